What follows belongs to an exercise in optimizing a design on an open flow for small area and a short achievable clock period; a production flow would make more cautious choices. Only simulation tests tie the RTL to the original design; equivalence was not proved. The runs stand in the order in which they began. Some may have run side by side, so a run need not build on the results above it, and the first need not be the original design. Not every run is shown, and edits may drop behaviour that the tests do not exercise. No activity file was given, so power comes from the tool's default toggle rates.

==> design/flow/design.v <==
module mux_2x1 #(parameter W=4) (in0,in1,sel,out);
	input [(W-1):0] in0,in1;
	input sel;
	output [(W-1):0] out;
	assign out = sel ? in1 : in0;
endmodule
module mux_4x1 #(parameter W=32) (in0,in1,in2,in3,sel,out);
	input [(W-1):0] in0,in1,in2,in3;
	input [1:0] sel;
	output reg [(W-1):0] out;
	always @(in0,in1,in2,in3,sel)
		case(sel)
			2'b00: out = in0;
			2'b01: out = in1;
			2'b10: out = in2;
			2'b11: out = in3;
		endcase
endmodule
module register_r #(parameter W=32)(clk, reset, in, out);
	input clk;
	input wire [(W-1):0] in;
	input wire reset;
	output reg [(W-1):0] out;
	always @(posedge clk)
		out <= (reset==1) ? 0 : in;
endmodule
module register_we #(parameter W=8) (clk, reset, en, in, out);
	input clk, reset, en;
	input [(W-1):0] in;
	output reg [(W-1):0] out;
	always @(posedge clk)
		begin
			if (reset) begin
				out <= 0;
			end
			else if (en) begin
				out <= in;
			end
		end
endmodule
  module add_four (in,out);
	input [31:0] in;
	output [31:0] out;
	assign out = in + 2'b01;
endmodule 
module ALU #(parameter W=32)(A,B,control,C,V,N,Z,out);
	input [(W-1):0] A,B;
	input [2:0] control;
	output reg C,V,N,Z;
	output reg [(W-1):0] out;
	wire [(W-1):0] A_comp,B_comp;
	assign A_comp = ~A + 1;
	assign B_comp = ~B + 1;
	always @(*)
		begin
		case(control)
			3'b000: begin
				{C,out} = A + B;
				V = (A[W-1] ~^ B[W-1]) & (A[W-1] ^ out[W-1]);
				end
			3'b001: begin
				{C,out} = A + B_comp;
				V = (A[W-1] ~^ B_comp[W-1]) & (A[W-1] ^ out[W-1]);
				end
			3'b010: begin 
				{C,out} = B + A_comp;
				V = (A_comp[W-1] ~^ B[W-1]) & (A_comp[W-1] ^ out[W-1]);
				end
			3'b011: begin
				out = A & ~B;
				C = 0;
				V = 0;
				end
			3'b100: begin 
				out = A & B;
				C = 0;
				V = 0;
				end
			3'b101: begin 
				out = A | B;
				C = 0;
				V = 0;
				end
			3'b110: begin 
				out = A ^ B;
				C = 0;
				V = 0;
				end
			3'b111: begin 
				out = ~(A ^ B);
				C = 0;
				V = 0;
				end
		endcase
		Z = (out==0);
		N = out[W-1];
		end
endmodule
module shifter(A,B,dir_sel,out);
	input [31:0] A,B;
	input dir_sel;
	output reg [31:0] out;
	always @(*)begin
			if(dir_sel==0)begin
				out=A<<B;
			end else begin
				out=A>>B;
			end
	end
endmodule
module extend(in,len_sel,out);
	input [11:0] in;
	input len_sel;
	output reg [31:0] out;
	always @ (*)
	begin
		if(len_sel==0)begin
			if(in[11]==0)begin
			out={24'b0, in[7:0]};			
			end
			else begin
			out={24'b1, in[7:0]};
			end
		end
		else begin
			if(in[11]==0)begin
			out={20'b0, in};			
			end
			else begin
			out={20'b1, in};
			end
		end
	end
endmodule
module register_file(CLK,reset,A1,A2,A3,WE3,WD3,R15,RD1,RD2);
input CLK, reset, WE3;
input [3:0] A1, A2, A3;
input [31:0]  WD3, R15;
output [31:0] RD1, RD2;
wire [31:0] r0,r1,r2,r3,r4,r5,r6,r7,r8,r9,r10,r11,r12,r13,r14,r15, o10,o11,o12,o13,o20,o21,o22,o23; 
wire [15:0] we;
assign we[0] = ~A3[3] & ~A3[2] & ~A3[1] & ~A3[0] & WE3; 
assign we[1] = ~A3[3] & ~A3[2] & ~A3[1] &  A3[0] & WE3; 
assign we[2] = ~A3[3] & ~A3[2] &  A3[1] & ~A3[0] & WE3; 
assign we[3] = ~A3[3] & ~A3[2] &  A3[1] &  A3[0] & WE3; 
assign we[4] = ~A3[3] &  A3[2] & ~A3[1] & ~A3[0] & WE3; 
assign we[5] = ~A3[3] &  A3[2] & ~A3[1] &  A3[0] & WE3; 
assign we[6] = ~A3[3] &  A3[2] &  A3[1] & ~A3[0] & WE3; 
assign we[7] = ~A3[3] &  A3[2] &  A3[1] &  A3[0] & WE3; 
assign we[8] =  A3[3] & ~A3[2] & ~A3[1] & ~A3[0] & WE3; 
assign we[9] =  A3[3] & ~A3[2] & ~A3[1] &  A3[0] & WE3; 
assign we[10] = A3[3] & ~A3[2] &  A3[1] & ~A3[0] & WE3; 
assign we[11] = A3[3] & ~A3[2] &  A3[1] &  A3[0] & WE3; 
assign we[12] = A3[3] &  A3[2] & ~A3[1] & ~A3[0] & WE3; 
assign we[13] = A3[3] &  A3[2] & ~A3[1] &  A3[0] & WE3; 
assign we[14] = A3[3] &  A3[2] &  A3[1] & ~A3[0] & WE3; 
assign we[15] = A3[3] &  A3[2] &  A3[1] &  A3[0] & WE3;
register_we #(32) R0(.clk(CLK), .reset(reset), .en(we[0]), .in(WD3), .out(r0));
register_we #(32) R1(.clk(CLK), .reset(reset), .en(we[1]), .in(WD3), .out(r1));
register_we #(32) R2(.clk(CLK), .reset(reset), .en(we[2]), .in(WD3), .out(r2));
register_we #(32) R3(.clk(CLK), .reset(reset), .en(we[3]), .in(WD3), .out(r3));
register_we #(32) R4(.clk(CLK), .reset(reset), .en(we[4]), .in(WD3), .out(r4));
register_we #(32) R5(.clk(CLK), .reset(reset), .en(we[5]), .in(WD3), .out(r5));
register_we #(32) R6(.clk(CLK), .reset(reset), .en(we[6]), .in(WD3), .out(r6));
register_we #(32) R7(.clk(CLK), .reset(reset), .en(we[7]), .in(WD3), .out(r7));
register_we #(32) R8(.clk(CLK), .reset(reset), .en(we[8]), .in(WD3), .out(r8));
register_we #(32) R9(.clk(CLK), .reset(reset), .en(we[9]), .in(WD3), .out(r9));
register_we #(32) R10(.clk(CLK), .reset(reset), .en(we[10]), .in(WD3), .out(r10));
register_we #(32) R11(.clk(CLK), .reset(reset), .en(we[11]), .in(WD3), .out(r11));
register_we #(32) R12(.clk(CLK), .reset(reset), .en(we[12]), .in(WD3), .out(r12));
register_we #(32) R13(.clk(CLK), .reset(reset), .en(we[13]), .in(WD3), .out(r13));
register_we #(32) R14(.clk(CLK), .reset(reset), .en(we[14]), .in(WD3), .out(r14));
register_we #(32) R15_reg(.clk(CLK), .reset(reset), .en(1'b1), .in(R15), .out(r15));
mux_4x1 #(32) m10(.in0(r0),.in1(r1),.in2(r2),.in3(r3),.sel(A1[1:0]),.out(o10));
mux_4x1 #(32) m11(.in0(r4),.in1(r5),.in2(r6),.in3(r7),.sel(A1[1:0]),.out(o11));
mux_4x1 #(32) m12(.in0(r8),.in1(r9),.in2(r10),.in3(r11),.sel(A1[1:0]),.out(o12));
mux_4x1 #(32) m13(.in0(r12),.in1(r13),.in2(r14),.in3(r15),.sel(A1[1:0]),.out(o13));
mux_4x1 #(32) m14(.in0(o10),.in1(o11),.in2(o12),.in3(o13),.sel(A1[3:2]),.out(RD1));
mux_4x1 #(32) m20(.in0(r0),.in1(r1),.in2(r2),.in3(r3),.sel(A2[1:0]),.out(o20));
mux_4x1 #(32) m21(.in0(r4),.in1(r5),.in2(r6),.in3(r7),.sel(A2[1:0]),.out(o21));
mux_4x1 #(32) m22(.in0(r8),.in1(r9),.in2(r10),.in3(r11),.sel(A2[1:0]),.out(o22));
mux_4x1 #(32) m23(.in0(r12),.in1(r13),.in2(r14),.in3(r15),.sel(A2[1:0]),.out(o23));
mux_4x1 #(32) m24(.in0(o20),.in1(o21),.in2(o22),.in3(o23),.sel(A2[3:2]),.out(RD2));
endmodule
module datapath(
	reg_Write,
	alu_srcB,
	shift_dir,
	alu_or_shift,
	mem_to_reg,
	clk,
	A2src,
	pcsrc,
	extend_length,
	pc_reset,
	alu_op,
	aluflags,
	cond,
	funct,
	op,
	imem_addr,
	imem_data,
	dmem_addr,
	dmem_wdata,
	dmem_rdata
);
input wire	reg_Write;
input wire	alu_srcB;
input wire	shift_dir;
input wire	alu_or_shift;
input wire	mem_to_reg;
input wire	clk;
input wire	A2src;
input wire	pcsrc;
input wire	extend_length;
input wire	pc_reset;
input wire	[2:0] alu_op;
output wire	[3:0] aluflags;
output wire	[3:0] cond;
output wire	[5:0] funct;
output wire	[1:0] op;
output wire	[31:0] imem_addr;
input wire	[31:0] imem_data;
output wire	[31:0] dmem_addr;
output wire	[31:0] dmem_wdata;
input wire	[31:0] dmem_rdata;
wire	[3:0] aluflags_ALTERA_SYNTHESIZED;
wire	[31:0] instr;
wire	[31:0] SYNTHESIZED_WIRE_21;
wire	[31:0] SYNTHESIZED_WIRE_22;
wire	[31:0] SYNTHESIZED_WIRE_23;
wire	[31:0] SYNTHESIZED_WIRE_3;
wire	[31:0] SYNTHESIZED_WIRE_24;
wire	[31:0] SYNTHESIZED_WIRE_5;
wire	[31:0] SYNTHESIZED_WIRE_25;
wire	[31:0] SYNTHESIZED_WIRE_9;
wire	[31:0] SYNTHESIZED_WIRE_10;
wire	[31:0] SYNTHESIZED_WIRE_11;
wire	[31:0] SYNTHESIZED_WIRE_26;
wire	[3:0] SYNTHESIZED_WIRE_14;
wire	[31:0] SYNTHESIZED_WIRE_15;
wire	[31:0] SYNTHESIZED_WIRE_27;
add_four	b2v_adder4_1(
	.in(SYNTHESIZED_WIRE_21),
	.out(SYNTHESIZED_WIRE_22));
add_four	b2v_adder4_2(
	.in(SYNTHESIZED_WIRE_22),
	.out(SYNTHESIZED_WIRE_15));
ALU	b2v_alu(
	.A(SYNTHESIZED_WIRE_23),
	.B(SYNTHESIZED_WIRE_3),
	.control(alu_op),
	.C(aluflags_ALTERA_SYNTHESIZED[1]),
	.V(aluflags_ALTERA_SYNTHESIZED[0]),
	.N(aluflags_ALTERA_SYNTHESIZED[3]),
	.Z(aluflags_ALTERA_SYNTHESIZED[2]),
	.out(SYNTHESIZED_WIRE_24));
	defparam	b2v_alu.W = 32;
mux_2x1	b2v_aluorshft(
	.sel(alu_or_shift),
	.in0(SYNTHESIZED_WIRE_24),
	.in1(SYNTHESIZED_WIRE_5),
	.out(SYNTHESIZED_WIRE_10));
	defparam	b2v_aluorshft.W = 32;
assign	dmem_addr = SYNTHESIZED_WIRE_24;
assign	dmem_wdata = SYNTHESIZED_WIRE_25;
assign	SYNTHESIZED_WIRE_9 = dmem_rdata;
extend	b2v_inst1(
	.len_sel(extend_length),
	.in(instr[11:0]),
	.out(SYNTHESIZED_WIRE_27));
assign	imem_addr = SYNTHESIZED_WIRE_21;
assign	instr = imem_data;
mux_2x1	b2v_memtoreg(
	.sel(mem_to_reg),
	.in0(SYNTHESIZED_WIRE_9),
	.in1(SYNTHESIZED_WIRE_10),
	.out(SYNTHESIZED_WIRE_26));
	defparam	b2v_memtoreg.W = 32;
register_r	b2v_PC(
	.clk(clk),
	.reset(pc_reset),
	.in(SYNTHESIZED_WIRE_11),
	.out(SYNTHESIZED_WIRE_21));
	defparam	b2v_PC.W = 32;
mux_2x1	b2v_PC_src(
	.sel(pcsrc),
	.in0(SYNTHESIZED_WIRE_26),
	.in1(SYNTHESIZED_WIRE_22),
	.out(SYNTHESIZED_WIRE_11));
	defparam	b2v_PC_src.W = 32;
mux_2x1	b2v_reg_A2src(
	.sel(A2src),
	.in0(instr[3:0]),
	.in1(instr[15:12]),
	.out(SYNTHESIZED_WIRE_14));
	defparam	b2v_reg_A2src.W = 4;
register_file	b2v_regfile(
	.CLK(clk),
	.reset(pc_reset),
	.WE3(reg_Write),
	.A1(instr[19:16]),
	.A2(SYNTHESIZED_WIRE_14),
	.A3(instr[15:12]),
	.R15(SYNTHESIZED_WIRE_15),
	.WD3(SYNTHESIZED_WIRE_26),
	.RD1(SYNTHESIZED_WIRE_23),
	.RD2(SYNTHESIZED_WIRE_25));
shifter	b2v_shifter(
	.dir_sel(shift_dir),
	.A(SYNTHESIZED_WIRE_23),
	.B(SYNTHESIZED_WIRE_27),
	.out(SYNTHESIZED_WIRE_5));
mux_2x1	b2v_srcB(
	.sel(alu_srcB),
	.in0(SYNTHESIZED_WIRE_25),
	.in1(SYNTHESIZED_WIRE_27),
	.out(SYNTHESIZED_WIRE_3));
	defparam	b2v_srcB.W = 32;
assign	aluflags = aluflags_ALTERA_SYNTHESIZED;
assign	cond[3:0] = instr[31:28];
assign	funct[5:0] = instr[25:20];
assign	op[1:0] = instr[27:26];
endmodule
module controller_decoder(op,funct,flagW,pcs,reg_A2src,regW,immsrc,alu_srcB,alu_op,shift_dir,memW,aluorshft,memtoreg);
	input [1:0] op;
	input [5:0] funct;
	output reg pcs,reg_A2src,regW,immsrc,alu_srcB,shift_dir,flagW,memW,aluorshft,memtoreg;
	output reg [2:0] alu_op;
	parameter add=6'b001000,sub=6'b000100,and_op=6'b000000,orr=6'b011000,lsr=6'b111110,lsl=6'b111100,cmp=6'b010101;
	parameter str=6'b011000,ldr=6'b011001;
	always @(*)begin
		pcs=1;
		reg_A2src=0;
		regW=0;
		immsrc=0;
		alu_srcB=0;
		shift_dir=0;
		flagW=0;
		memW=0;
		aluorshft=0;
		memtoreg=1;
		alu_op=3'b000;
		case(op)
			2'b00:begin
						reg_A2src=0;
						immsrc=0;
						alu_srcB=0;
						memW=0;
						memtoreg=1;
						if(funct==cmp)begin
							regW=0;
							flagW=1;
						end else begin
							regW=1;
							flagW=0;
						end
						if(funct==lsr)begin
							shift_dir=1;
							aluorshft=1;
						end else if(funct==lsl)begin
							shift_dir=0;
							aluorshft=1;
						end else begin
							shift_dir=0;
							aluorshft=0;
						end
						case(funct)
							add: alu_op=3'b000;
							sub: alu_op=3'b001;
							and_op: alu_op=3'b100;
							orr: alu_op=3'b101;
							lsr: alu_op=3'b000;
							lsl: alu_op=3'b000;
							cmp: alu_op=3'b001;
						endcase
					end
			2'b01:begin
						reg_A2src=1;
						immsrc=1;
						alu_srcB=1;
						alu_op=3'b000;
						shift_dir=0;
						aluorshft=0;
						memtoreg=0;
						flagW=0;
						if(funct==str)begin
							regW=0;
							memW=1;
						end else if(funct==ldr)begin
							regW=1;
							memW=0;
						end
					end				
		endcase
	end
endmodule
module controller_conditional_logic(clk,ALU_flags,cond,flagW,pcs,regW,memW,pc_src,regWrite,memWrite);
	input clk;
	input [3:0] ALU_flags;
	input [3:0] cond;
	input flagW,pcs,regW,memW;
	output wire pc_src,regWrite,memWrite;
	assign pc_src = pcs & (cond==4'b0000);
	assign regWrite = regW & (cond==4'b0000);
	assign memWrite = memW & (cond==4'b0000);
endmodule
module controller(clk,cond,op,funct,ALU_flags,pc_src,reg_A2src,regWrite,immsrc,alu_srcB,alu_op,shift_dir,memWrite,aluorshft,memtoreg);
	input clk;
	input [3:0] cond;
	input [1:0] op;
	input [5:0] funct;
	input [3:0] ALU_flags;
	output wire [2:0] alu_op;
	output wire pc_src,reg_A2src,regWrite,immsrc,alu_srcB,shift_dir,memWrite,aluorshft,memtoreg;
	wire flag_en,pcs_pcsrc,regw_regWrite,memW_memWrite;
	controller_decoder cd(.op(op),
								 .funct(funct),
								 .flagW(flag_en),
								 .pcs(pcs_pcsrc),
								 .reg_A2src(reg_A2src),
								 .regW(regw_regWrite),
								 .immsrc(immsrc),
								 .alu_srcB(alu_srcB),
								 .alu_op(alu_op),
								 .shift_dir(shift_dir),
								 .memW(memW_memWrite),
								 .aluorshft(aluorshft),
								 .memtoreg(memtoreg)
								 );
	controller_conditional_logic ccl(.clk(clk),
											  .ALU_flags(ALU_flags),
											  .cond(cond),
											  .flagW(flag_en),
											  .pcs(pcs_pcsrc),
											  .regW(regw_regWrite),
											  .memW(memW_memWrite),
											  .pc_src(pc_src),
											  .regWrite(regWrite),
											  .memWrite(memWrite)
											  );
endmodule
module single_cycle_processor(clk,reset,imem_addr,imem_data,dmem_addr,dmem_wdata,dmem_we,dmem_rdata);
	input clk;
	input reset;
	output [31:0] imem_addr;
	input [31:0] imem_data;
	output [31:0] dmem_addr;
	output [31:0] dmem_wdata;
	output dmem_we;
	input [31:0] dmem_rdata;
	wire [3:0] condwire;
	wire [1:0] opwire;
	wire [5:0] functwire;
	wire [3:0] alu_flags_wire;
	wire [2:0] alu_op_wire;
	wire PCSwire,reg_A2src_wire,regWrite_wire,immsrc_wire,alu_srcB_wire,shftdir_wire,memWrite_wire,aluorshft_wire,memtoreg_wire;
	assign dmem_we = memWrite_wire;
	controller CU(.clk(clk),
					  .cond(condwire),
					  .op(opwire),
					  .funct(functwire),
					  .ALU_flags(alu_flags_wire),
					  .pc_src(PCSwire),
					  .reg_A2src(reg_A2src_wire),
					  .regWrite(regWrite_wire),
					  .immsrc(immsrc_wire),
					  .alu_srcB(alu_srcB_wire),
					  .alu_op(alu_op_wire),
					  .shift_dir(shftdir_wire),
					  .memWrite(memWrite_wire),
					  .aluorshft(aluorshft_wire),
					  .memtoreg(memtoreg_wire)
						);
	datapath DP(.reg_Write(regWrite_wire),
					.alu_srcB(alu_srcB_wire),
					.shift_dir(shftdir_wire),
					.alu_or_shift(aluorshft_wire),
					.mem_to_reg(memtoreg_wire),
					.clk(clk),
					.A2src(reg_A2src_wire),
					.pcsrc(PCSwire),
					.extend_length(immsrc_wire),
					.pc_reset(reset),
					.alu_op(alu_op_wire),
					.aluflags(alu_flags_wire),
					.cond(condwire),
					.funct(functwire),
					.op(opwire),
					.imem_addr(imem_addr),
					.imem_data(imem_data),
					.dmem_addr(dmem_addr),
					.dmem_wdata(dmem_wdata),
					.dmem_rdata(dmem_rdata)
					);
endmodule
==> design/flow/run.sh <==
#!/bin/bash
# synth_recipe.tcl (not shown) runs the flow's synth.tcl, then flattens the netlist and writes it again
# the make line also repeats each setting of config.mk as NAME=value (left out here)
make -C /OpenROAD-flow-scripts/flow DESIGN_CONFIG=/design/flow/config.mk WORK_HOME=/design/flow/orfs CLKGATE_MAP_FILE= SYNTH_SCRIPT=/design/flow/synth_recipe.tcl finish
==> design/flow/config.mk <==
export PLATFORM = sky130hd
export DESIGN_NAME = single_cycle_processor
export DESIGN_NICKNAME = single_cycle_processor
export VERILOG_FILES = /design/flow/design.v
export SDC_FILE = /design/flow/constraint.sdc
export NUM_CORES = 4
export LEC_CHECK = 0
export CAP_MARGIN = 20
export CORE_MARGIN = 2
export CORE_UTILIZATION = 40
export SLEW_MARGIN = 20
==> design/flow/constraint.sdc <==
create_clock -name core_clock -period 12.0 [get_ports {clk}]
set_input_delay 2.4000 -clock core_clock [delete_from_list [all_inputs] [get_ports {clk}]]
set_output_delay 2.4000 -clock core_clock [all_outputs]
set_load 0.01 [all_outputs]
==> results.cfg, run 1 <==
[cells_and_area]
final_common_cell = nor2_1
synthToLayoutAreaGrowth_pct = 13.4
fillers = 10000
nets = 5298
final_area_mm2 = 0.0457
drive_above_1_share = 0.132
mostFrequentLayoutCells = nor2_1 (611), dfxtp_1 (544), nand2_1 (377)

[critical_path]
slowest_delay_ns = 0.79
worst-path-stages = 19
rr_startpoint = DP.b2v_regfile.R4.out[0]
worstPathCellList = clkdlybuf4s50_1, and3b_1, a21o_4, buf_4, mux2i_1, o22ai_1, or4_1, nand2_1, ha_1, or4_1, nor4_1, a31oi_1, a31oi_1, buf_4, a21boi_0, o22ai_1, nor2_1, o2bb2ai_1, clkdlybuf4s50_1
worstSetupStartpointType = input pin
ff2ff_path_depth = 20
end_kind = output port
path_class = input pin to output port
path_delay_family = simple AND/OR/NAND/NOR gates
required_ns = 9.60
cp_slowest_cell = or4_1
worstReg2RegEnd = DP.b2v_regfile.R6.out[12]
reg2reg_slack_ns = 5.53
crit_buf_inv = 4
crit_fanout = 39
cp.arrival_ns = 9.18

[detailed_routing]
dr.first_iter.drc_count = 6554
drc = 0
dr_wl_met3_um = 23000
first_pass_iters = 6
vias = 43900
wire_per_inst_um = 32.3
ant_nets = 0
viasPerCell = 6.77
drt-total-wl_um = 209000
wirelength_met1_um = 84100
top_layer = met5
wl_met2_um = 89500

[clocking]
insertion_delay_ns = 0.65
cts_buffers = 57
cts-root-buf = clkbuf_16
cts_sinks = 544
ctsHoldBuffers = 0
htreeDepth = 2
cts_buffer_depth = 3
cts_tree = done
cts_resized = 0
clkSlewWorstSetupHoldPaths_ns = 0.06
post-cts-setup-buffers = 0

[logic_synthesis]
synth_ff_type = dfxtp_1
synth_edf_count = 0
synth_area_leader_cell = dfxtp_1
synth_area_leaders = dfxtp_1 (27%), a211oi_1 (7.0%), nor2_1 (5.8%), mux2_2 (4.7%), nand2_1 (3.5%)
ys_seq_elements = 544
synth_nets = 5321
synth_cell_type_count = 102
seq_area_frac_synth = 0.270
syn_inst = 5156
yosysWarnings = 7
syn-cell-area_mm2 = 0.0403
async_reset_ff_frac = 0
yosys.area.top_type_share = 0.270
syn_area_per_cell_um2 = 7.81

[timing]
rsz0062_at_grt = no
final.setup.tns_ns = 0
hold_viol = 0
setup_slack_ns = 0.418
period_share = 0.965
tightestPinTransition_ns = 1.31
drv_slew = 0
max_freq_mhz = 86.3
min_period_ns = 11.58
relSlewSlack = 0.128
setup_viol = 0
fin_skew_ns = 0.0456

[placement]
postPlaceCellArea_mm2 = 0.0436
dp_hpwl_um = 152000
dp_slack_ns = 0.480
routabilityCongestion = 1.07
io_buffers = 162

[global_routing]
grt_pass1_vias = 40200
grt_pass1_wl_um = 296000
antenna_found_initial = 3
grt_max_degree = 229
overflow = 0
track_usage = 0.389

[hold_path]
holdPathEnd = DP.b2v_regfile.R14.out[17]
min_delay_path_depth = 2
hold_start = DP.b2v_regfile.R14.out[17]
hp-class = flop to flop

[floorplan]
die_w_um = 321
die_h_um = 321
die-area_mm2 = 0.103
coreArea_mm2 = 0.100
rows = 116
ios = 163
initial_core_util = 0.403

[power_and_ir_drop]
switching_share = 0.352
clock_power_share = 0.368
leakage_nw = 15.9
internal-power_w = 0.00349
p_seq_frac = 0.347
ir_drop_mv = 0.114
total_power_w = 0.00539
p_comb_frac = 0.285
p_sw_w = 0.00189
power_density_mw_per_mm2 = 118

[run_status]
status = no timing/DRC/antenna violations

[job]
maxCapViolations = 0
[Yosys cell counts, types with 28 or more instances]
master,instances
buf_2,77
a41oi_1,71
o22ai_1,54
xnor2_1,43
o21ai_1,75
and2_1,46
mux2i_1,93
mux2_2,168
nand3_1,82
o211ai_1,163
nand2_1,377
o21ai_0,266
a21o_1,34
inv_1,122
a21oi_1,257
a311oi_1,32
a221oi_1,34
nor2b_1,28
nor4_1,33
nor2_1,624
o31ai_1,57
dfxtp_1,544
a31oi_1,40
nand3b_1,65
buf_6,29
ha_1,97
or3_1,42
mux2_1,104
o221ai_1,102
a211oi_1,375
nor3_1,92
nand4_1,57
clkbuf_1,359
a22oi_1,49
[per-layer routing]
metal  vias to the layer above  GRT usage
li1                      19500          -
met1                     21200      0.516
met2                      2723      0.590
met3                       565     0.0834
met4                         2      0.204
met5                         -          0
[power groups by stage]
stage                     combinational [W]  sequential (W)  clock (W)
after floorplan                    0.000801         0.00189          0
after global placement              0.00148         0.00191          0
after detailed placement            0.00147         0.00191          0
after CTS                           0.00147         0.00187    0.00199
after global routing                0.00158         0.00187    0.00207
final                               0.00153         0.00187    0.00198
[worst register-to-register path, cell delays in order (launching register included)]
cell	delay (ns)
dfxtp_1	0.35
mux2_2	0.28
o211ai_1	0.18
nand4_1	0.35
or2_2	0.51
inv_1	0.40
ha_1	0.26
inv_1	0.06
fa_1	0.45
a21oi_1	0.19
o22ai_1	0.20
o31ai_1	0.23
buf_4	0.18
o21ai_0	0.14
xnor2_1	0.24
a21oi_1	0.09
a311oi_1	0.43
a211oi_1	0.13
a21oi_1	0.38
o31a_1	1.06
a211oi_1	0.19
[per-stage QoR]
step	cells	utilization	hold slack [ns]
2_1_floorplan	5156	-	0.441
3_3_place_gp	6372	0.436	0.457
3_5_place_dp	6372	0.436	0.461
4_1_cts	6480	0.456	0.470
5_1_grt	6480	0.456	0.486
6_report	6481	0.456	0.472
[area by class of cell]
class,count,area (µm²),share of cell area
antenna,1,2.50,0.0000548
clock buffer,77,1680,0.0369
clock inverter,31,397,0.00869
inverter,129,484,0.0106
multi-input combinational,3977,26900,0.588
sequential,544,10900,0.239
tap,1298,1620,0.0356
timing repair buffer,424,3720,0.0814
[worst max path at each step]
stage | start | to | slack (ns)
floorplan | imem_data[13] | dmem_addr[31] | 2.41
global placement | imem_data[13] | dmem_addr[23] | 0.55
detailed placement | imem_data[27] | dmem_addr[25] | 0.48
CTS | imem_data[27] | dmem_addr[25] | 0.47
global route | imem_data[26] | dmem_addr[31] | 0.16
finish | imem_data[13] | dmem_addr[23] | 0.42
[cells by family (layout without fill, tap and decap cells)]
logic type / count (synthesis) / count (layout) / synth area share
buffers and inverters: 635 / 661 / 0.0689
and+or+nand+nor: 1555 / 1555 / 0.178
adders and majority gates: 99 / 99 / 0.0311
other: 0 / 1 / 0
AOI/OAI and AO/OA: 1879 / 1879 / 0.333
xor gates and xnor gates: 69 / 69 / 0.0150
muxes: 375 / 375 / 0.104
DFF: 544 / 544 / 0.270
==> inputs of run 2 (changes only) <==
==> design/flow/design.v (replaced) <==
module single_cycle_processor(clk,reset,imem_addr,imem_data,dmem_addr,dmem_wdata,dmem_we,dmem_rdata);
	input clk;
	input reset;
	output [31:0] imem_addr;
	input [31:0] imem_data;
	output [31:0] dmem_addr;
	output [31:0] dmem_wdata;
	output dmem_we;
	input [31:0] dmem_rdata;
	wire [31:0] ins = imem_data;
	wire [3:0] cond = ins[31:28];
	wire [1:0] op = ins[27:26];
	wire [5:0] funct = ins[25:20];
	wire [3:0] rn = ins[19:16];
	wire [3:0] rd = ins[15:12];
	wire [3:0] rm = ins[3:0];
	reg [31:0] pc;
	reg [31:0] r15;
	wire [511:0] rq;    
	wire cond0 = (cond == 4'b0000);
	wire is_dp = (op == 2'b00);
	wire is_mem = (op == 2'b01);
	wire f_sub = (funct == 6'b000100) | (funct == 6'b010101);
	wire f_and = (funct == 6'b000000);
	wire f_orr = (funct == 6'b011000);
	wire f_lsr = (funct == 6'b111110);
	wire f_lsl = (funct == 6'b111100);
	wire f_cmp = (funct == 6'b010101);
	wire big = ins[11] | ins[7] | ins[6] | ins[5];    
	wire s_mem = is_mem;
	wire s_and = is_dp & f_and;
	wire s_orr = is_dp & f_orr;
	wire s_lsr = is_dp & f_lsr & ~big;
	wire s_lsl = is_dp & f_lsl & ~big;
	wire s_sum = ~is_mem & ~(is_dp & (f_and | f_orr | f_lsr | f_lsl));
	wire sub = is_dp & f_sub;
	wire reg_we = cond0 & ((is_dp & ~f_cmp) | (is_mem & (funct == 6'b011001)));
	assign dmem_we = cond0 & is_mem & (funct == 6'b011000);
	wire [3:0] a2 = is_mem ? rd : rm;
	wire [31:0] ra, rb;
	rf_read u_rda(.sel(rn), .rq(rq), .out(ra));
	rf_read u_rdb(.sel(a2), .rq(rq), .out(rb));
	wire [31:0] imm12 = {19'b0, ins[11], ins[11:0]};
	addr_add u_aadd(.a(ra), .b(imm12), .s(dmem_addr));
	assign dmem_wdata = rb;
	assign imem_addr = pc;
	wire [31:0] sum;
	alu_add u_alu(.a(ra), .b(rb ^ {32{sub}}), .cin(sub), .s(sum));
	wire [31:0] sr, sl;
	shifter u_sh(.a(ra), .left(~funct[1]), .amt(ins[4:0]), .sr(sr), .sl(sl));
	wire [31:0] result = ({32{s_mem}} & dmem_rdata)
	                   | ({32{s_and}} & (ra & rb))
	                   | ({32{s_orr}} & (ra | rb))
	                   | ({32{s_lsr}} & sr)
	                   | ({32{s_lsl}} & sl)
	                   | ({32{s_sum}} & sum);
	wire [31:0] pc1, pc2;
	pc_inc u_inc(.pc(pc), .pc1(pc1), .pc2(pc2));
	always @(posedge clk) begin
		pc <= reset ? 32'd0 : (cond0 ? pc1 : result);
		r15 <= reset ? 32'd0 : pc2;
	end
	assign rq[511:480] = r15;
	wire [31:0] wd = result & {32{~reset}};
	genvar i;
	generate for (i = 0; i < 15; i = i + 1) begin : g_rf
		reg [31:0] q;
		wire en = reset | (reg_we & (rd == i));
		always @(posedge clk)
			if (en) q <= wd;
		assign rq[32*i+31:32*i] = q;
	end endgenerate
endmodule
module rf_read(sel, rq, out);
	input [3:0] sel;
	input [511:0] rq;
	output reg [31:0] out;
	wire [15:0] oh = 16'd1 << sel;
	integer k;
	always @(*) begin
		out = 32'd0;
		for (k = 0; k < 16; k = k + 1)
			out = out | ({32{oh[k]}} & rq[32*k +: 32]);
	end
endmodule
module pc_inc(pc, pc1, pc2);
	input [31:0] pc;
	output [31:0] pc1, pc2;
	wire [31:0] t;
	assign t[0] = 1'b0;
	assign t[1] = 1'b1;
	genvar i;
	generate for (i = 2; i < 32; i = i + 1) begin : g_inc
		assign t[i] = t[i-1] & pc[i-1];
	end endgenerate
	assign pc2 = {pc[31:1] ^ t[31:1], pc[0]};
	assign pc1 = pc[0] ? {pc2[31:1], 1'b0} : {pc[31:1], 1'b1};
endmodule
module shifter(a, left, amt, sr, sl);
	input [31:0] a;
	input left;
	input [4:0] amt;
	output [31:0] sr, sl;
	wire [31:0] a_rev;
	genvar i;
	generate for (i = 0; i < 32; i = i + 1) begin : g_rev
		assign a_rev[i] = a[31 - i];
		assign sl[i] = sr[31 - i];
	end endgenerate
	wire [31:0] sh0 = left ? a_rev : a;
	wire [31:0] sh1 = amt[0] ? {1'b0, sh0[31:1]} : sh0;
	wire [31:0] sh2 = amt[1] ? {2'b0, sh1[31:2]} : sh1;
	wire [31:0] sh3 = amt[2] ? {4'b0, sh2[31:4]} : sh2;
	wire [31:0] sh4 = amt[3] ? {8'b0, sh3[31:8]} : sh3;
	assign sr = amt[4] ? {16'b0, sh4[31:16]} : sh4;
endmodule
module addr_add(a, b, s);
	input [31:0] a, b;
	output [31:0] s;
	prefix_add #(.N(32), .BK(0)) u(.a(a), .b(b), .cin(1'b0), .s(s));
endmodule
module alu_add(a, b, cin, s);
	input [31:0] a, b;
	input cin;
	output [31:0] s;
	prefix_add #(.N(32), .BK(1)) u(.a(a), .b(b), .cin(cin), .s(s));
endmodule
module prefix_add #(parameter N = 32, parameter BK = 0) (a, b, cin, s);
	input [N-1:0] a, b;
	input cin;
	output [N-1:0] s;
	reg [N-1:0] g, p, gg, pp;
	reg [N:0] c;
	integer i, j, d;
	always @(*) begin
		g = a & b;
		p = a ^ b;
		g[0] = g[0] | (p[0] & cin);
		gg = g;
		pp = p;
		if (BK == 0) begin
			for (d = 1; d < N; d = d * 2)
				for (i = 0; i < N; i = i + 1)
					if ((i / d) % 2 == 1) begin
						j = (i / d) * d - 1;
						gg[i] = gg[i] | (pp[i] & gg[j]);
						pp[i] = pp[i] & pp[j];
					end
		end else begin
			for (d = 1; d < N; d = d * 2)
				for (i = 2 * d - 1; i < N; i = i + 2 * d) begin
					gg[i] = gg[i] | (pp[i] & gg[i - d]);
					pp[i] = pp[i] & pp[i - d];
				end
			for (d = N / 2; d >= 1; d = d / 2)
				for (i = 3 * d - 1; i < N; i = i + 2 * d) begin
					gg[i] = gg[i] | (pp[i] & gg[i - d]);
					pp[i] = pp[i] & pp[i - d];
				end
		end
		c[0] = cin;
		for (i = 0; i < N; i = i + 1)
			c[i + 1] = gg[i];
	end
	assign s = p ^ c[N-1:0];
endmodule
==> results.cfg, run 2 <==
[run_status]
status = no timing/DRC/antenna violations

[hold_path]
hold_start = pc[1]
hp-class = flop to flop

[critical_path]
cp_slowest_cell = a2111oi_1
worst-path-stages = 18
crit_buf_inv = 3
ff2ff_path_depth = 27
slowest_delay_ns = 0.87
worstReg2RegEnd = g_rf[8].q[31]
end_kind = output port
worstSetupStartpointType = input pin
cp.arrival_ns = 8.65
required_ns = 9.60
worstPathCellList = buf_4, buf_4, or3b_2, a21oi_1, a2111oi_1, nand3_1, ha_1, nor3_1, nor2_1, nand2_1, o21ai_0, nor2_1, a221o_1, or4_1, nor3_2, nand4_1, xnor2_1, clkdlybuf4s50_1
cp-startpoint = imem_data[18]
reg2reg_slack_ns = 4.66
endpoint = dmem_addr[31]
path_class = input pin to output port
rr_startpoint = g_rf[7].q[0]
path_delay_family = simple AND/OR/NAND/NOR gates
crit_fanout = 50

[floorplan]
rows = 105
coreArea_mm2 = 0.0820
die_h_um = 291
die-area_mm2 = 0.0849
initial_core_util = 0.403
ios = 163
die_w_um = 291

[timing]
min_period_ns = 11.05
fin_skew_ns = 0.0330
hold_viol = 0
tightestPinTransition_ns = 1.28
final.setup.tns_ns = 0
relSlewSlack = 0.137
max_freq_mhz = 90.5
drv_slew = 0
period_share = 0.921
rsz0062_at_grt = no
setup_viol = 0

[logic_synthesis]
yosys.area.top_type_share = 0.436
syn-cell-area_mm2 = 0.0331
synth_edf_count = 480
synth_cell_type_count = 110
syn_area_per_cell_um2 = 10.8
synth_nets = 3212
yosysWarnings = 4
synth_area_leader_cell = edfxtp_1
async_reset_ff_frac = 0
synth_most_common_cell = edfxtp_1
seq_area_frac_synth = 0.475
syn_inst = 3054
ys_top_cells_by_count = edfxtp_1 (480), a22oi_1 (189), nand3_1 (188)
synth_ff_type = edfxtp_1
synth_area_leaders = edfxtp_1 (44%), a22oi_1 (4.3%), dfxtp_1 (3.9%), mux2i_1 (3.2%), nand3_1 (2.8%)
ys_seq_elements = 544

[clocking]
cts_sinks = 544
cts-root-buf = clkbuf_16
insertion_delay_ns = 0.65
clkSlewWorstSetupHoldPaths_ns = 0.06
cts_buffers = 55
post-cts-setup-buffers = 0
htreeDepth = 2
ctsHoldBuffers = 0
cts_buffer_depth = 3
cts_resized = 0
cts_tree = done

[cells_and_area]
mostFrequentLayoutCells = edfxtp_1 (480), buf_4 (257), a22oi_1 (189)
synthToLayoutAreaGrowth_pct = 18.7
final_cells = 4427
largest_reg_flops = 480
reg_top3 = g_rf.q (480), pc (32), r15 (32)
nets = 3461
top_register = g_rf.q
drive_above_1_share = 0.166
fillers = 7550
seq_area_mm2 = 0.0157
final_common_cell = edfxtp_1
multiInputGateArea_mm2 = 0.0162
post-route-util = 0.478

[detailed_routing]
first_pass_iters = 9
dr.first_iter.drc_count = 5966
viasPerCell = 7.41
vias = 32800
wire_per_inst_um = 46.1
ant_nets = 0
drc = 0
drt-total-wl_um = 204000

[global_routing]
overflow = 0
track_usage = 0.468
grt_pass1_wl_um = 271000
grt_max_degree = 73
antenna_found_initial = 14
grt_pass1_vias = 30900

[job]
maxCapViolations = 0

[power_and_ir_drop]
ir_drop_mv = 0.153
power_density_mw_per_mm2 = 202
leakage_nw = 14.2

[placement]
placed_cells = 4314
routabilityCongestion = 1.09
dp_hpwl_um = 150000
io_buffers = 162
==> run 2: worst register-to-register path, delay by kind of cell, from the launching register on <==
kind                     cells  cell delay [ns]
XOR/XNOR                     3             0.51
adder cells (fa/ha/maj)      2             0.90
AO/OA/AOI/OAI               13             2.68
flip-flops                   1             0.56
AND/OR/NAND/NOR              5             1.67
buffers and inverters        4             0.67
==> run 2: per-layer routing <==
metal | routed length [µm] | vias up | track usage
met3 | 27100 | 864 | 0.141
met2 | 84400 | 3131 | 0.689
li1 | - | 12700 | -
met4 | 21400 | 8 | 0.377
met1 | 71100 | 16100 | 0.567
met5 | 57 | - | 0
==> run 2: layout make-up <==
type                       count  area share
multi-input combinational   2186       0.413
tap                         1070      0.0341
antenna                        9    0.000574
clock buffer                  58      0.0354
clock inverter                44      0.0140
sequential                   544       0.400
timing repair buffer         426      0.0943
inverter                      90     0.00861
==> run 2: cell families (layout without fill, tap and decap cells) <==
family | after synthesis | after routing | synth area share
AO/OA/AOI/OAI | 918 | 918 | 0.210
XOR/XNOR | 71 | 71 | 0.0188
adder cells (fa/ha/maj) | 92 | 92 | 0.0394
buffers and inverters | 324 | 618 | 0.0434
flip-flops | 544 | 544 | 0.475
multiplexers | 163 | 163 | 0.0582
other | 0 | 9 | 0
AND/OR/NAND/NOR | 942 | 942 | 0.156
==> run 2: through the flow <==
step / instance area (µm²) / total power [W] / worst slack, ns / hold WS [ns]
after floorplan: 33100 / 0.00407 / 2.97 / 0.479
final: 39200 / 0.00791 / 0.950 / 0.523
after detailed placement: 37200 / 0.00588 / 1.11 / 0.505
after global placement: 37200 / 0.00588 / 1.18 / 0.494
after CTS: 39100 / 0.00771 / 1.21 / 0.522
after global routing: 39200 / 0.00802 / 0.756 / 0.573
==> run 2: how the worst min path moves through the flow <==
| stage | to | slack (ns) | depth (start not counted) |
|---|---|---|---|
| 2_1_floorplan | r15[1] | 0.48 | 1 |
| 3_3_place_gp | r15[1] | 0.49 | 1 |
| 3_5_place_dp | r15[1] | 0.51 | 1 |
| 4_1_cts | r15[1] | 0.52 | 1 |
| 5_1_grt | r15[1] | 0.57 | 1 |
| 6_report | r15[1] | 0.52 | 1 |
==> run 2: power breakdown <==
group,total (W),switching (W),leakage (nW),internal [W]
registers,0.00296,0.000347,5.43,0.00262
logic,0.00308,0.00205,7.87,0.00103
clock network,0.00186,0.000795,0.920,0.00106
==> inputs of run 3 (changes only) <==
--- a/design/flow/config.mk
+++ b/design/flow/config.mk
@@ -9,3 +9,4 @@
 export CORE_MARGIN = 2
 export CORE_UTILIZATION = 40
+export SETUP_SLACK_MARGIN = 3
 export SLEW_MARGIN = 20
==> results.cfg, run 3 <==
[power_and_ir_drop]
ir_drop_mv = 0.151
clock_power_share = 0.227
power_density_mw_per_mm2 = 193
p_comb_frac = 0.411
p_sw_w = 0.00329
switching_share = 0.404
p_seq_frac = 0.363
internal-power_w = 0.00486
leakage_nw = 15.6
total_power_w = 0.00815

[hold_path]
min_delay_path_depth = 1
hp-class = flop to flop

[timing]
hold_viol = 0
drv_slew = 0
setup_viol = 0
tightestPinTransition_ns = 1.33
relSlewSlack = 0.108
fin_skew_ns = 0.0281
min_period_ns = 9.12
final.setup.tns_ns = 0
max_freq_mhz = 110
period_share = 0.760
rsz0062_at_grt = yes

[critical_path]
cp.arrival_ns = 6.72
required_ns = 9.60
path_class = input pin to output port
slowest_delay_ns = 0.63
end_kind = output port
crit_fanout = 12
cp_slowest_cell = or2_1
worstPathCellList = buf_16, buf_16, or2_1, a21oi_1, nor4_2, buf_4, nand3_1, ha_1, o21ai_0, a221o_1, or4_4, nor3_4, buf_4, nand3_2, xnor2_1, buf_2
ff2ff_path_depth = 31
worstSetupStartpointType = input pin

[placement]
dp_hpwl_um = 149000
io_buffers = 162
routabilityCongestion = 1.10

[detailed_routing]
drt-total-wl_um = 215000
dr.first_iter.drc_count = 6273
ant_nets = 0
wire_per_inst_um = 46.7
vias = 34300
drc = 0
first_pass_iters = 9
viasPerCell = 7.46

[logic_synthesis]
ys_top_cells_by_count = edfxtp_1 (480), a22oi_1 (189), nand3_1 (188)
synth_most_common_cell = edfxtp_1
synth_area_leader_cell = edfxtp_1
yosysWarnings = 4
syn-cell-area_mm2 = 0.0331
syn_area_per_cell_um2 = 10.8
synth_cell_type_count = 110
seq_area_frac_synth = 0.475
synth_nets = 3212
synth_ff_type = edfxtp_1
ys_seq_elements = 544
synth_area_leaders = edfxtp_1 (44%), a22oi_1 (4.3%), dfxtp_1 (3.9%), mux2i_1 (3.2%), nand3_1 (2.8%)
async_reset_ff_frac = 0
yosys.area.top_type_share = 0.436
synth_edf_count = 480
syn_inst = 3054

[floorplan]
die-area_mm2 = 0.0849
die_w_um = 291
initial_core_util = 0.403
rows = 105
die_h_um = 291
ios = 163
coreArea_mm2 = 0.0820

[cells_and_area]
synthToLayoutAreaGrowth_pct = 27.4
post-route-util = 0.514
seq_area_mm2 = 0.0157
reg_top3 = g_rf.q (480), pc (32), r15 (32)
mostFrequentLayoutCells = edfxtp_1 (480), buf_4 (353), a22oi_1 (185)
nets = 3619
multiInputGateArea_mm2 = 0.0171
final_common_cell = edfxtp_1
largest_reg_flops = 480
drive_above_1_share = 0.241
fillers = 7305
top_register = g_rf.q

[global_routing]
track_usage = 0.483
grt_pass1_vias = 31900
overflow = 0
grt_pass1_wl_um = 280000
grt_max_degree = 63
antenna_found_initial = 16

[job]
maxCapViolations = 0

[clocking]
clkSlewWorstSetupHoldPaths_ns = 0.07
insertion_delay_ns = 0.66
htreeDepth = 2
cts_sinks = 544
cts_buffers = 53
cts_tree = done
cts-root-buf = clkbuf_16
cts_buffer_depth = 3

[run_status]
status = no timing/DRC/antenna violations
run 3: what timing repair did:
item	4_1_cts	5_1_grt
pin swaps	24	46
cloned	16	11
gates resized for setup	177	128
hold buffers	0	0
buffers inserted	58	50
endpoints found under the setup margin	306	203
run 3: worst paths after layout:
check | start | end | slack, ns
setup / recovery | imem_data[18] | dmem_addr[28] | 2.88
setup reg to reg | pc[1] | pc[30] | 5.37
hold reg to reg | pc[1] | r15[1] | 0.52
hold / removal | pc[1] | r15[1] | 0.52
run 3: area by class of cell:
| class | count | share of cell area |
|---|---|---|
| flip-flops and latches | 544 | 0.373 |
| inverters | 90 | 0.00802 |
| multi-input cells | 2190 | 0.406 |
| well taps | 1070 | 0.0318 |
| repair buffers | 582 | 0.135 |
| clock inverters | 37 | 0.0103 |
| diodes | 17 | 0.00101 |
| clock buffers | 63 | 0.0351 |
run 3: cell families after synthesis:
kind of cell             share of synthesized area
AND/OR/NAND/NOR                              0.156
flip-flops                                   0.475
buffers and inverters                       0.0434
adder cells (fa/ha/maj)                     0.0394
AO/OA/AOI/OAI                                0.210
XOR/XNOR                                    0.0188
multiplexers                                0.0582
run 3: power by group through the flow:
| stage | registers [W] | clock network, W | logic, W |
|---|---|---|---|
| floorplan | 0.00280 | 0 | 0.00127 |
| global placement | 0.00296 | 0 | 0.00293 |
| detailed placement | 0.00296 | 0 | 0.00293 |
| CTS | 0.00292 | 0.00184 | 0.00306 |
| global route | 0.00297 | 0.00192 | 0.00336 |
| finish | 0.00295 | 0.00185 | 0.00335 |
run 3: critical path, delay by kind of cell:
family / cells / cell delay [ns]
xor+xnor: 1 / 0.17
compound gates: 3 / 0.70
simple gates: 6 / 2.11
buf+inv: 5 / 0.87
fa+ha+maj: 1 / 0.43
run 3: per-layer routing:
metal | global-route usage | wire length (µm) | part of all wire
met4 | 0.411 | 23900 | 0.11
met2 | 0.695 | 86900 | 0.40
met3 | 0.205 | 32000 | 0.15
met1 | 0.553 | 71400 | 0.33
met5 | 0.0164 | 407 | 0.0019
run 3: metrics by stage:
stage / cell area (µm²) / hold WS [ns] / std cells / worst slack, ns
floorplan: 33100 / 0.479 / 3054 / 3.04
global placement: 37400 / 0.493 / 4339 / 0.948
detailed placement: 37400 / 0.509 / 4340 / 1.08
CTS: 41000 / 0.527 / 4514 / 2.87
global route: 42100 / 0.555 / 4578 / 2.81
finish: 42100 / 0.519 / 4593 / 2.88
==> inputs of run 4 (changes only) <==
==> design/flow/design.v (replaced) <==
module single_cycle_processor(clk,reset,imem_addr,imem_data,dmem_addr,dmem_wdata,dmem_we,dmem_rdata);
	input clk;
	input reset;
	output [31:0] imem_addr;
	input [31:0] imem_data;
	output [31:0] dmem_addr;
	output [31:0] dmem_wdata;
	output dmem_we;
	input [31:0] dmem_rdata;
	wire [31:0] ins = imem_data;
	wire [3:0] cond = ins[31:28];
	wire [1:0] op = ins[27:26];
	wire [5:0] funct = ins[25:20];
	wire [3:0] rn = ins[19:16];
	wire [3:0] rd = ins[15:12];
	wire [3:0] rm = ins[3:0];
	reg [31:0] pc;
	reg [31:0] r15;
	wire [511:0] rq;    
	wire cond0 = (cond == 4'b0000);
	wire is_dp = (op == 2'b00);
	wire is_mem = (op == 2'b01);
	wire f_sub = (funct == 6'b000100) | (funct == 6'b010101);
	wire f_and = (funct == 6'b000000);
	wire f_orr = (funct == 6'b011000);
	wire f_lsr = (funct == 6'b111110);
	wire f_lsl = (funct == 6'b111100);
	wire f_cmp = (funct == 6'b010101);
	wire big = ins[11] | ins[7] | ins[6] | ins[5];    
	wire nrst = ~reset;
	wire s_mem = nrst & is_mem;
	wire s_g   = nrst & is_dp & (f_and | f_orr);
	wire s_orr = nrst & is_dp & f_orr;
	wire s_sh  = nrst & is_dp & (f_lsr | f_lsl) & ~big;
	wire s_sum = nrst & ~is_mem & ~(is_dp & (f_and | f_orr | f_lsr | f_lsl));
	wire sub = is_dp & f_sub;
	wire reg_we = cond0 & ((is_dp & ~f_cmp) | (is_mem & (funct == 6'b011001)));
	assign dmem_we = cond0 & is_mem & (funct == 6'b011000);
	wire [3:0] a2 = is_mem ? rd : rm;
	wire [15:0] oha = 16'd1 << rn;
	wire [15:0] ohb = 16'd1 << a2;
	wire [31:0] ra, rb;
	rd_port u_rda(.oh(oha), .rq(rq), .out(ra));
	rd_port u_rdb(.oh(ohb), .rq(rq), .out(rb));
	addr_add u_aadd(.a(ra), .b({ins[11], ins[11:0]}), .s(dmem_addr));
	assign dmem_wdata = rb;
	assign imem_addr = pc;
	wire [31:0] sum, g, p;
	alu_add u_alu(.a(ra), .b(rb), .sub(sub), .s(sum), .g(g), .p(p));
	wire left = ~funct[1];
	wire [31:0] sh_n;
	shifter u_sh(.a(ra), .amt(ins[4:0]), .left(left), .y_n(sh_n));
	wire [31:0] result;
	result_mux u_res(.s_mem(s_mem), .s_g(s_g), .s_orr(s_orr), .s_sh_n(~s_sh), .s_sum(s_sum),
		.rdata(dmem_rdata), .g(g), .p(p), .sh_n(sh_n), .sum(sum), .y(result));
	wire [31:0] t;    
	assign t[0] = 1'b0;
	assign t[1] = 1'b1;
	genvar i;
	generate for (i = 2; i < 32; i = i + 1) begin : g_inc
		g_and2 u(.a(t[i-1]), .b(pc[i-1]), .y(t[i]));
	end endgenerate
	wire [31:0] pc2 = {pc[31:1] ^ t[31:1], pc[0]};
	wire s_inc1 = cond0 & nrst & pc[0];     
	wire s_inc0 = cond0 & nrst & ~pc[0];    
	wire s_jmp = ~cond0;                    
	wire [31:0] pc_next;
	assign pc_next[0] = s_inc0 | (s_jmp & result[0]);
	generate for (i = 1; i < 32; i = i + 1) begin : g_pcn
		wire n;
		g_a222oi u(.a1(s_inc1), .a2(pc2[i]), .b1(s_inc0), .b2(pc[i]), .c1(s_jmp), .c2(result[i]), .y(n));
		g_inv v(.a(n), .y(pc_next[i]));
	end endgenerate
	always @(posedge clk) begin
		pc <= pc_next;
		r15 <= pc2 & {32{nrst}};
	end
	assign rq[511:480] = r15;
	generate for (i = 0; i < 15; i = i + 1) begin : g_rf
		reg [31:0] q;
		wire en = reset | (reg_we & (rd == i));
		always @(posedge clk)
			if (en) q <= result;
		assign rq[32*i+31:32*i] = q;
	end endgenerate
endmodule
module rd_port(oh, rq, out);
	input [15:0] oh;
	input [511:0] rq;
	output [31:0] out;
	genvar i, k;
	generate for (i = 0; i < 32; i = i + 1) begin : b
		wire [15:0] r;
		for (k = 0; k < 16; k = k + 1) begin : w
			assign r[k] = rq[32*k + i];
		end
		rd_bit u(.oh(oh), .r(r), .y(out[i]));
	end endgenerate
endmodule
module rd_bit(oh, r, y);
	input [15:0] oh, r;
	output y;
	wire [5:0] n;
	wire x0, x1;
	genvar k;
	generate for (k = 0; k < 5; k = k + 1) begin : g
		g_a222oi u(.a1(oh[3*k]), .a2(r[3*k]), .b1(oh[3*k+1]), .b2(r[3*k+1]), .c1(oh[3*k+2]), .c2(r[3*k+2]), .y(n[k]));
	end endgenerate
	g_nand2 u15(.a(oh[15]), .b(r[15]), .y(n[5]));
	g_nand3 ux0(.a(n[0]), .b(n[1]), .c(n[2]), .y(x0));
	g_nand3 ux1(.a(n[3]), .b(n[4]), .c(n[5]), .y(x1));
	g_or2 uo(.a(x0), .b(x1), .y(y));
endmodule
module result_mux(s_mem, s_g, s_orr, s_sh_n, s_sum, rdata, g, p, sh_n, sum, y);
	input s_mem, s_g, s_orr, s_sh_n, s_sum;
	input [31:0] rdata, g, p, sh_n, sum;
	output [31:0] y;
	genvar i;
	generate for (i = 0; i < 32; i = i + 1) begin : b
		wire n1, n2, tsh;
		g_a222oi u1(.a1(s_mem), .a2(rdata[i]), .b1(s_g), .b2(g[i]), .c1(s_orr), .c2(p[i]), .y(n1));
		g_nor2 u2(.a(s_sh_n), .b(sh_n[i]), .y(tsh));
		g_a21oi u3(.a1(s_sum), .a2(sum[i]), .b1(tsh), .y(n2));
		g_nand2 u4(.a(n1), .b(n2), .y(y[i]));
	end endgenerate
endmodule
module shifter(a, amt, left, y_n);
	input [31:0] a;
	input [4:0] amt;
	input left;
	output [31:0] y_n;
	wire [31:0] x [0:5];
	assign x[0] = a;
	genvar k, i;
	generate for (k = 0; k < 5; k = k + 1) begin : st
		localparam S = 1 << k;
		wire sl = amt[k] & left;     
		wire sr = amt[k] & ~left;    
		wire sp = ~amt[k];           
		for (i = 0; i < 32; i = i + 1) begin : b
			if (k % 2 == 0) begin : tru
				if (i - S >= 0 && i + S < 32)
					g_a222oi u(.a1(sp), .a2(x[k][i]), .b1(sl), .b2(x[k][i-S]), .c1(sr), .c2(x[k][i+S]), .y(x[k+1][i]));
				else if (i - S >= 0)
					g_a22oi u(.a1(sp), .a2(x[k][i]), .b1(sl), .b2(x[k][i-S]), .y(x[k+1][i]));
				else
					g_a22oi u(.a1(sp), .a2(x[k][i]), .b1(sr), .b2(x[k][i+S]), .y(x[k+1][i]));
			end else begin : inv
				if (i - S >= 0 && i + S < 32)
					g_a222oi u(.a1(sp), .a2(x[k][i]), .b1(sl), .b2(x[k][i-S]), .c1(sr), .c2(x[k][i+S]), .y(x[k+1][i]));
				else if (i - S >= 0)
					g_a221oi u(.a1(sp), .a2(x[k][i]), .b1(sl), .b2(x[k][i-S]), .c1(sr), .y(x[k+1][i]));
				else
					g_a221oi u(.a1(sp), .a2(x[k][i]), .b1(sr), .b2(x[k][i+S]), .c1(sl), .y(x[k+1][i]));
			end
		end
	end endgenerate
	assign y_n = x[5];
endmodule
module addr_add(a, b, s);
	input [31:0] a;
	input [12:0] b;
	output [31:0] s;
	assign s = a + {19'b0, b};
endmodule
module alu_add(a, b, sub, s, g, p);
	input [31:0] a, b;
	input sub;
	output [31:0] s;
	output reg [31:0] g, p;
	reg [31:0] gg, pp;
	reg [32:0] c;
	integer i, d;
	always @(*) begin
		g = a & (b ^ {32{sub}});
		p = a ^ (b ^ {32{sub}});
		gg = g;
		pp = p;
		gg[0] = g[0] | (p[0] & sub);
		for (d = 1; d < 32; d = d * 2)
			for (i = 2 * d - 1; i < 32; i = i + 2 * d) begin
				gg[i] = gg[i] | (pp[i] & gg[i - d]);
				pp[i] = pp[i] & pp[i - d];
			end
		for (d = 16; d >= 1; d = d / 2)
			for (i = 3 * d - 1; i < 32; i = i + 2 * d) begin
				gg[i] = gg[i] | (pp[i] & gg[i - d]);
				pp[i] = pp[i] & pp[i - d];
			end
		c[0] = sub;
		for (i = 0; i < 32; i = i + 1)
			c[i + 1] = gg[i];
	end
	assign s = p ^ c[31:0];
endmodule
module g_a222oi(input a1, a2, b1, b2, c1, c2, output y);
	assign y = ~((a1 & a2) | (b1 & b2) | (c1 & c2));
endmodule
module g_a221oi(input a1, a2, b1, b2, c1, output y);
	assign y = ~((a1 & a2) | (b1 & b2) | c1);
endmodule
module g_a22oi(input a1, a2, b1, b2, output y);
	assign y = ~((a1 & a2) | (b1 & b2));
endmodule
module g_a21oi(input a1, a2, b1, output y);
	assign y = ~((a1 & a2) | b1);
endmodule
module g_nand2(input a, b, output y);
	assign y = ~(a & b);
endmodule
module g_nand3(input a, b, c, output y);
	assign y = ~(a & b & c);
endmodule
module g_nor2(input a, b, output y);
	assign y = ~(a | b);
endmodule
module g_or2(input a, b, output y);
	assign y = a | b;
endmodule
module g_and2(input a, b, output y);
	assign y = a & b;
endmodule
module g_inv(input a, output y);
	assign y = ~a;
endmodule
--- a/design/flow/config.mk
+++ b/design/flow/config.mk
@@ -9,4 +9,6 @@
 export CORE_MARGIN = 2
 export CORE_UTILIZATION = 40
-export SETUP_SLACK_MARGIN = 3
+export SETUP_SLACK_MARGIN = 4
 export SLEW_MARGIN = 20
+export SYNTH_HIERARCHICAL = 1
+export SYNTH_MINIMUM_KEEP_SIZE = 0
==> results.cfg, run 4 <==
[clocking]
cts_tree = done
clkSlewWorstSetupHoldPaths_ns = 0.06
cts_sinks = 544
cts_buffers = 56
cts-root-buf = clkbuf_16
ctsHoldBuffers = 0
htreeDepth = 2
cts_buffer_depth = 3
insertion_delay_ns = 0.62

[critical_path]
worstSetupStartpointType = input pin
path_class = input pin to output port
required_ns = 9.60
crit_fanout = 12
rr_startpoint = pc[1]
end_kind = output port
reg2reg_slack_ns = 5.14
ff2ff_path_depth = 33
cp.arrival_ns = 5.81
worstReg2RegEnd = pc[31]

[logic_synthesis]
syn-cell-area_mm2 = 0.0274
synth_area_leaders = edfxtp_1 (53%), a222oi_1 (18%), dfxtp_1 (4.7%), xor2_1 (2.5%), nand3_1 (2.5%)
syn_inst = 2011
yosys.area.top_type_share = 0.525
async_reset_ff_frac = 0
synth_area_leader_cell = edfxtp_1
seq_area_frac_synth = 0.572
yosysWarnings = 9
synth_edf_count = 480
synth_cell_type_count = 70
syn_area_per_cell_um2 = 13.6
synth_most_common_cell = a222oi_1
synth_nets = 2139
ys_seq_elements = 544
synth_ff_type = edfxtp_1
ys_top_cells_by_count = a222oi_1 (481), edfxtp_1 (480), nand3_1 (137)

[hold_path]
hp-class = flop to flop
hold_start = pc[1]
holdPathEnd = r15[1]
min_delay_path_depth = 1

[global_routing]
top_usage_layer = met2
grt_use_met1 = 0.405
grt_util_met2 = 0.488
overflow = 0
grt_max_degree = 43
grt_pass1_vias = 23200
track_usage = 0.314
antenna_found_initial = 3
grtUsageMet3 = 0.0806
grt_pass1_wl_um = 161000

[detailed_routing]
viasPerCell = 7.38
dr.first_iter.drc_count = 5686
vias = 24300
ant_nets = 0
first_pass_iters = 22
drt-total-wl_um = 115000
wire_per_inst_um = 35.0
drc = 0

[cells_and_area]
mostFrequentLayoutCells = a222oi_1 (481), edfxtp_1 (480), nand3_1 (133)
reg_top3 = g_rf.q (480), pc (32), r15 (32)
final_common_cell = a222oi_1
nets = 2489
synthToLayoutAreaGrowth_pct = 24.6
top_register = g_rf.q
final_area_mm2 = 0.0342
drive_above_1_share = 0.221
largest_reg_flops = 480
fillers = 5840

[floorplan]
die-area_mm2 = 0.0707
ios = 163
die_w_um = 266
initial_core_util = 0.402
rows = 96
die_h_um = 266
coreArea_mm2 = 0.0682

[placement]
io_buffers = 162
dp_hpwl_um = 68700
routabilityCongestion = 0.942
postPlaceCellArea_mm2 = 0.0307

[timing]
tightestPinTransition_ns = 1.23
period_share = 0.684
drv_slew = 0
min_period_ns = 8.21
relSlewSlack = 0.181
setup_viol = 0
fin_skew_ns = 0.0231
final.setup.tns_ns = 0
rsz0062_at_grt = yes
hold_viol = 0
max_freq_mhz = 122

[power_and_ir_drop]
ir_drop_mv = 0.138
leakage_nw = 12.6
power_density_mw_per_mm2 = 222

[job]
maxCapViolations = 0

[run_status]
status = no timing/DRC/antenna violations
## run 4: cell types whose count changed after synthesis, sizes merged, moves of 53 or more
cell    delta
a222oi   +444
a22oi    -147
xor2      +71
buf       -92
mux2i    -107
a21oi     -73
clkbuf   -125
or2       +60
a22o      -66
a211oi    -73
nor2     -114
nand4     -55
nand3     -53
## run 4: logic make-up (layout without fill, tap and decap cells)
| kind of cell | count (synthesis) | count (layout) | synth area share |
|---|---|---|---|
| xor+xnor | 108 | 108 | 0.0345 |
| simple gates | 533 | 533 | 0.101 |
| buf+inv | 84 | 481 | 0.0125 |
| flops | 544 | 544 | 0.572 |
| fa+ha+maj | 62 | 62 | 0.0329 |
| other cells | 1 | 4 | 0.000137 |
| compound gates | 678 | 679 | 0.247 |
| mux | 1 | 1 | 0.000365 |
## run 4: worst max path at each step
stage / slack (ns) / to / from
finish: 3.79 / dmem_addr[25] / imem_data[17]
global route: 3.72 / dmem_addr[29] / imem_data[19]
CTS: 3.92 / dmem_addr[31] / imem_data[17]
detailed placement: 1.92 / dmem_addr[21] / imem_data[19]
global placement: 2.11 / dmem_addr[27] / imem_data[18]
floorplan: 4.02 / dmem_addr[31] / imem_data[18]
## run 4: metal layers
layer / vias to the layer above / wire (µm)
met5: - / 0
met4: 0 / 6920
met3: 367 / 16300
met2: 2133 / 50900
met1: 12000 / 41300
li1: 9769 / -
## run 4: stage by stage
step,hold slack (ns),utilization,total power (W),cells,setup WS (ns)
after floorplan,0.458,-,0.00458,2011,4.02
after global placement,0.467,0.450,0.00548,3097,2.11
after detailed placement,0.475,0.451,0.00557,3098,1.92
after CTS,0.494,0.495,0.00748,3273,3.92
after global routing,0.539,0.501,0.00789,3291,3.72
final,0.502,0.501,0.00760,3294,3.79
## run 4: layout make-up
cell class,instances,area (µm²),area share
flip-flops and latches,544,15700,0.459
multi-input cells,1384,12200,0.357
repair buffers,308,3010,0.0881
clock buffers,81,1630,0.0476
well taps,882,1100,0.0323
clock inverters,25,294,0.00860
inverters,67,251,0.00736
diodes,3,7.51,0.000220
## run 4: power by group
group	switching, W	total, W	internal, W
registers	0.000343	0.00329	0.00295
logic	0.00154	0.00249	0.000958
clock network	0.000746	0.00182	0.00107
total	0.00263	0.00760	0.00498
## run 4: repair_timing
action	in CTS	in global routing
gates cloned	4	0
pin swaps	72	53
setup buffers	65	17
endpoints found under the setup margin	453	279
hold endpoints to repair	0	0
gates resized for setup	246	70
## run 4: Yosys stat by module, one instance, submodules excluded, excerpt
module / cells / cell area, µm² / flops+latches / copies in the design
g_nand3: 1 / 5.00 / 0 / 128
g_and2: 1 / 6.26 / 0 / 30
g_a22oi: 1 / 12.5 / 0 / 42
shifter: 15 / 81.3 / 0 / 1
g_a222oi: 1 / 10.0 / 0 / 481
addr_add: 127 / 1020 / 0 / 1
## run 4: critical path, stage by stage
cell and delay [ns]:
buf_12 0.11, nand2b_4 0.18, nor3_4 0.08, buf_12 0.16, a222oi_1 0.44, nand3_1 0.24, or2_4 0.33, ha_4 0.29
nand4b_1 0.23, a21boi_4 0.34, a311o_2 0.35, buf_6 0.18, nand4_4 0.11, xnor2_2 0.19, buf_2 0.15
==> inputs of run 5 (changes only) <==
--- a/design/flow/design.v
+++ b/design/flow/design.v
@@ -40,18 +40,18 @@
 	wire [15:0] oha = 16'd1 << rn;
 	wire [15:0] ohb = 16'd1 << a2;
-	wire [31:0] ra, rb;
-	rd_port u_rda(.oh(oha), .rq(rq), .out(ra));
-	rd_port u_rdb(.oh(ohb), .rq(rq), .out(rb));
-	addr_add u_aadd(.a(ra), .b({ins[11], ins[11:0]}), .s(dmem_addr));
+	wire [31:0] ra_n, rb;
+	rd_port #(.INV(1)) u_rda(.oh(oha), .rq(rq), .out(ra_n));
+	rd_port #(.INV(0)) u_rdb(.oh(ohb), .rq(rq), .out(rb));
+	addr_add u_aadd(.a_n(ra_n), .b({ins[11], ins[11:0]}), .s(dmem_addr));
 	assign dmem_wdata = rb;
 	assign imem_addr = pc;
 	wire [31:0] sum, g, p;
-	alu_add u_alu(.a(ra), .b(rb), .sub(sub), .s(sum), .g(g), .p(p));
+	alu_add u_alu(.a_n(ra_n), .b(rb), .sub(sub), .s(sum), .g(g), .p(p));
 	wire left = ~funct[1];
-	wire [31:0] sh_n;
-	shifter u_sh(.a(ra), .amt(ins[4:0]), .left(left), .y_n(sh_n));
+	wire [31:0] sh;
+	shifter u_sh(.a_n(ra_n), .amt(ins[4:0]), .left(left), .y(sh));
 	wire [31:0] result;
-	result_mux u_res(.s_mem(s_mem), .s_g(s_g), .s_orr(s_orr), .s_sh_n(~s_sh), .s_sum(s_sum),
-		.rdata(dmem_rdata), .g(g), .p(p), .sh_n(sh_n), .sum(sum), .y(result));
+	result_mux u_res(.s_mem(s_mem), .s_g(s_g), .s_orr(s_orr), .s_sh(s_sh), .s_sum(s_sum),
+		.rdata(dmem_rdata), .g(g), .p(p), .sh(sh), .sum(sum), .y(result));
 	wire [31:0] t;    
 	assign t[0] = 1'b0;
@@ -85,5 +85,5 @@
 	end endgenerate
 endmodule
-module rd_port(oh, rq, out);
+module rd_port #(parameter INV = 0) (oh, rq, out);
 	input [15:0] oh;
 	input [511:0] rq;
@@ -95,5 +95,9 @@
 			assign r[k] = rq[32*k + i];
 		end
-		rd_bit u(.oh(oh), .r(r), .y(out[i]));
+		if (INV) begin : n
+			rd_bit_n u(.oh(oh), .r(r), .y_n(out[i]));
+		end else begin : t
+			rd_bit u(.oh(oh), .r(r), .y(out[i]));
+		end
 	end endgenerate
 endmodule
@@ -112,61 +116,145 @@
 	g_or2 uo(.a(x0), .b(x1), .y(y));
 endmodule
-module result_mux(s_mem, s_g, s_orr, s_sh_n, s_sum, rdata, g, p, sh_n, sum, y);
-	input s_mem, s_g, s_orr, s_sh_n, s_sum;
-	input [31:0] rdata, g, p, sh_n, sum;
+module rd_bit_n(oh, r, y_n);
+	input [15:0] oh, r;
+	output y_n;
+	wire x0, x1;
+	rd_grp8 u0(.oh(oh[7:0]), .r(r[7:0]), .x(x0));
+	rd_grp8 u1(.oh(oh[15:8]), .r(r[15:8]), .x(x1));
+	g_nor2 uo(.a(x0), .b(x1), .y(y_n));
+endmodule
+module rd_grp8(oh, r, x);
+	input [7:0] oh, r;
+	output x;
+	assign x = |(oh & r);
+endmodule
+module result_mux(s_mem, s_g, s_orr, s_sh, s_sum, rdata, g, p, sh, sum, y);
+	input s_mem, s_g, s_orr, s_sh, s_sum;
+	input [31:0] rdata, g, p, sh, sum;
 	output [31:0] y;
 	genvar i;
 	generate for (i = 0; i < 32; i = i + 1) begin : b
-		wire n1, n2, tsh;
-		g_a222oi u1(.a1(s_mem), .a2(rdata[i]), .b1(s_g), .b2(g[i]), .c1(s_orr), .c2(p[i]), .y(n1));
-		g_nor2 u2(.a(s_sh_n), .b(sh_n[i]), .y(tsh));
-		g_a21oi u3(.a1(s_sum), .a2(sum[i]), .b1(tsh), .y(n2));
-		g_nand2 u4(.a(n1), .b(n2), .y(y[i]));
-	end endgenerate
-endmodule
-module shifter(a, amt, left, y_n);
-	input [31:0] a;
+		res_bit u(.s_mem(s_mem), .rdata(rdata[i]), .s_g(s_g), .g(g[i]), .s_orr(s_orr), .p(p[i]),
+			.s_sum(s_sum), .sum(sum[i]), .s_sh(s_sh), .sh(sh[i]), .y(y[i]));
+	end endgenerate
+endmodule
+module res_bit(s_mem, rdata, s_g, g, s_orr, p, s_sum, sum, s_sh, sh, y);
+	input s_mem, rdata, s_g, g, s_orr, p, s_sum, sum, s_sh, sh;
+	output y;
+	assign y = (s_mem & rdata) | (s_g & g) | (s_orr & p) | (s_sum & sum) | (s_sh & sh);
+endmodule
+module shifter(a_n, amt, left, y);
+	input [31:0] a_n;
 	input [4:0] amt;
 	input left;
-	output [31:0] y_n;
+	output [31:0] y;
 	wire [31:0] x [0:5];
-	assign x[0] = a;
+	assign x[0] = a_n;
 	genvar k, i;
 	generate for (k = 0; k < 5; k = k + 1) begin : st
-		localparam S = 1 << k;
-		wire sl = amt[k] & left;     
-		wire sr = amt[k] & ~left;    
-		wire sp = ~amt[k];           
+		localparam B = (k == 0) ? 0 : (k == 1) ? 4 : (k == 2) ? 1 : (k == 3) ? 3 : 2;
+		localparam S = 1 << B;
+		wire sl = amt[B] & left;     
+		wire sr = amt[B] & ~left;    
+		wire sp = ~amt[B];           
+		localparam [0:0] FILL = (k % 2 == 0) ? 1'b1 : 1'b0;
 		for (i = 0; i < 32; i = i + 1) begin : b
-			if (k % 2 == 0) begin : tru
-				if (i - S >= 0 && i + S < 32)
-					g_a222oi u(.a1(sp), .a2(x[k][i]), .b1(sl), .b2(x[k][i-S]), .c1(sr), .c2(x[k][i+S]), .y(x[k+1][i]));
-				else if (i - S >= 0)
-					g_a22oi u(.a1(sp), .a2(x[k][i]), .b1(sl), .b2(x[k][i-S]), .y(x[k+1][i]));
-				else
-					g_a22oi u(.a1(sp), .a2(x[k][i]), .b1(sr), .b2(x[k][i+S]), .y(x[k+1][i]));
-			end else begin : inv
-				if (i - S >= 0 && i + S < 32)
-					g_a222oi u(.a1(sp), .a2(x[k][i]), .b1(sl), .b2(x[k][i-S]), .c1(sr), .c2(x[k][i+S]), .y(x[k+1][i]));
-				else if (i - S >= 0)
-					g_a221oi u(.a1(sp), .a2(x[k][i]), .b1(sl), .b2(x[k][i-S]), .c1(sr), .y(x[k+1][i]));
-				else
-					g_a221oi u(.a1(sp), .a2(x[k][i]), .b1(sr), .b2(x[k][i+S]), .c1(sl), .y(x[k+1][i]));
-			end
-		end
-	end endgenerate
-	assign y_n = x[5];
-endmodule
-module addr_add(a, b, s);
-	input [31:0] a;
+			if (i - S >= 0 && i + S < 32) begin : m
+				g_a222oi u(.a1(sp), .a2(x[k][i]), .b1(sl), .b2(x[k][i-S]), .c1(sr), .c2(x[k][i+S]), .y(x[k+1][i]));
+			end else if (i < 16) begin : e
+				if (FILL) g2_a221oi u(.a1(sp), .a2(x[k][i]), .b1(sr), .b2(x[k][i+S]), .c1(sl),
+				                      .d2(x[k][31-i]), .e1(sl), .e2(x[k][31-i-S]), .f1(sr), .y(x[k+1][i]), .z(x[k+1][31-i]));
+				else g2s_a22oi u(.a1(sp), .a2(x[k][i]), .b1(sr), .b2(x[k][i+S]),
+				                .d2(x[k][31-i]), .e1(sl), .e2(x[k][31-i-S]), .y(x[k+1][i]), .z(x[k+1][31-i]));
+			end
+		end
+	end endgenerate
+	assign y = x[5];
+endmodule
+module addr_add(a_n, b, s);
+	input [31:0] a_n;
 	input [12:0] b;
 	output [31:0] s;
-	assign s = a + {19'b0, b};
-endmodule
-module alu_add(a, b, sub, s, g, p);
-	input [31:0] a, b;
+	wire [12:0] bn, g, p;
+	wire [12:0] gn1, pn1, g2, p2, gn3, pn3, g4;
+	genvar i;
+	generate for (i = 0; i < 13; i = i + 1) begin : l0
+		g_inv ub(.a(b[i]), .y(bn[i]));
+		g_nor2 ug(.a(a_n[i]), .b(bn[i]), .y(g[i]));       
+		g_xnor2 up(.a(a_n[i]), .b(b[i]), .y(p[i]));       
+	end endgenerate
+	generate for (i = 0; i < 13; i = i + 1) begin : l1
+		if (i >= 1) begin : c
+			g_a21oi ug(.a1(p[i]), .a2(g[i-1]), .b1(g[i]), .y(gn1[i]));
+			if (i >= 2) begin : pp
+				g_nand2 up(.a(p[i]), .b(p[i-1]), .y(pn1[i]));
+			end else begin : np
+				assign pn1[i] = 1'b1;
+			end
+		end else begin : f
+			g_inv ug(.a(g[i]), .y(gn1[i]));
+			assign pn1[i] = 1'b1;
+		end
+	end endgenerate
+	generate for (i = 0; i < 13; i = i + 1) begin : l2
+		if (i >= 2) begin : c
+			g_o21ai ug(.a1(pn1[i]), .a2(gn1[i-2]), .b1(gn1[i]), .y(g2[i]));
+			if (i >= 4) begin : pp
+				g_nor2 up(.a(pn1[i]), .b(pn1[i-2]), .y(p2[i]));
+			end else begin : np
+				assign p2[i] = 1'b0;
+			end
+		end else begin : f
+			g_inv ug(.a(gn1[i]), .y(g2[i]));
+			assign p2[i] = 1'b0;
+		end
+	end endgenerate
+	generate for (i = 0; i < 13; i = i + 1) begin : l3
+		if (i >= 4) begin : c
+			g_a21oi ug(.a1(p2[i]), .a2(g2[i-4]), .b1(g2[i]), .y(gn3[i]));
+			if (i >= 8) begin : pp
+				g_nand2 up(.a(p2[i]), .b(p2[i-4]), .y(pn3[i]));
+			end else begin : np
+				assign pn3[i] = 1'b1;
+			end
+		end else begin : f
+			g_inv ug(.a(g2[i]), .y(gn3[i]));
+			assign pn3[i] = 1'b1;
+		end
+	end endgenerate
+	generate for (i = 0; i < 13; i = i + 1) begin : l4
+		if (i >= 8) begin : c
+			g_o21ai ug(.a1(pn3[i]), .a2(gn3[i-8]), .b1(gn3[i]), .y(g4[i]));
+		end else begin : f
+			g_inv ug(.a(gn3[i]), .y(g4[i]));
+		end
+	end endgenerate
+	assign s[0] = p[0];
+	generate for (i = 1; i < 13; i = i + 1) begin : sm
+		g_xor2 u(.a(p[i]), .b(g4[i-1]), .y(s[i]));
+	end endgenerate
+	wire [18:0] A;
+	inc_pfx u_pfx(.a_n(a_n[30:13]), .A(A));
+	generate for (i = 13; i < 32; i = i + 1) begin : up
+		wire w;
+		g_nand2 un(.a(g4[12]), .b(A[i-13]), .y(w));
+		g_xor2 ux(.a(a_n[i]), .b(w), .y(s[i]));
+	end endgenerate
+endmodule
+module inc_pfx(a_n, A);
+	input [17:0] a_n;
+	output [18:0] A;
+	genvar k;
+	assign A[0] = 1'b1;
+	generate for (k = 1; k < 19; k = k + 1) begin : b
+		assign A[k] = ~|a_n[k-1:0];
+	end endgenerate
+endmodule
+module alu_add(a_n, b, sub, s, g, p);
+	input [31:0] a_n, b;
 	input sub;
 	output [31:0] s;
 	output reg [31:0] g, p;
+	wire [31:0] a = ~a_n;
 	reg [31:0] gg, pp;
 	reg [32:0] c;
@@ -197,29 +285,40 @@
 	assign y = ~((a1 & a2) | (b1 & b2) | (c1 & c2));
 endmodule
-module g_a221oi(input a1, a2, b1, b2, c1, output y);
+module g2_a221oi(input a1, a2, b1, b2, c1, d2, e1, e2, f1, output y, z);
 	assign y = ~((a1 & a2) | (b1 & b2) | c1);
-endmodule
-module g_a22oi(input a1, a2, b1, b2, output y);
+	assign z = ~((a1 & d2) | (e1 & e2) | f1);
+endmodule
+module g2s_a22oi(input a1, a2, b1, b2, d2, e1, e2, output y, z);
 	assign y = ~((a1 & a2) | (b1 & b2));
+	assign z = ~((a1 & d2) | (e1 & e2));
+endmodule
+module g_nand2(input a, b, output y);
+	assign y = ~(a & b);
+endmodule
+module g_nand3(input a, b, c, output y);
+	assign y = ~(a & b & c);
+endmodule
+module g_nor2(input a, b, output y);
+	assign y = ~(a | b);
+endmodule
+module g_or2(input a, b, output y);
+	assign y = a | b;
+endmodule
+module g_and2(input a, b, output y);
+	assign y = a & b;
+endmodule
+module g_inv(input a, output y);
+	assign y = ~a;
+endmodule
+module g_xnor2(input a, b, output y);
+	assign y = ~(a ^ b);
+endmodule
+module g_xor2(input a, b, output y);
+	assign y = a ^ b;
 endmodule
 module g_a21oi(input a1, a2, b1, output y);
 	assign y = ~((a1 & a2) | b1);
 endmodule
-module g_nand2(input a, b, output y);
-	assign y = ~(a & b);
-endmodule
-module g_nand3(input a, b, c, output y);
-	assign y = ~(a & b & c);
-endmodule
-module g_nor2(input a, b, output y);
-	assign y = ~(a | b);
-endmodule
-module g_or2(input a, b, output y);
-	assign y = a | b;
-endmodule
-module g_and2(input a, b, output y);
-	assign y = a & b;
-endmodule
-module g_inv(input a, output y);
-	assign y = ~a;
-endmodule
+module g_o21ai(input a1, a2, b1, output y);
+	assign y = ~((a1 | a2) & b1);
+endmodule
==> results.cfg, run 5 <==
[run_status]
status = no timing/DRC/antenna violations

[cells_and_area]
top_register = g_rf.q
drive_above_1_share = 0.185
largest_reg_flops = 480
final_cells = 3472
mostFrequentLayoutCells = edfxtp_1 (480), a22oi_1 (336), a222oi_1 (321)
synthToLayoutAreaGrowth_pct = 26.7
reg_top3 = g_rf.q (480), pc (32), r15 (32)
fillers = 5732
nets = 2653
final_common_cell = edfxtp_1

[critical_path]
crit_fanout = 17
path_class = input pin to output port
reg2reg_slack_ns = 4.52
worstSetupStartpointType = input pin
cp.arrival_ns = 5.58
required_ns = 9.60
end_kind = output port

[timing]
hold_slack_ns = 0.522
min_period_ns = 7.98
setup_viol = 0
final.setup.tns_ns = 0
fin_skew_ns = 0.0201
relSlewSlack = 0.198
drv_slew = 0
period_share = 0.665
setup_slack_ns = 4.02
max_freq_mhz = 125
hold_viol = 0
rsz0062_at_grt = yes
tightestPinTransition_ns = 1.20

[global_routing]
grt_pass1_wl_um = 175000
grt_max_degree = 54
overflow = 0
antenna_found_initial = 8
track_usage = 0.341
grt_pass1_vias = 24200

[clocking]
cts-root-buf = clkbuf_16
cts_tree = done
clkSlewWorstSetupHoldPaths_ns = 0.06
htreeDepth = 2
cts_sinks = 544
cts_buffer_depth = 3
cts_buffers = 54
ctsHoldBuffers = 0
insertion_delay_ns = 0.62

[logic_synthesis]
synth_area_leader_cell = edfxtp_1
synth_most_common_cell = edfxtp_1
yosysWarnings = 9
synth_ff_type = edfxtp_1
synth_nets = 2260
async_reset_ff_frac = 0
ys_seq_elements = 544
synth_cell_type_count = 64
ys_top_cells_by_count = edfxtp_1 (480), a22oi_1 (336), a222oi_1 (321)
syn_area_per_cell_um2 = 12.8
yosys.area.top_type_share = 0.523
synth_edf_count = 480
synth_area_leaders = edfxtp_1 (52%), a222oi_1 (12%), a22oi_1 (9.1%), dfxtp_1 (4.6%), xor2_1 (3.2%)
syn-cell-area_mm2 = 0.0276
seq_area_frac_synth = 0.569
syn_inst = 2146

[detailed_routing]
ant_nets = 0
vias = 25800
viasPerCell = 7.42
wire_per_inst_um = 36.2
drt-total-wl_um = 126000
first_pass_iters = 13
dr.first_iter.drc_count = 5750
drc = 0

[job]
maxCapViolations = 0

[floorplan]
die_w_um = 267
die_h_um = 267
ios = 163
rows = 96
initial_core_util = 0.403
coreArea_mm2 = 0.0685
die-area_mm2 = 0.0710

[power_and_ir_drop]
internal-power_w = 0.00451
p_seq_frac = 0.434
ir_drop_mv = 0.118
p_comb_frac = 0.297
clock_power_share = 0.270
switching_share = 0.334
leakage_nw = 13.2
p_sw_w = 0.00226
power_density_mw_per_mm2 = 194

[placement]
routabilityCongestion = 0.935
io_buffers = 162
placed_cells = 3273
dp_hpwl_um = 76300
dp_slack_ns = 1.96

[hold_path]
hp-class = flop to flop
[run 5: power groups by stage]
stage / combinational (W) / sequential (W) / clock [W]
2_1_floorplan: 0.000986 / 0.00287 / 0
3_3_place_gp: 0.00176 / 0.00295 / 0
3_5_place_dp: 0.00178 / 0.00296 / 0
4_1_cts: 0.00187 / 0.00292 / 0.00183
5_1_grt: 0.00211 / 0.00297 / 0.00191
6_report: 0.00201 / 0.00294 / 0.00183
[run 5: path summary, 6_finish.rpt]
check | cells after the start | start | endpoint
setup / recovery | 10 | imem_data[15] | dmem_wdata[15]
hold / removal | 1 | pc[1] | r15[1]
setup reg to reg | 33 | pc[1] | pc[31]
hold reg to reg | 1 | pc[1] | r15[1]
[run 5: per-module statistics from Yosys (local to each module, per instance), excerpt]
module	area (µm²)	copies in the design	cells	flip-flops and latches
shifter	81.3	1	15	0
rd_grp8	36.3	64	5	0
g_o21ai	5.00	16	1	0
g_or2	6.26	32	1	0
g2_a221oi	30.0	7	2	0
g_nand2	3.75	67	1	0
g2s_a22oi	15.0	24	2	0
single_cycle_processor	16900	1	731	544
alu_add	1820	1	217	0
res_bit	21.3	32	3	0
g_nand3	5.00	64	1	0
g_xor2	8.76	31	1	0
g_nor2	3.75	54	1	0
[run 5: worst max-delay path, cell delays in order]
cell and delay, ns:
clkdlybuf4s50_1 0.65, nor3b_1 0.39, a31oi_2 0.08, buf_4 0.20
nor2_4 0.31, buf_6 0.33, a222oi_1 0.16, nand3_1 0.13
or2_1 0.32, clkdlybuf4s50_1 0.61
[run 5: area by class of cell]
type / instances / area [µm²] / share of cell area
multi-input cells: 1461 / 12400 / 0.354
inverters: 127 / 479 / 0.0137
diodes: 6 / 15.0 / 0.000430
clock buffers: 65 / 1420 / 0.0407
clock inverters: 36 / 464 / 0.0133
repair buffers: 351 / 3410 / 0.0976
well taps: 882 / 1100 / 0.0316
flip-flops and latches: 544 / 15700 / 0.449
[run 5: cells by family after synthesis]
logic type | after synthesis | share of synthesized area
xor+xnor | 124 | 0.0394
fa+ha+maj | 48 | 0.0261
compound gates | 780 | 0.246
other cells | 2 | 0.000272
flops | 544 | 0.569
buf+inv | 143 | 0.0206
simple gates | 505 | 0.0979
[run 5: through the flow]
stage	instance area [µm²]	power, W	utilization
after floorplan	27700	0.00385	-
after global placement	31400	0.00471	0.459
after detailed placement	31400	0.00474	0.459
after CTS	34300	0.00663	0.501
after global routing	34900	0.00699	0.510
final	34900	0.00677	0.510
[run 5: per-layer routing]
metal / GRT usage / wire length, µm
met3: 0.116 / 19200
met2: 0.518 / 54100
met4: 0.187 / 8800
met1: 0.428 / 43700
met5: 0 / 31
[run 5: what timing repair did]
action | CTS | global route
endpoints found under the setup margin | 528 | 334
buffers inserted | 55 | 32
gates resized for setup | 146 | 74
gates cloned | 2 | 3
pin swaps | 29 | 22
==> inputs of run 6 (changes only) <==
==> design/flow/flow/run.sh (new file) <==
#!/bin/bash
# The standard layout (standard.sh), with the port buffers made from
# buf_2 cells instead of ORFS's default choice (a delay cell).
set -o pipefail
export BUFFER_PORTS_ARGS="-buffer_cell sky130_fd_sc_hd__buf_2"
bash standard.sh > standard.log 2>&1
==> design/flow/standard.sh (new file) <==
#!/bin/bash
# synth_recipe.tcl (not shown) runs the flow's synth.tcl, then flattens the netlist and writes it again
# the make line also repeats each setting of config.mk as NAME=value (left out here)
make -C /OpenROAD-flow-scripts/flow DESIGN_CONFIG=/design/flow/config.mk WORK_HOME=/design/flow/orfs CLKGATE_MAP_FILE= SYNTH_SCRIPT=/design/flow/synth_recipe.tcl "${@:-finish}"
--- a/design/flow/config.mk
+++ b/design/flow/config.mk
@@ -9,4 +9,5 @@
 export CORE_MARGIN = 2
 export CORE_UTILIZATION = 40
+export CTS_BUF_LIST = sky130_fd_sc_hd__clkbuf_4 sky130_fd_sc_hd__clkbuf_8
 export SETUP_SLACK_MARGIN = 4
 export SLEW_MARGIN = 20
removed: design/flow/run.sh
==> results.cfg, run 6 <==
[critical_path]
crit_buf_inv = 6
worstReg2RegEnd = pc[31]
slowest_delay_ns = 0.24
ff2ff_path_depth = 33
cp.arrival_ns = 5.50
reg2reg_slack_ns = 4.37
rr_startpoint = pc[1]
worstPathCellList = clkbuf_4, nand2b_4, nor2_4, buf_8, a22oi_1, nand4_1, nor2_1, buf_4, xnor2_2, nand2_1, nor2_2, nand2_1, o21ai_4, buf_12, buf_8, nand2_1, xor2_1, buf_2
worstSetupStartpointType = input pin
critical_path.most_common_cell = nand2_1
path_delay_family = buffers and inverters
cp_slowest_cell = nand2b_4
crit_fanout = 32
path_class = input pin to output port
required_ns = 9.60
end_kind = output port

[detailed_routing]
ant_nets = 0
drc = 0
vias = 24900
dr.first_iter.drc_count = 6177
drt-total-wl_um = 119000
first_pass_iters = 16
viasPerCell = 7.23
wire_per_inst_um = 34.6

[timing]
drv_slew = 0
min_period_ns = 7.90
max_freq_mhz = 127
relSlewSlack = 0.285
hold_viol = 0
rsz0062_at_grt = no
period_share = 0.658
tightestPinTransition_ns = 1.07
final.setup.tns_ns = 0
fin_skew_ns = 0.0444
setup_viol = 0
hold_slack_ns = 0.502

[hold_path]
min_delay_path_depth = 1
hold_start = pc[0]
hp-class = flop to flop
holdPathEnd = r15[0]

[job]
maxCapViolations = 0

[floorplan]
initial_core_util = 0.403
ios = 163
die_w_um = 267
die-area_mm2 = 0.0710
die_h_um = 267
rows = 96
coreArea_mm2 = 0.0685

[power_and_ir_drop]
clock_power_share = 0.271
p_seq_frac = 0.456
internal-power_w = 0.00423
switching_share = 0.340
power_density_mw_per_mm2 = 192
total_power_w = 0.00641
ir_drop_mv = 0.0948
p_sw_w = 0.00218
p_comb_frac = 0.273
leakage_nw = 12.6

[logic_synthesis]
synth_area_leader_cell = edfxtp_1
ys_top_cells_by_count = edfxtp_1 (480), a22oi_1 (336), a222oi_1 (321)
yosys.area.top_type_share = 0.523
synth_ff_type = edfxtp_1
synth_area_leaders = edfxtp_1 (52%), a222oi_1 (12%), a22oi_1 (9.1%), dfxtp_1 (4.6%), xor2_1 (3.2%)
seq_area_frac_synth = 0.569
yosysWarnings = 9
synth_edf_count = 480
synth_most_common_cell = edfxtp_1
syn-cell-area_mm2 = 0.0276
synth_nets = 2260
async_reset_ff_frac = 0
syn_area_per_cell_um2 = 12.8
syn_inst = 2146
synth_cell_type_count = 64
ys_seq_elements = 544

[global_routing]
grt_max_degree = 54
grt_pass1_vias = 23900
antenna_found_initial = 1
overflow = 0
grt_pass1_wl_um = 165000
track_usage = 0.322

[cells_and_area]
top_register = g_rf.q
drive_above_1_share = 0.233
synthToLayoutAreaGrowth_pct = 20.8
reg_top3 = g_rf.q (480), pc (32), r15 (32)
nets = 2602
final_area_mm2 = 0.0333
mostFrequentLayoutCells = edfxtp_1 (480), a22oi_1 (335), a222oi_1 (321)
final_common_cell = edfxtp_1
largest_reg_flops = 480

[placement]
postPlaceCellArea_mm2 = 0.0306
routabilityCongestion = 0.951
io_buffers = 162
dp_hpwl_um = 68300

[clocking]
insertion_delay_ns = 0.71
clkSlewWorstSetupHoldPaths_ns = 0.06
cts_buffer_depth = 3
cts-root-buf = clkbuf_8
cts_buffers = 90
cts_tree = done
htreeDepth = 3
cts_sinks = 544

[run_status]
status = no timing/DRC/antenna violations
run 6: through the flow:
step           utilization  setup WS (ns)  cells
3_3_place_gp         0.447           3.14   3266
5_1_grt              0.487           3.97   3447
6_report             0.487           4.10   3447
3_5_place_dp         0.447           2.92   3266
4_1_cts              0.480           4.03   3436
2_1_floorplan            -           4.02   2146
run 6: metal layers:
metal  GRT usage  up-vias  part of all wire
met2       0.486     2259              0.44
met3      0.0982      424              0.15
li1            -    10000                 -
met1       0.413    12200              0.36
met4       0.181        0             0.056
met5           0        -                 0
run 6: modules after synthesis, one instance, submodules excluded, a selection:
| module | cells | area [µm²] |
|---|---|---|
| g_or2 | 1 | 6.26 |
| g_nand3 | 1 | 5.00 |
| alu_add | 217 | 1820 |
| g_a222oi | 1 | 10.0 |
| g_o21ai | 1 | 5.00 |
| g2_a221oi | 2 | 30.0 |
| g_a21oi | 1 | 8.76 |
| g_nor2 | 1 | 3.75 |
| addr_add | 1 | 7.51 |
| g_nand2 | 1 | 3.75 |
run 6: cell families (layout without fill, tap and decap cells):
logic type / Yosys count / after routing / share of synthesized area
buffers and inverters: 143 / 561 / 0.0206
adder cells (fa/ha/maj): 48 / 48 / 0.0261
other: 2 / 3 / 0.000272
flip-flops: 544 / 544 / 0.569
AND/OR/NAND/NOR: 505 / 505 / 0.0979
XOR/XNOR: 124 / 124 / 0.0394
AO/OA/AOI/OAI: 780 / 780 / 0.246
run 6: worst max path at each step:
stage,from,end,slack [ns],cells past startpoint
CTS,imem_data[17],dmem_addr[31],4.03,18
finish,imem_data[19],dmem_addr[31],4.10,18
floorplan,imem_data[18],dmem_addr[13],4.02,11
detailed placement,imem_data[27],pc[31],2.92,22
global route,imem_data[18],dmem_addr[31],3.97,18
global placement,imem_data[27],pc[31],3.14,22
run 6: what timing repair did:
| item | CTS | global route |
|---|---|---|
| hold buffers | 0 | 0 |
| buffers inserted | 1 | 7 |
| endpoints found under the setup margin | 101 | 117 |
| pin swaps | 1 | 5 |
| gates resized for setup | 69 | 60 |
| gates cloned | 1 | 3 |
run 6: power by group through the flow:
stage                     registers [W]  logic (W)  clock network (W)
after floorplan                 0.00287   0.000986                  0
after detailed placement        0.00294    0.00163                  0
after global placement          0.00293    0.00160                  0
final                           0.00292    0.00175            0.00173
after global routing            0.00296    0.00186            0.00184
after CTS                       0.00291    0.00165            0.00175
run 6: final cells by class:
class	count	area (µm²)
clock inverter	27	223
tap	882	1100
fill	5980	35200
timing repair buffer	266	1920
clock buffer	141	1700
sequential	544	15700
multi-input combinational	1459	12200
antenna	1	2.50
inverter	127	479
run 6: worst register-to-register path, delay by kind of cell, from the launching register on:
family	cells	cell delay (ns)
buffers and inverters	1	0.08
flip-flops	1	0.47
XOR/XNOR	1	0.10
AO/OA/AOI/OAI	1	0.32
AND/OR/NAND/NOR	30	6.57
==> inputs of run 7 (changes only) <==
--- a/design/flow/design.v
+++ b/design/flow/design.v
@@ -254,31 +254,212 @@
 	input [31:0] a_n, b;
 	input sub;
-	output [31:0] s;
-	output reg [31:0] g, p;
-	wire [31:0] a = ~a_n;
-	reg [31:0] gg, pp;
-	reg [32:0] c;
-	integer i, d;
-	always @(*) begin
-		g = a & (b ^ {32{sub}});
-		p = a ^ (b ^ {32{sub}});
-		gg = g;
-		pp = p;
-		gg[0] = g[0] | (p[0] & sub);
-		for (d = 1; d < 32; d = d * 2)
-			for (i = 2 * d - 1; i < 32; i = i + 2 * d) begin
-				gg[i] = gg[i] | (pp[i] & gg[i - d]);
-				pp[i] = pp[i] & pp[i - d];
-			end
-		for (d = 16; d >= 1; d = d / 2)
-			for (i = 3 * d - 1; i < 32; i = i + 2 * d) begin
-				gg[i] = gg[i] | (pp[i] & gg[i - d]);
-				pp[i] = pp[i] & pp[i - d];
-			end
-		c[0] = sub;
-		for (i = 0; i < 32; i = i + 1)
-			c[i + 1] = gg[i];
-	end
-	assign s = p ^ c[31:0];
+	output [31:0] s, g, p;
+	wire [31:0] bxn;
+	genvar k;
+	generate for (k = 0; k < 32; k = k + 1) begin : pg
+		g_xnor2 ub(.a(b[k]), .b(sub), .y(bxn[k]));       
+		g_nor2 ug(.a(a_n[k]), .b(bxn[k]), .y(g[k]));     
+		g_xor2 up(.a(a_n[k]), .b(bxn[k]), .y(p[k]));     
+	end endgenerate
+	wire g0c_n;
+	wire i_g0c_n;
+	wire G1_3;
+	wire G3_4;
+	wire P3_4;
+	wire G5_6;
+	wire P5_6;
+	wire G7_8;
+	wire P7_8;
+	wire G9_10;
+	wire P9_10;
+	wire G11_12;
+	wire P11_12;
+	wire G13_14;
+	wire P13_14;
+	wire G15_16;
+	wire P15_16;
+	wire G17_18;
+	wire P17_18;
+	wire G19_20;
+	wire P19_20;
+	wire G21_22;
+	wire P21_22;
+	wire G23_24;
+	wire P23_24;
+	wire G25_26;
+	wire P25_26;
+	wire G27_28;
+	wire P27_28;
+	wire G29_30;
+	wire P29_30;
+	wire G3_32;
+	wire G7_33;
+	wire P7_33;
+	wire G11_35;
+	wire P11_35;
+	wire G15_37;
+	wire P15_37;
+	wire G19_39;
+	wire P19_39;
+	wire G23_41;
+	wire P23_41;
+	wire G27_43;
+	wire P27_43;
+	wire G7_45;
+	wire G15_46;
+	wire P15_46;
+	wire G23_48;
+	wire P23_48;
+	wire G15_50;
+	wire i_G15_50;
+	wire G23_52;
+	wire i_G7_45;
+	wire G11_54;
+	wire G19_55;
+	wire G27_56;
+	wire i_G3_32;
+	wire G5_58;
+	wire G9_59;
+	wire G13_60;
+	wire G17_61;
+	wire G21_62;
+	wire i_G23_52;
+	wire G25_64;
+	wire G29_65;
+	wire i_G1_3;
+	wire G2_67;
+	wire G4_68;
+	wire G6_69;
+	wire G8_70;
+	wire G10_71;
+	wire i_G11_54;
+	wire G12_73;
+	wire G14_74;
+	wire G16_75;
+	wire G18_76;
+	wire i_G19_55;
+	wire G20_78;
+	wire G22_79;
+	wire G24_80;
+	wire G26_81;
+	wire i_G27_56;
+	wire G28_83;
+	wire G30_84;
+	g_a21oi u1(.a1(p[0]), .a2(sub), .b1(g[0]), .y(g0c_n));
+	g_inv u2(.a(g0c_n), .y(i_g0c_n));
+	g_a21oi u3(.a1(p[1]), .a2(i_g0c_n), .b1(g[1]), .y(G1_3));
+	g_a21oi u4(.a1(p[3]), .a2(g[2]), .b1(g[3]), .y(G3_4));
+	g_nand2 u5(.a(p[3]), .b(p[2]), .y(P3_4));
+	g_a21oi u6(.a1(p[5]), .a2(g[4]), .b1(g[5]), .y(G5_6));
+	g_nand2 u7(.a(p[5]), .b(p[4]), .y(P5_6));
+	g_a21oi u8(.a1(p[7]), .a2(g[6]), .b1(g[7]), .y(G7_8));
+	g_nand2 u9(.a(p[7]), .b(p[6]), .y(P7_8));
+	g_a21oi u10(.a1(p[9]), .a2(g[8]), .b1(g[9]), .y(G9_10));
+	g_nand2 u11(.a(p[9]), .b(p[8]), .y(P9_10));
+	g_a21oi u12(.a1(p[11]), .a2(g[10]), .b1(g[11]), .y(G11_12));
+	g_nand2 u13(.a(p[11]), .b(p[10]), .y(P11_12));
+	g_a21oi u14(.a1(p[13]), .a2(g[12]), .b1(g[13]), .y(G13_14));
+	g_nand2 u15(.a(p[13]), .b(p[12]), .y(P13_14));
+	g_a21oi u16(.a1(p[15]), .a2(g[14]), .b1(g[15]), .y(G15_16));
+	g_nand2 u17(.a(p[15]), .b(p[14]), .y(P15_16));
+	g_a21oi u18(.a1(p[17]), .a2(g[16]), .b1(g[17]), .y(G17_18));
+	g_nand2 u19(.a(p[17]), .b(p[16]), .y(P17_18));
+	g_a21oi u20(.a1(p[19]), .a2(g[18]), .b1(g[19]), .y(G19_20));
+	g_nand2 u21(.a(p[19]), .b(p[18]), .y(P19_20));
+	g_a21oi u22(.a1(p[21]), .a2(g[20]), .b1(g[21]), .y(G21_22));
+	g_nand2 u23(.a(p[21]), .b(p[20]), .y(P21_22));
+	g_a21oi u24(.a1(p[23]), .a2(g[22]), .b1(g[23]), .y(G23_24));
+	g_nand2 u25(.a(p[23]), .b(p[22]), .y(P23_24));
+	g_a21oi u26(.a1(p[25]), .a2(g[24]), .b1(g[25]), .y(G25_26));
+	g_nand2 u27(.a(p[25]), .b(p[24]), .y(P25_26));
+	g_a21oi u28(.a1(p[27]), .a2(g[26]), .b1(g[27]), .y(G27_28));
+	g_nand2 u29(.a(p[27]), .b(p[26]), .y(P27_28));
+	g_a21oi u30(.a1(p[29]), .a2(g[28]), .b1(g[29]), .y(G29_30));
+	g_nand2 u31(.a(p[29]), .b(p[28]), .y(P29_30));
+	g_o21ai u32(.a1(P3_4), .a2(G1_3), .b1(G3_4), .y(G3_32));
+	g_o21ai u33(.a1(P7_8), .a2(G5_6), .b1(G7_8), .y(G7_33));
+	g_nor2 u34(.a(P7_8), .b(P5_6), .y(P7_33));
+	g_o21ai u35(.a1(P11_12), .a2(G9_10), .b1(G11_12), .y(G11_35));
+	g_nor2 u36(.a(P11_12), .b(P9_10), .y(P11_35));
+	g_o21ai u37(.a1(P15_16), .a2(G13_14), .b1(G15_16), .y(G15_37));
+	g_nor2 u38(.a(P15_16), .b(P13_14), .y(P15_37));
+	g_o21ai u39(.a1(P19_20), .a2(G17_18), .b1(G19_20), .y(G19_39));
+	g_nor2 u40(.a(P19_20), .b(P17_18), .y(P19_39));
+	g_o21ai u41(.a1(P23_24), .a2(G21_22), .b1(G23_24), .y(G23_41));
+	g_nor2 u42(.a(P23_24), .b(P21_22), .y(P23_41));
+	g_o21ai u43(.a1(P27_28), .a2(G25_26), .b1(G27_28), .y(G27_43));
+	g_nor2 u44(.a(P27_28), .b(P25_26), .y(P27_43));
+	g_a21oi u45(.a1(P7_33), .a2(G3_32), .b1(G7_33), .y(G7_45));
+	g_a21oi u46(.a1(P15_37), .a2(G11_35), .b1(G15_37), .y(G15_46));
+	g_nand2 u47(.a(P15_37), .b(P11_35), .y(P15_46));
+	g_a21oi u48(.a1(P23_41), .a2(G19_39), .b1(G23_41), .y(G23_48));
+	g_nand2 u49(.a(P23_41), .b(P19_39), .y(P23_48));
+	g_o21ai u50(.a1(P15_46), .a2(G7_45), .b1(G15_46), .y(G15_50));
+	g_inv u51(.a(G15_50), .y(i_G15_50));
+	g_o21ai u52(.a1(P23_48), .a2(i_G15_50), .b1(G23_48), .y(G23_52));
+	g_inv u53(.a(G7_45), .y(i_G7_45));
+	g_a21oi u54(.a1(P11_35), .a2(i_G7_45), .b1(G11_35), .y(G11_54));
+	g_a21oi u55(.a1(P19_39), .a2(G15_50), .b1(G19_39), .y(G19_55));
+	g_a21oi u56(.a1(P27_43), .a2(G23_52), .b1(G27_43), .y(G27_56));
+	g_inv u57(.a(G3_32), .y(i_G3_32));
+	g_o21ai u58(.a1(P5_6), .a2(i_G3_32), .b1(G5_6), .y(G5_58));
+	g_o21ai u59(.a1(P9_10), .a2(G7_45), .b1(G9_10), .y(G9_59));
+	g_o21ai u60(.a1(P13_14), .a2(G11_54), .b1(G13_14), .y(G13_60));
+	g_o21ai u61(.a1(P17_18), .a2(i_G15_50), .b1(G17_18), .y(G17_61));
+	g_o21ai u62(.a1(P21_22), .a2(G19_55), .b1(G21_22), .y(G21_62));
+	g_inv u63(.a(G23_52), .y(i_G23_52));
+	g_o21ai u64(.a1(P25_26), .a2(i_G23_52), .b1(G25_26), .y(G25_64));
+	g_o21ai u65(.a1(P29_30), .a2(G27_56), .b1(G29_30), .y(G29_65));
+	g_inv u66(.a(G1_3), .y(i_G1_3));
+	g_a21oi u67(.a1(p[2]), .a2(i_G1_3), .b1(g[2]), .y(G2_67));
+	g_a21oi u68(.a1(p[4]), .a2(G3_32), .b1(g[4]), .y(G4_68));
+	g_a21oi u69(.a1(p[6]), .a2(G5_58), .b1(g[6]), .y(G6_69));
+	g_a21oi u70(.a1(p[8]), .a2(i_G7_45), .b1(g[8]), .y(G8_70));
+	g_a21oi u71(.a1(p[10]), .a2(G9_59), .b1(g[10]), .y(G10_71));
+	g_inv u72(.a(G11_54), .y(i_G11_54));
+	g_a21oi u73(.a1(p[12]), .a2(i_G11_54), .b1(g[12]), .y(G12_73));
+	g_a21oi u74(.a1(p[14]), .a2(G13_60), .b1(g[14]), .y(G14_74));
+	g_a21oi u75(.a1(p[16]), .a2(G15_50), .b1(g[16]), .y(G16_75));
+	g_a21oi u76(.a1(p[18]), .a2(G17_61), .b1(g[18]), .y(G18_76));
+	g_inv u77(.a(G19_55), .y(i_G19_55));
+	g_a21oi u78(.a1(p[20]), .a2(i_G19_55), .b1(g[20]), .y(G20_78));
+	g_a21oi u79(.a1(p[22]), .a2(G21_62), .b1(g[22]), .y(G22_79));
+	g_a21oi u80(.a1(p[24]), .a2(G23_52), .b1(g[24]), .y(G24_80));
+	g_a21oi u81(.a1(p[26]), .a2(G25_64), .b1(g[26]), .y(G26_81));
+	g_inv u82(.a(G27_56), .y(i_G27_56));
+	g_a21oi u83(.a1(p[28]), .a2(i_G27_56), .b1(g[28]), .y(G28_83));
+	g_a21oi u84(.a1(p[30]), .a2(G29_65), .b1(g[30]), .y(G30_84));
+	assign s[0] = p[0] ^ sub;
+	g_xnor2 u85(.a(p[1]), .b(g0c_n), .y(s[1]));
+	g_xnor2 u86(.a(p[2]), .b(G1_3), .y(s[2]));
+	g_xnor2 u87(.a(p[3]), .b(G2_67), .y(s[3]));
+	g_xor2 u88(.a(p[4]), .b(G3_32), .y(s[4]));
+	g_xnor2 u89(.a(p[5]), .b(G4_68), .y(s[5]));
+	g_xor2 u90(.a(p[6]), .b(G5_58), .y(s[6]));
+	g_xnor2 u91(.a(p[7]), .b(G6_69), .y(s[7]));
+	g_xnor2 u92(.a(p[8]), .b(G7_45), .y(s[8]));
+	g_xnor2 u93(.a(p[9]), .b(G8_70), .y(s[9]));
+	g_xor2 u94(.a(p[10]), .b(G9_59), .y(s[10]));
+	g_xnor2 u95(.a(p[11]), .b(G10_71), .y(s[11]));
+	g_xnor2 u96(.a(p[12]), .b(G11_54), .y(s[12]));
+	g_xnor2 u97(.a(p[13]), .b(G12_73), .y(s[13]));
+	g_xor2 u98(.a(p[14]), .b(G13_60), .y(s[14]));
+	g_xnor2 u99(.a(p[15]), .b(G14_74), .y(s[15]));
+	g_xor2 u100(.a(p[16]), .b(G15_50), .y(s[16]));
+	g_xnor2 u101(.a(p[17]), .b(G16_75), .y(s[17]));
+	g_xor2 u102(.a(p[18]), .b(G17_61), .y(s[18]));
+	g_xnor2 u103(.a(p[19]), .b(G18_76), .y(s[19]));
+	g_xnor2 u104(.a(p[20]), .b(G19_55), .y(s[20]));
+	g_xnor2 u105(.a(p[21]), .b(G20_78), .y(s[21]));
+	g_xor2 u106(.a(p[22]), .b(G21_62), .y(s[22]));
+	g_xnor2 u107(.a(p[23]), .b(G22_79), .y(s[23]));
+	g_xor2 u108(.a(p[24]), .b(G23_52), .y(s[24]));
+	g_xnor2 u109(.a(p[25]), .b(G24_80), .y(s[25]));
+	g_xor2 u110(.a(p[26]), .b(G25_64), .y(s[26]));
+	g_xnor2 u111(.a(p[27]), .b(G26_81), .y(s[27]));
+	g_xnor2 u112(.a(p[28]), .b(G27_56), .y(s[28]));
+	g_xnor2 u113(.a(p[29]), .b(G28_83), .y(s[29]));
+	g_xor2 u114(.a(p[30]), .b(G29_65), .y(s[30]));
+	g_xnor2 u115(.a(p[31]), .b(G30_84), .y(s[31]));
 endmodule
 module g_a222oi(input a1, a2, b1, b2, c1, c2, output y);
==> results.cfg, run 7 <==
[logic_synthesis]
yosysWarnings = 8
synth_edf_count = 480
syn-cell-area_mm2 = 0.0272
synth_compound_area_frac = 0.251
async_reset_ff_frac = 0
synth-adder-area-share = 0
synth_area_leaders = edfxtp_1 (53%), a222oi_1 (12%), a22oi_1 (9.3%), dfxtp_1 (4.7%), xor2_1 (3.3%)
synth_area_leader_cell = edfxtp_1
synth_top_family_by_area = compound AO/OA/AOI/OAI gates
synth_most_common_cell = edfxtp_1
syn_area_per_cell_um2 = 12.7
yosys-mux-area-fraction = 0
ys_seq_elements = 544
synthSimpleGateAreaFrac = 0.103
synth_ff_type = edfxtp_1
synthXorXnorAreaFrac = 0.0553
syn_inst = 2141
ys_top_cells_by_count = edfxtp_1 (480), a22oi_1 (336), a222oi_1 (321)
yosys.area.top_type_share = 0.529
seq_area_frac_synth = 0.576
synth_cell_type_count = 49
synth_nets = 2207

[timing]
drv_slew = 0
setup_viol = 0
fin_skew_ns = 0.0491
relSlewSlack = 0.106
hold_viol = 0
final.setup.tns_ns = 0
max_freq_mhz = 126
hold_slack_ns = 0.507
period_share = 0.661
tightestPinTransition_ns = 1.34
rsz0062_at_grt = no
min_period_ns = 7.93

[cells_and_area]
fillers = 5872
seq_area_mm2 = 0.0157
largest_reg_flops = 480
reg_top3 = g_rf.q (480), pc (32), r15 (32)
top_register = g_rf.q
multiInputGateArea_mm2 = 0.0121
synthToLayoutAreaGrowth_pct = 22.8
final_common_cell = edfxtp_1
nets = 2614
mostFrequentLayoutCells = edfxtp_1 (480), a22oi_1 (336), a222oi_1 (321)
drive_above_1_share = 0.259

[hold_path]
hold_start = pc[1]
hp-class = flop to flop
min_delay_path_depth = 1
holdPathEnd = r15[1]

[critical_path]
crit_fanout = 19
reg2reg_slack_ns = 5.04
worstReg2RegEnd = pc[31]
required_ns = 9.60
critical_path.most_common_cell = nor2_4
cp_slowest_cell = nor2_4
rr_startpoint = pc[1]
path_class = input pin to output port
worstPathCellList = clkbuf_4, nand2_2, nor2_4, buf_12, buf_4, a22oi_1, nand4_1, nor2_4, xnor2_4, nand2_2, nor2_4, nand2_1, o21ai_4, buf_12, nand2_1, xor2_1, buf_2
end_kind = output port
worstSetupStartpointType = input pin
cp.arrival_ns = 5.53
ff2ff_path_depth = 33
slowest_delay_ns = 0.35

[clocking]
htreeDepth = 3
cts-root-buf = clkbuf_8
cts_buffers = 90
insertion_delay_ns = 0.72
cts_sinks = 544
cts_buffer_depth = 3
cts_tree = done
ctsHoldBuffers = 0
clkSlewWorstSetupHoldPaths_ns = 0.06

[global_routing]
overflow = 0
track_usage = 0.329
grt_pass1_vias = 24000
grt_pass1_wl_um = 168000
grt_max_degree = 35
antenna_found_initial = 2

[floorplan]
die-area_mm2 = 0.0702
rows = 95
coreArea_mm2 = 0.0673
die_h_um = 265
initial_core_util = 0.405
ios = 163
die_w_um = 265

[job]
maxCapViolations = 0

[power_and_ir_drop]
ir_drop_mv = 0.106
leakage_nw = 12.1
power_density_mw_per_mm2 = 196
total_power_w = 0.00656

[run_status]
status = no timing/DRC/antenna violations

[detailed_routing]
wire_per_inst_um = 34.7
drc = 0
drt-total-wl_um = 121000
vias = 25600
ant_nets = 0
viasPerCell = 7.33
dr.first_iter.drc_count = 6311
first_pass_iters = 17

[placement]
dp_hpwl_um = 75700
routabilityCongestion = 0.992
io_buffers = 162
## run 7: cell types whose count changed after synthesis, moves of 10 or more
cell	previous run	this run
a21o_1	12	1
a21oi_1	11	1
a21oi_2	21	58
fa_1	16	0
ha_1	32	0
inv_1	126	82
nor2_1	92	127
o21ai_1	17	32
xnor2_1	24	68
## run 7: metrics by stage
step / util / area (µm²) / cells / worst slack, ns
2_1_floorplan: - / 27300 / 2141 / 4.00
3_3_place_gp: 0.450 / 30300 / 3260 / 2.27
3_5_place_dp: 0.450 / 30300 / 3261 / 2.17
4_1_cts: 0.489 / 32900 / 3464 / 4.01
5_1_grt: 0.497 / 33400 / 3498 / 3.97
6_report: 0.497 / 33400 / 3499 / 4.07
## run 7: worst max-delay path, delay by kind of cell
family	cells	cell delay [ns]
XOR/XNOR	2	0.34
AO/OA/AOI/OAI	2	0.40
AND/OR/NAND/NOR	8	1.42
buffers and inverters	5	0.93
## run 7: Yosys stat by module, one instance, submodules excluded, a selection
| module | cells | flops+latches |
|---|---|---|
| g_and2 | 1 | 0 |
| addr_add | 1 | 0 |
| g_nand2 | 1 | 0 |
| g_a21oi | 1 | 0 |
| g_xor2 | 1 | 0 |
| g2_a221oi | 2 | 0 |
| shifter | 15 | 0 |
| g_a222oi | 1 | 0 |
| res_bit | 3 | 0 |
| single_cycle_processor | 731 | 544 |
| rd_grp8 | 5 | 0 |
| g_or2 | 1 | 0 |
| g2s_a22oi | 2 | 0 |
| g_nand3 | 1 | 0 |
| g_o21ai | 1 | 0 |
| alu_add | 1 | 0 |
## run 7: logic make-up after synthesis
family,count (synthesis)
flip-flops,544
buffers and inverters,94
AO/OA/AOI/OAI,789
XOR/XNOR,172
AND/OR/NAND/NOR,540
other,2
## run 7: how the worst max path moves through the flow
| stage | from | end | slack, ns | cells after the start |
|---|---|---|---|---|
| finish | imem_data[16] | dmem_addr[29] | 4.07 | 17 |
| global route | imem_data[27] | pc[27] | 3.97 | 29 |
| CTS | imem_data[27] | pc[31] | 4.01 | 28 |
| detailed placement | imem_data[27] | pc[31] | 2.17 | 27 |
| global placement | imem_data[27] | pc[27] | 2.27 | 27 |
| floorplan | imem_data[27] | pc[31] | 4.00 | 26 |
## run 7: final cells by class
cell class | count | share of cell area
sequential | 544 | 0.469
clock inverter | 44 | 0.0112
inverter | 83 | 0.00939
antenna | 2 | 0.000150
timing repair buffer | 320 | 0.0680
tap | 873 | 0.0327
multi-input combinational | 1509 | 0.363
clock buffer | 124 | 0.0464
## run 7: what timing repair did
item                                    CTS  global route
endpoints found under the hold margin     0             0
resized for setup                        56            49
endpoints found under the setup margin  290           108
buffers inserted                         33            29
gates cloned                              2             4
pin swaps                                19            15
## run 7: where the power goes
part / total, W / switching, W / internal [W] / leakage, nW
Clock: 0.00175 / 0.000783 / 0.000971 / 1.01
Sequential: 0.00298 / 0.000297 / 0.00268 / 5.43
Combinational: 0.00183 / 0.00122 / 0.000608 / 5.67
Total: 0.00656 / 0.00230 / 0.00426 / 12.1
## run 7: layer usage
layer | vias up | global-route usage | wire length [µm]
li1 | 10100 | - | -
met1 | 12500 | 0.438 | 43900
met2 | 2494 | 0.481 | 50900
met3 | 466 | 0.0968 | 19100
met4 | 2 | 0.179 | 7380
met5 | - | 0 | 135
==> inputs of run 8 (changes only) <==
--- a/design/flow/config.mk
+++ b/design/flow/config.mk
@@ -10,4 +10,6 @@
 export CORE_UTILIZATION = 40
 export CTS_BUF_LIST = sky130_fd_sc_hd__clkbuf_4 sky130_fd_sc_hd__clkbuf_8
+export CTS_CLUSTER_DIAMETER = 60
+export CTS_CLUSTER_SIZE = 12
 export SETUP_SLACK_MARGIN = 4
 export SLEW_MARGIN = 20
==> results.cfg, run 8 <==
[run_status]
status = no timing/DRC/antenna violations

[power_and_ir_drop]
leakage_nw = 11.7
ir_drop_mv = 0.111
power_density_mw_per_mm2 = 188
total_power_w = 0.00613

[timing]
rsz0062_at_grt = yes
drv_slew = 0
setup_viol = 0
min_period_ns = 7.90
relSlewSlack = 0.188
period_share = 0.658
hold_slack_ns = 0.514
hold_viol = 0
fin_skew_ns = 0.0528
tightestPinTransition_ns = 1.22
setup_slack_ns = 4.10
final.setup.tns_ns = 0
max_freq_mhz = 127

[global_routing]
track_usage = 0.323
grt_pass1_vias = 23500
grt_max_degree = 35
overflow = 0
antenna_found_initial = 3
grt_pass1_wl_um = 166000

[cells_and_area]
fillers = 5934
synthToLayoutAreaGrowth_pct = 20.0
largest_reg_flops = 480
final_common_cell = edfxtp_1
mostFrequentLayoutCells = edfxtp_1 (480), a22oi_1 (335), a222oi_1 (321)
drive_above_1_share = 0.247
top_register = g_rf.q
nets = 2574
reg_top3 = g_rf.q (480), pc (32), r15 (32)

[detailed_routing]
wire_per_inst_um = 35.1
viasPerCell = 7.38
ant_nets = 0
first_pass_iters = 15
vias = 25300
dr.first_iter.drc_count = 6450
drc = 0
drt-total-wl_um = 120000

[logic_synthesis]
seq_area_frac_synth = 0.576
synth_area_leaders = edfxtp_1 (53%), a222oi_1 (12%), a22oi_1 (9.3%), dfxtp_1 (4.7%), xor2_1 (3.3%)
synth_area_leader_cell = edfxtp_1
synth_cell_type_count = 49
syn_area_per_cell_um2 = 12.7
async_reset_ff_frac = 0
syn_inst = 2141
yosys.area.top_type_share = 0.529
synth_edf_count = 480
synth_nets = 2207
ys_top_cells_by_count = edfxtp_1 (480), a22oi_1 (336), a222oi_1 (321)
yosysWarnings = 8
ys_seq_elements = 544
synth_most_common_cell = edfxtp_1
synth_ff_type = edfxtp_1
syn-cell-area_mm2 = 0.0272

[placement]
routabilityCongestion = 0.992
dp_hpwl_um = 75700
io_buffers = 162
dp_slack_ns = 2.17

[clocking]
clkSlewWorstSetupHoldPaths_ns = 0.08
cts_sinks = 544
cts-root-buf = clkbuf_8
htreeDepth = 2
cts_buffers = 56
cts_tree = done
ctsHoldBuffers = 0
insertion_delay_ns = 0.74
cts_buffer_depth = 3

[floorplan]
initial_core_util = 0.405
rows = 95
die_w_um = 265
die-area_mm2 = 0.0702
ios = 163
coreArea_mm2 = 0.0673
die_h_um = 265

[critical_path]
required_ns = 9.60
cp.arrival_ns = 5.50
crit_fanout = 32
path_class = input pin to output port
worstSetupStartpointType = input pin
end_kind = output port

[hold_path]
hp-class = flop to flop

[job]
maxCapViolations = 0
==> run 8: kinds of logic (layout without fill, tap and decap cells) <==
kind of cell	Yosys count	in the layout	share of synthesized area
AOI/OAI and AO/OA	789	789	0.251
xor gates and xnor gates	172	172	0.0553
buffers and inverters	94	503	0.0138
DFF	544	544	0.576
other	2	4	0.000276
and+or+nand+nor	540	545	0.103
==> run 8: layout make-up <==
| type | instances | area, µm² | area share |
|---|---|---|---|
| clock buffers | 90 | 1040 | 0.0320 |
| diodes | 2 | 5.00 | 0.000153 |
| inverters | 83 | 314 | 0.00961 |
| well taps | 873 | 1090 | 0.0334 |
| flip-flops and latches | 544 | 15700 | 0.480 |
| multi-input cells | 1508 | 12100 | 0.371 |
| repair buffers | 315 | 2200 | 0.0675 |
| clock inverters | 15 | 206 | 0.00632 |
==> run 8: worst paths after layout <==
| check | from | endpoint | slack (ns) | cells past startpoint |
|---|---|---|---|---|
| setup / recovery | imem_data[18] | dmem_addr[29] | 4.10 | 16 |
| hold / removal | pc[1] | r15[1] | 0.51 | 1 |
| setup reg to reg | pc[1] | pc[31] | 5.03 | 33 |
| hold reg to reg | pc[1] | r15[1] | 0.51 | 1 |
==> run 8: modules after synthesis, one instance, submodules excluded, a selection <==
module / area (µm²) / cells inside
res_bit: 21.3 / 3
single_cycle_processor: 16900 / 731
g2s_a22oi: 15.0 / 2
rd_grp8: 36.3 / 5
shifter: 81.3 / 15
g2_a221oi: 30.0 / 2
g_xor2: 8.76 / 1
alu_add: 8.76 / 1
g_or2: 6.26 / 1
g_a222oi: 10.0 / 1
g_nand3: 5.00 / 1
==> run 8: metal layers <==
metal / vias up / GRT usage / share of wire
li1: 10000 / - / -
met1: 12300 / 0.435 / 0.36
met2: 2515 / 0.478 / 0.42
met3: 446 / 0.0921 / 0.16
met4: 2 / 0.161 / 0.054
met5: - / 0 / 0.000091
==> run 8: what timing repair did <==
action / 4_1_cts / 5_1_grt
resized for setup: 56 / 51
gates cloned: 0 / 5
pin swaps: 17 / 17
setup buffers: 27 / 30
setup endpoints to repair: 284 / 107
==> run 8: worst max-delay path, stage by stage <==
cell	delay [ns]
clkbuf_4	0.20
nor4_4	0.31
buf_6	0.46
a22oi_1	0.17
nand4_1	0.12
nor2_1	0.06
buf_4	0.19
xnor2_2	0.26
nand2_1	0.17
o21ai_2	0.21
a21oi_2	0.08
o21ai_4	0.16
buf_12	0.18
nand2_1	0.08
xor2_1	0.16
buf_2	0.20
==> run 8: power breakdown <==
| part | internal, W | total (W) | switching [W] |
|---|---|---|---|
| clock network | 0.000647 | 0.00134 | 0.000697 |
| logic | 0.000604 | 0.00182 | 0.00122 |
| registers | 0.00268 | 0.00297 | 0.000296 |
| total | 0.00393 | 0.00613 | 0.00221 |
==> run 8: stage by stage <==
| stage | cell area [µm²] | utilization | cells |
|---|---|---|---|
| 3_5_place_dp | 30300 | 0.450 | 3261 |
| 5_1_grt | 32700 | 0.486 | 3428 |
| 2_1_floorplan | 27300 | - | 2141 |
| 4_1_cts | 32100 | 0.478 | 3393 |
| 6_report | 32700 | 0.486 | 3430 |
| 3_3_place_gp | 30300 | 0.450 | 3260 |
==> inputs of run 9 (changes only) <==
--- a/design/flow/config.mk
+++ b/design/flow/config.mk
@@ -8,5 +8,5 @@
 export CAP_MARGIN = 20
 export CORE_MARGIN = 2
-export CORE_UTILIZATION = 40
+export CORE_UTILIZATION = 50
 export CTS_BUF_LIST = sky130_fd_sc_hd__clkbuf_4 sky130_fd_sc_hd__clkbuf_8
 export CTS_CLUSTER_DIAMETER = 60
==> results.cfg, run 9 <==
[critical_path]
end_kind = output port
cp-startpoint = imem_data[17]
worstReg2RegEnd = pc[31]
reg2reg_slack_ns = 4.92
required_ns = 9.60
ff2ff_path_depth = 33
path_class = input pin to output port
worstSetupStartpointType = input pin
crit_fanout = 8
rr_startpoint = pc[1]
cp.arrival_ns = 5.53

[cells_and_area]
reg_top3 = g_rf.q (480), pc (32), r15 (32)
post-route-util = 0.598
nets = 2556
final_common_cell = edfxtp_1
drive_above_1_share = 0.239
largest_reg_flops = 480
top_register = g_rf.q
mostFrequentLayoutCells = edfxtp_1 (480), a22oi_1 (336), a222oi_1 (321)
final_area_mm2 = 0.0322
synthToLayoutAreaGrowth_pct = 18.2

[global_routing]
grt_pass1_wl_um = 164000
grt_max_degree = 54
track_usage = 0.407
antenna_found_initial = 5
grt_pass1_vias = 23400
overflow = 0

[placement]
routabilityCongestion = 0.983
postPlaceCellArea_mm2 = 0.0301
dp_hpwl_um = 73800
io_buffers = 162

[timing]
drv_slew = 0
relSlewSlack = 0.237
rsz0062_at_grt = yes
hold_viol = 0
setup_viol = 0
fin_skew_ns = 0.0521
final.setup.tns_ns = 0
min_period_ns = 7.93
period_share = 0.661
tightestPinTransition_ns = 1.14
max_freq_mhz = 126

[floorplan]
ios = 163
die_w_um = 237
die_h_um = 237
die-area_mm2 = 0.0563
initial_core_util = 0.506
rows = 85
coreArea_mm2 = 0.0538

[detailed_routing]
viasPerCell = 7.78
vias = 25200
ant_nets = 0
dr_wl_met3_um = 18200
top_layer = met5
wire_per_inst_um = 36.6
drt-total-wl_um = 118000
dr.first_iter.drc_count = 5887
drc = 0
wl_met2_um = 49600
first_pass_iters = 11
wirelength_met1_um = 42500

[clocking]
htreeDepth = 2
cts_buffer_depth = 3
cts-root-buf = clkbuf_8
cts_tree = done
ctsHoldBuffers = 0
insertion_delay_ns = 0.72
clkSlewWorstSetupHoldPaths_ns = 0.08
cts_buffers = 54
cts_sinks = 544

[logic_synthesis]
synth_most_common_cell = edfxtp_1
synth_area_leaders = edfxtp_1 (53%), a222oi_1 (12%), a22oi_1 (9.3%), dfxtp_1 (4.7%), xor2_1 (3.3%)
synth_nets = 2207
synth_cell_type_count = 49
synth_ff_type = edfxtp_1
ys_top_cells_by_count = edfxtp_1 (480), a22oi_1 (336), a222oi_1 (321)
syn_inst = 2141
yosys.area.top_type_share = 0.529
synth_area_leader_cell = edfxtp_1
synth_edf_count = 480
syn-cell-area_mm2 = 0.0272
seq_area_frac_synth = 0.576
async_reset_ff_frac = 0
ys_seq_elements = 544
syn_area_per_cell_um2 = 12.7
yosysWarnings = 8

[hold_path]
hp-class = flop to flop
min_delay_path_depth = 1
hold_start = pc[1]
holdPathEnd = r15[1]

[job]
maxCapViolations = 0

[power_and_ir_drop]
ir_drop_mv = 0.116
leakage_nw = 11.6
power_density_mw_per_mm2 = 187

[run_status]
status = no timing/DRC/antenna violations
## run 9: cell counts after synthesis
No cell type changed its count.
## run 9: metal layers
| metal | up-vias | GRT usage |
|---|---|---|
| met4 | 6 | 0.242 |
| li1 | 9992 | - |
| met3 | 496 | 0.116 |
| met5 | - | 0 |
| met1 | 12200 | 0.552 |
| met2 | 2469 | 0.582 |
## run 9: cell type report
type	instances	area, µm²
fill	4344	21600
sequential	544	15700
multi-input combinational	1503	12100
timing repair buffer	304	2060
clock buffer	91	1030
tap	696	871
inverter	83	314
clock inverter	9	143
antenna	3	7.51
## run 9: kinds of logic (layout without fill, tap and decap cells)
kind of cell | Yosys count | in the layout | share of synthesized area
AO/OA/AOI/OAI | 789 | 789 | 0.251
flip-flops | 544 | 544 | 0.576
XOR/XNOR | 172 | 172 | 0.0553
AND/OR/NAND/NOR | 540 | 540 | 0.103
other | 2 | 5 | 0.000276
buffers and inverters | 94 | 487 | 0.0138
## run 9: Yosys stat by module, one instance, submodules excluded, excerpt
module / times used / flip-flops and latches / area [µm²]
shifter: 1 / 0 / 81.3
g_and2: 30 / 0 / 6.26
g_o21ai: 32 / 0 / 5.00
g2s_a22oi: 24 / 0 / 15.0
g_a21oi: 58 / 0 / 8.76
g2_a221oi: 7 / 0 / 30.0
g_inv: 68 / 0 / 3.75
## run 9: worst max path at each step
stage | end | slack, ns | depth (start not counted)
global placement | pc[31] | 2.47 | 27
detailed placement | pc[31] | 2.29 | 27
global route | pc[27] | 3.87 | 27
floorplan | pc[31] | 4.00 | 26
CTS | dmem_addr[28] | 4.01 | 17
finish | dmem_addr[27] | 4.07 | 18
## run 9: metrics by stage
stage                     hold slack (ns)  instances  total power, W  setup WS (ns)
after global placement              0.465       3089         0.00460           2.47
after detailed placement            0.474       3089         0.00462           2.29
final                               0.501       3233         0.00602           4.07
after CTS                           0.491       3213         0.00592           4.01
after floorplan                     0.457       2141         0.00391           4.00
after global routing                0.504       3232         0.00622           3.87
## run 9: what timing repair did
action | CTS | global route
setup endpoints to repair | 208 | 103
pin swaps | 12 | 9
buffers inserted | 24 | 17
resized for setup | 66 | 35
gates cloned | 0 | 0
## run 9: worst max-delay path, stage by stage
cell and delay, ns:
buf_4 0.17, nand2b_4 0.20, nor3_4 0.23, buf_4 0.23, buf_4 0.22, a22oi_1 0.12
nand4_1 0.14, nor2_1 0.07, buf_4 0.19, xnor2_4 0.25, nand2_1 0.14, nor2_2 0.17
a21oi_2 0.10, o21ai_4 0.26, buf_4 0.19, nand2_1 0.07, xor2_1 0.17, buf_2 0.19
## run 9: power by group
| group | leakage (nW) | total [W] | switching [W] | internal (W) |
|---|---|---|---|---|
| clock network | 0.626 | 0.00128 | 0.000670 | 0.000612 |
| registers | 5.43 | 0.00296 | 0.000289 | 0.00268 |
| logic | 5.56 | 0.00178 | 0.00118 | 0.000593 |

what the ideal ports hide:
Ports are ideal in the flow. The routed layouts listed here were re-timed in OpenROAD. Step 1, drivers: a clkbuf_16 drives clk and a buf_2 each remaining input, both assumed. Step 2 adds t to the input delays and takes it off the output delays; t is the mean of the earliest and latest rising clock arrival at the registers after step 1. Input paths then give back, and output paths get back, about the clock's delay inside the block. a / b / c = no drivers / after step 1 / after step 2; a / b = the first two.
| run | t (ns) | setup slack, ns | worst hold slack (ns) | worst register clock-pin slew, ns |
|---|---|---|---|---|
| run 1 | 0.701 | 0.418 / 0.383 / 0.383 | 0.472 / 0.472 / 0.472 | 0.07 / 0.07 |
| run 2 | 0.706 | 0.950 / 0.925 / 0.906 | 0.523 / 0.523 / 0.523 | 0.07 / 0.07 |
| run 3 | 0.709 | 2.879 / 2.645 / 2.428 | 0.519 / 0.519 / 0.519 | 0.07 / 0.07 |
| run 4 | 0.669 | 3.791 / 3.706 / 3.476 | 0.502 / 0.502 / 0.502 | 0.07 / 0.07 |
| run 5 | 0.673 | 4.016 / 3.944 / 3.486 | 0.522 / 0.522 / 0.522 | 0.07 / 0.07 |
| run 6 | 0.744 | 4.104 / 4.074 / 3.461 | 0.502 / 0.502 / 0.502 | 0.07 / 0.07 |
| run 7 | 0.758 | 4.068 / 4.045 / 3.428 | 0.507 / 0.507 / 0.507 | 0.07 / 0.07 |
| run 8 | 0.767 | 4.101 / 4.079 / 3.407 | 0.514 / 0.514 / 0.514 | 0.09 / 0.09 |
| run 9 | 0.757 | 4.073 / 4.042 / 3.460 | 0.501 / 0.501 / 0.501 | 0.09 / 0.09 |
After both steps setup and hold are still met in every run listed. For run 8, which loses most, drivers alone change the setup slack by -0.022 ns; drivers and shift together by -0.694 ns.
